What follows belongs to an exercise in optimizing a design on an open flow for small area; a production flow would make more cautious choices. The RTL was checked by simulation tests, not by an equivalence proof against the original design. Order is by start time. A run may have started before the one above it ended, and the first run may already hold edits. Some runs may be left out. An edit can pass the tests and still lose a function that they never use. The clock port is modelled as an ideal driver; clocking choices that lean on that would not hold on a real chip.

==> flow/design.v <==
module freq_div #(
parameter FREQUENCY = 50000000 	 
)
(
input clk_in,							 
input rst,								 
output clk_out						 
);
localparam FREQ_DIV = 50000000/FREQUENCY;		 
reg [26:0] counter;					 
wire count_out;										 
always@(posedge clk_in)begin 							 
if (rst) begin counter <= FREQ_DIV*2;			 
end else if (counter > 0) begin counter <= counter - 1;	 
end else begin 											 
counter <= FREQ_DIV*2; 									 
end
end
assign clk_out = (counter>=((FREQ_DIV)))?1:0;	 
assign count_out = counter;							 
endmodule
module Button_DB 
(
input clk_in,				 
input rst,					 
input Button_in,			 
output reg Button_out	 
);
localparam DB_MAX = 32;						 
localparam DB_WIDTH = ( 
 ((DB_MAX) <= 2) ? 1 : 
 ((DB_MAX) <= 4) ? 2 : 
 ((DB_MAX) <= 8) ? 3 : 
 ((DB_MAX) <= 16) ? 4 : 
 ((DB_MAX) <= 32) ? 5 : 
 ((DB_MAX) <= 64) ? 6 : 
 ((DB_MAX) <= 128) ? 7 : 
 ((DB_MAX) <= 256) ? 8 : 
 ((DB_MAX) <= 512) ? 9 : 
 ((DB_MAX) <= 1024) ? 10 : 
 ((DB_MAX) <= 2048) ? 11 : 
 ((DB_MAX) <= 4096) ? 12 : 16);	 
localparam DB_HIGH = ((9*DB_MAX)/10);	 
localparam DB_LOW = ((1*DB_MAX)/10);	 
reg [DB_WIDTH-1:0] counter;				 
reg Button_db;									 
reg Button_check;								 
reg clk_en_q;									 
wire clk_en;									 
wire clk_en_rise = clk_en & ~clk_en_q;	 
freq_div #(6250000) fd1 				 
(.clk_in(clk_in),					 
.rst(rst),							 
.clk_out(clk_en)					 
);
always@(posedge clk_in)			 
begin
if (rst) begin
	counter = 0;
	Button_db = 0;
	Button_check = 0;
	Button_out <= 0;
	clk_en_q = 1;
end else begin
	Button_check = Button_in;	 
	if ((Button_db == 0) && (counter>DB_HIGH)) begin	 
	Button_db = 1;													 
	end		
	if ((Button_db == 1) && (counter<DB_LOW)) begin		 
	Button_db = 0;													 
	end
	Button_out <= Button_db;		 
	if ((Button_check == 1) && (clk_en_rise == 1)) begin		 
	if (counter < (DB_MAX - 1)) begin					 
	counter = counter + 1;									 
	end
	end
	if ((Button_check == 0) && (clk_en_rise == 1)) begin	 
	if (counter > 0) begin									 
	counter = counter - 1;									 
	end
	end
	clk_en_q = clk_en;
end
end
endmodule
module b_test
(
input clock_in,					 
input rst,							 
input Button_input0,				 
input Button_input1,				 
input Button_input2,				 
input Button_input3,				 
output reg [3:0]Button_press,	 
output reg reset					 
);
reg b_flag;    								 
reg c_flag;    								 
reg [3:0] timeout;    						 
wire [3:0] Button_in;						 
wire Button_out0;								 
wire Button_out1;								 
wire Button_out2;								 
wire Button_out3;								 
wire Button_in0, Button_in1, Button_in2, Button_in3;	 
wire clk_en;									 
assign Button_in0 = ~Button_input0;		 
assign Button_in1 = ~Button_input1;		 
assign Button_in2 = ~Button_input2;		 
assign Button_in3 = ~Button_input3;		 
always@(posedge clock_in) begin
if (rst) begin
	b_flag = 0;
	c_flag = 0;
	timeout = 0;
	Button_press <= 4'b0000;
	reset <= 0;
end else begin
Button_press <= 4'b0000; 			 
if ((Button_out0 == 1)&&(Button_out1 == 0)&&(Button_out2 == 0)&&(Button_out3 == 0)) begin  
		if (b_flag == 0) begin		 
		Button_press <= 4'b0001;		 
		b_flag = 1;						 
		timeout = 0;					 
		end
end
else 
if ((Button_out1 == 1)&&(Button_out0 == 0)&&(Button_out2 == 0)&&(Button_out3 == 0)) begin  
		if (b_flag == 0) begin		 
		Button_press <= 4'b0010;		 
		b_flag = 1;						 
		timeout = 0;					 
		end
end
else 
if ((Button_out2 == 1)&&(Button_out0 == 0)&&(Button_out1 == 0)&&(Button_out3 == 0)) begin	 
		if (b_flag == 0) begin		 
		Button_press <= 4'b0100;		 
		b_flag = 1;						 
		timeout = 0;					 
		end
end
else 
if ((Button_out3 == 1)&&(Button_out0 == 0)&&(Button_out1 == 0)&&(Button_out2 == 0)) begin	 
		if (b_flag == 0) begin		 
		Button_press <= 4'b1000;		 
		b_flag = 1;						 
		timeout = 0;					 
		end
end
else 
if ((Button_out3 == 0)&&(Button_out0 == 0)&&(Button_out1 == 0)&&(Button_out2 == 0))begin  
		b_flag = 0;						 
		Button_press <= 4'b0000;		 
end
if (clk_en == 1) begin				 
if (c_flag == 0) begin				 
	timeout = timeout +1;			 
	c_flag = 1;							 
end
end
else 
if (clk_en == 0) begin				 
	c_flag = 0;							 
end
if (timeout >= 5) begin				 
	reset <= 1;							 
	timeout = 0;						 
end 
else begin								 
	reset <= 0;							 
end
end
end
freq_div #(50000) fd1 			 
(.clk_in(clock_in),			 
.rst(rst),						 
.clk_out(clk_en)				 
);
Button_DB Button0 (			 
.clk_in(clock_in),			 
.rst(rst),						 
.Button_in(Button_in0), 	 
.Button_out(Button_out0)	 
);
Button_DB Button1 (			 
.clk_in(clock_in),			 
.rst(rst),						 
.Button_in(Button_in1), 	 
.Button_out(Button_out1)	 
);
Button_DB Button2 (			 
.clk_in(clock_in),			 
.rst(rst),						 
.Button_in(Button_in2), 	 
.Button_out(Button_out2)	 
);
Button_DB Button3 (			 
.clk_in(clock_in),			 
.rst(rst),						 
.Button_in(Button_in3), 	 
.Button_out(Button_out3)	 
);
endmodule
module seg7
(
input [2:0]in_seg,				 
input clock_in,					 
input rst,							 
input error,						 
input [16:0] count_in,			 
output reg [6:0] segm_disp0,	 
output reg [6:0] segm_disp1,	 
output reg [6:0] segm_disp2,	 
output reg [6:0] segm_disp3,	 
output reg [6:0] segm_disp4,	 
output reg [6:0] segm_disp5	 
);
localparam State_0 = 3'b000;
localparam State_1 = 3'b001;
localparam State_2 = 3'b010;
localparam State_3 = 3'b011;
localparam State_4 = 3'b100;
localparam State_5 = 3'b101;
localparam seg_C = 7'b0100111;		 
localparam seg_L = 7'b1000111;		 
localparam seg_O = 7'b1000000;		 
localparam seg_S = 7'b0010010;		 
localparam seg_E = 7'b0000110;		 
localparam seg_D = 7'b0100001;		 
localparam seg_P = 7'b0001100;		 
localparam seg_N = 7'b0101011;		 
localparam seg_R = 7'b0101111;		 
localparam seg_CL = 7'b1111111;		 
localparam seg_0 = 7'b1000000;		 
localparam seg_1 = 7'b1111001;		 
localparam seg_2 = 7'b0100100;		 
localparam seg_3 = 7'b0110000;		 
localparam seg_4 = 7'b0011001;		 
localparam seg_5 = 7'b0010010;		 
localparam seg_6 = 7'b0000010;		 
localparam seg_7 = 7'b1111000;		 
localparam seg_8 = 7'b0000000;		 
localparam seg_9 = 7'b0010000;		 
integer Value_in;    					 
reg [2:0] seg7_state;          		 
reg [4:0] e_count;    					 
wire clk_en;								 
reg c_flag;    							 
reg error_flag;    						 
always@(posedge clock_in) begin		 
if (rst) begin
	seg7_state = State_0;
	e_count = 0;
	c_flag = 0;
	error_flag = 0;
	Value_in = 0;
	segm_disp0 = seg_C;
	segm_disp1 = seg_L;
	segm_disp2 = seg_O;
	segm_disp3 = seg_S;
	segm_disp4 = seg_E;
	segm_disp5 = seg_D;
end else begin
if (error_flag == 1) begin				 
if (clk_en == 1) begin					 
if (c_flag == 0) begin					 
	e_count = e_count+1;					 
	c_flag = 1;								 
end
end
else if (clk_en == 0) begin			 
	c_flag = 0;								 
end
end
if (e_count == 2) begin					 
	e_count = 15;							 
	error_flag = 0;						 
end
if (error_flag == 0) begin				 
seg7_state = in_seg;						 
e_count = 15;								 
end
if (error == 1) begin					 
	seg7_state = State_2;				 
	error_flag = 1;						 
	e_count = 0;							 
end
case(seg7_state)
	State_0: begin  
		segm_disp0 = seg_C;
		segm_disp1 = seg_L;
		segm_disp2 = seg_O;
		segm_disp3 = seg_S;
		segm_disp4 = seg_E;
		segm_disp5 = seg_D;
	end
	State_1: begin  
		segm_disp0 = seg_O;
		segm_disp1 = seg_P;
		segm_disp2 = seg_E;
		segm_disp3 = seg_N;
		segm_disp4 = seg_CL;
		segm_disp5 = seg_CL;
	end
	State_2: begin  
		segm_disp0 = seg_E;
		segm_disp1 = seg_R;
		segm_disp2 = seg_R;
		segm_disp3 = seg_O;
		segm_disp4 = seg_R;
		segm_disp5 = seg_CL;
	end
	State_3: begin	 
		segm_disp0 = seg_CL;
		segm_disp1 = seg_CL;
		segm_disp2 = seg_CL;
		segm_disp3 = seg_CL;
		segm_disp4 = seg_CL;
		segm_disp5 = seg_CL;
	end
	State_4: begin	 
	Value_in = count_in;				 
	if(Value_in >= 900000) begin
	segm_disp0 = seg_9;
	Value_in = Value_in - 900000;
	end else
	if(Value_in >= 800000) begin
	segm_disp0 = seg_8;
	Value_in = Value_in - 800000;
	end else
	if(Value_in >= 700000) begin 
	segm_disp0 = seg_7;
	Value_in = Value_in - 700000;
	end else
	if(Value_in >= 600000) begin 
	segm_disp0 = seg_6;
	Value_in = Value_in - 600000;
	end else
	if(Value_in >= 500000) begin 
	segm_disp0 = seg_5;
	Value_in = Value_in - 500000;
	end else
	if(Value_in >= 400000) begin 
	segm_disp0 = seg_4;
	Value_in = Value_in - 400000;
	end else
	if(Value_in >= 300000) begin 
	segm_disp0 = seg_3;
	Value_in = Value_in - 300000;
	end else
	if(Value_in >= 200000) begin 
	segm_disp0 = seg_2;
	Value_in = Value_in - 200000;
	end else
	if(Value_in >= 100000) begin 
	segm_disp0 = seg_1;
	Value_in = Value_in - 100000;
	end else segm_disp0 = seg_0;
	if(Value_in >= 90000) begin 
	segm_disp1 = seg_9;
	Value_in = Value_in - 90000;
	end else
	if(Value_in >= 80000) begin 
	segm_disp1 = seg_8;
	Value_in = Value_in - 80000;
	end else
	if(Value_in >= 70000) begin 
	segm_disp1 = seg_7;
	Value_in = Value_in - 70000;
	end else
	if(Value_in >= 60000) begin 
	segm_disp1 = seg_6;
	Value_in = Value_in - 60000;
	end else
	if(Value_in >= 50000) begin 
	segm_disp1 = seg_5;
	Value_in = Value_in - 50000;
	end else
	if(Value_in >= 40000) begin 
	segm_disp1 = seg_4;
	Value_in = Value_in - 40000;
	end else
	if(Value_in >= 30000) begin 
	segm_disp1 = seg_3;
	Value_in = Value_in - 30000;
	end else
	if(Value_in >= 20000) begin 
	segm_disp1 = seg_2;
	Value_in = Value_in - 20000;
	end else
	if(Value_in >= 10000) begin 
	segm_disp1 = seg_1;
	Value_in = Value_in - 10000;
	end else segm_disp1 = seg_0;
	if(Value_in >= 9000) begin 
	segm_disp2 = seg_9;
	Value_in = Value_in - 9000;
	end else
	if(Value_in >= 8000) begin 
	segm_disp2 = seg_8;
	Value_in = Value_in - 8000;
	end else
	if(Value_in >= 7000) begin 
	segm_disp2 = seg_7;
	Value_in = Value_in - 7000;
	end else
	if(Value_in >= 6000) begin 
	segm_disp2 = seg_6;
	Value_in = Value_in - 6000;
	end else
	if(Value_in >= 5000) begin 
	segm_disp2 = seg_5;
	Value_in = Value_in - 5000;
	end else
	if(Value_in >= 4000) begin 
	segm_disp2 = seg_4;
	Value_in = Value_in - 4000;
	end else
	if(Value_in >= 3000) begin 
	segm_disp2 = seg_3;
	Value_in = Value_in - 3000;
	end else
	if(Value_in >= 2000) begin 
	segm_disp2 = seg_2;
	Value_in = Value_in - 2000;
	end else
	if(Value_in >= 1000) begin 
	segm_disp2 = seg_1;
	Value_in = Value_in - 1000;
	end else segm_disp2 = seg_0;
	if(Value_in >= 900) begin 
	segm_disp3 = seg_9;
	Value_in = Value_in - 900;
	end else
	if(Value_in >= 800) begin 
	segm_disp3 = seg_8;
	Value_in = Value_in - 800;
	end else
	if(Value_in >= 700) begin 
	segm_disp3 = seg_7;
	Value_in = Value_in - 700;
	end else
	if(Value_in >= 600) begin 
	segm_disp3 = seg_6;
	Value_in = Value_in - 600;
	end else
	if(Value_in >= 500) begin 
	segm_disp3 = seg_5;
	Value_in = Value_in - 500;
	end else
	if(Value_in >= 400) begin 
	segm_disp3 = seg_4;
	Value_in = Value_in - 400;
	end else
	if(Value_in >= 300) begin 
	segm_disp3 = seg_3;
	Value_in = Value_in - 300;
	end else
	if(Value_in >= 200) begin 
	segm_disp3 = seg_2;
	Value_in = Value_in - 200;
	end else
	if(Value_in >= 100) begin 
	segm_disp3 = seg_1;
	Value_in = Value_in - 100;
	end else segm_disp3 = seg_0;
	if(Value_in >= 90) begin 
	segm_disp4 = seg_9;
	Value_in = Value_in - 90;
	end else
	if(Value_in >= 80) begin 
	segm_disp4 = seg_8;
	Value_in = Value_in - 80;
	end else
	if(Value_in >= 70) begin 
	segm_disp4 = seg_7;
	Value_in = Value_in - 70;
	end else
	if(Value_in >= 60) begin 
	segm_disp4 = seg_6;
	Value_in = Value_in - 60;
	end else
	if(Value_in >= 50) begin 
	segm_disp4 = seg_5;
	Value_in = Value_in - 50;
	end else
	if(Value_in >= 40) begin 
	segm_disp4 = seg_4;
	Value_in = Value_in - 40;
	end else
	if(Value_in >= 30) begin 
	segm_disp4 = seg_3;
	Value_in = Value_in - 30;
	end else
	if(Value_in >= 20) begin 
	segm_disp4 = seg_2;
	Value_in = Value_in - 20;
	end else
	if(Value_in >= 10) begin 
	segm_disp4 = seg_1;
	Value_in = Value_in - 10;
	end else segm_disp4 = seg_0;
	if(Value_in >= 9) begin 
	segm_disp5 = seg_9;
	Value_in = Value_in - 9;
	end else
	if(Value_in >= 8) begin 
	segm_disp5 = seg_8;
	Value_in = Value_in - 8;
	end else
	if(Value_in >= 7) begin 
	segm_disp5 = seg_7;
	Value_in = Value_in - 7;
	end else
	if(Value_in >= 6) begin 
	segm_disp5 = seg_6;
	Value_in = Value_in - 6;
	end else
	if(Value_in >= 5) begin 
	segm_disp5 = seg_5;
	Value_in = Value_in - 5;
	end else
	if(Value_in >= 4) begin 
	segm_disp5 = seg_4;
	Value_in = Value_in - 4;
	end else
	if(Value_in >= 3) begin 
	segm_disp5 = seg_3;
	Value_in = Value_in - 3;
	end else
	if(Value_in >= 2) begin 
	segm_disp5 = seg_2;
	Value_in = Value_in - 2;
	end else
	if(Value_in >= 1) begin 
	segm_disp5 = seg_1;
	Value_in = Value_in - 1;
	end else segm_disp5 = seg_0;
	end
endcase
end
end
freq_div #(50000) fd1 			 
(.clk_in(clock_in),			 
.rst(rst),						 
.clk_out(clk_en)				 
);
endmodule
module Pin_Verify
(
input 			clock_in,		 
input 			sys_reset,		 
input  Button_input0,			 
input  Button_input1,			 
input  Button_input2,			 
input  Button_input3,			 
output reg PIN_TRUE,				 
output reg PIN_FALSE,			 
output [6:0] seg0,				 
output [6:0] seg1,				 
output [6:0] seg2,				 
output [6:0] seg3,				 
output [6:0] seg4,				 
output [6:0] seg5,				 
output [6:0] redled_out			 
);
localparam State_0 = 3'b000;
localparam State_1 = 3'b001;
localparam State_2 = 3'b010;
localparam State_3 = 3'b011;
localparam State_4 = 3'b100;
reg [2:0] savestate;					 
reg [4:0]entry_number;			 
reg [4:0]entry_number2;		 
reg [7:0] redled;						 
reg [2:0] state;			 
reg [3:0] PIN_LI [11:0];			 
reg [3:0] PIN [5:0];					 
reg [3:0] PIN_INPUT [5:0];			 
reg [3:0] PIN_STORE;			 
reg [3:0] PIN_STORE2;			 
wire [3:0] PIN_Value;				 
reg pin_test;						 
wire rst;								 
reg reset;							 
reg pin_entry;					 
reg p_press;						 
reg seg_out;				 
reg pin_flag;
reg [4:0] entry_number_q;			 
assign redled_out = redled;		 
always@(posedge clock_in) begin	 
	if (sys_reset) begin			 
		savestate = State_0;
		entry_number = 0;
		entry_number2 = 0;
		redled = 8'b00100000;
		state = State_0;
		PIN_LI[0] = 0; PIN_LI[1] = 0; PIN_LI[2] = 0; PIN_LI[3] = 0;
		PIN_LI[4] = 0; PIN_LI[5] = 0; PIN_LI[6] = 0; PIN_LI[7] = 0;
		PIN_LI[8] = 0; PIN_LI[9] = 0; PIN_LI[10] = 0; PIN_LI[11] = 0;
		PIN[0] = 4'b0001; PIN[1] = 4'b0010; PIN[2] = 4'b0100;
		PIN[3] = 4'b1000; PIN[4] = 4'b0100; PIN[5] = 4'b1000;
		PIN_INPUT[0] = 0; PIN_INPUT[1] = 0; PIN_INPUT[2] = 0;
		PIN_INPUT[3] = 0; PIN_INPUT[4] = 0; PIN_INPUT[5] = 0;
		PIN_STORE = 0;
		PIN_STORE2 = 0;
		pin_test = 0;
		reset = 1;
		pin_entry = 0;
		p_press = 0;
		seg_out <= State_0;
		pin_flag <= 0;
		PIN_TRUE = 0;
		PIN_FALSE = 0;
	end else begin
		if (rst == 1) begin			 
		reset = 1;						 
		end
		if (reset == 1) begin				 
			PIN_INPUT[0] = 0;
			PIN_INPUT[1] = 0;
			PIN_INPUT[2] = 0;
			PIN_INPUT[3] = 0;
			PIN_INPUT[4] = 0;
			PIN_INPUT[5] = 0;
			PIN_LI[0] = 0;
			PIN_LI[1] = 0;
			PIN_LI[2] = 0;
			PIN_LI[3] = 0;
			PIN_LI[4] = 0;
			PIN_LI[5] = 0;
			PIN_LI[6] = 0;
			PIN_LI[7] = 0;
			PIN_LI[8] = 0;
			PIN_LI[9] = 0;
			PIN_LI[10] = 0;
			PIN_LI[11] = 0;
			entry_number = 0;
			PIN_STORE = 0;
			reset = 0;
		end
		pin_flag <= 0;					 
		if (PIN_FALSE == 1) begin	 
		if (p_press == 0) begin		 
		pin_flag <= 1;					 
		p_press = 1;					 
		end
		end
		else begin						 
		pin_flag <= 0;					 
		p_press = 0;					 
		end
		if (pin_entry != 1) begin	 
		PIN[0] = 4'b0001;				 
		PIN[1] =	4'b0010;				 
		PIN[2] =	4'b0100;				 
		PIN[3] = 4'b1000;				 
		PIN[4] =	4'b0100;				 
		PIN[5] = 4'b1000;				 
		PIN_TRUE = 0;					 
		PIN_FALSE = 0;					 
		pin_entry = 1;					 
		end
		if(pin_test == 1) begin					 
		entry_number2 = entry_number - 6;	 
		end else begin								 
		entry_number2 = entry_number;			 
		end
		if(entry_number2 == 0)  begin			 
		redled = 6'b100000;						 
		end
		if(entry_number2 == 1)  begin			 
		redled = 6'b110000;						 
		end
		if(entry_number2 == 2)  begin			 
		redled = 6'b111000;						 
		end
		if(entry_number2 == 3)  begin			 
		redled = 6'b111100;						 
		end
		if(entry_number2 == 4) begin			 
		redled = 6'b111110;						 
		end
		if(entry_number2 == 5) begin			 
		redled = 6'b111111;						 
		end
case(state)						 
	State_0: begin				 
		seg_out <= State_0;	 
		PIN_STORE = PIN_Value;	 
		if ((PIN_STORE != 4'b0000)&&(PIN_STORE != 0)&&(PIN_STORE2 == 4'b0000)) begin	 
		PIN_INPUT[entry_number] = PIN_STORE;		 
		entry_number = entry_number+1;				 
		end		
		PIN_STORE2 = PIN_Value;							 
		if (entry_number >= 6) begin			 
		entry_number = 0;							 
		PIN_TRUE = 0;								 
		PIN_FALSE = 0;								 
			if (PIN_INPUT[0] == PIN[0]) begin	
				if (PIN_INPUT[1] == PIN[1]) begin
					if (PIN_INPUT[2] == PIN[2]) begin
						if (PIN_INPUT[3] == PIN[3]) begin
							if (PIN_INPUT[4] == PIN[4]) begin
								if (PIN_INPUT[5] == PIN[5]) begin  
						PIN_TRUE = 1;			 
						state = State_1;		 
						reset = 1;				 
								end 
							end
						end
					end
				end
			end
			if ((PIN_TRUE == 0) && (PIN_FALSE == 0)) begin  
			PIN_FALSE = 1;				 
			p_press = 0;				 
			savestate = state;		 
			state = State_4;			 
			reset = 1;					 
			end
end
end  
State_1: begin  
		seg_out <= State_1;	 
		if (((PIN_TRUE == 1) || (PIN_FALSE == 1))) begin	 
		reset = 1;				 
		state = State_3;		 
		end
end  
State_2: begin	 
		seg_out <= State_0;	 
		if (((PIN_TRUE == 1) || (PIN_FALSE == 1))) begin	 
		reset = 1;				 
		state = State_0;		 
		end
end  
State_3: begin	 
		seg_out <= State_1;	 
		PIN_STORE = PIN_Value;					 
		if ((PIN_STORE != 4'b0000)&&(PIN_STORE != 0)&&(PIN_STORE2 == 4'b0000)) begin	 
		PIN_LI[entry_number] = PIN_STORE;	 
		entry_number = entry_number+1;		 
		end
		PIN_STORE2 = PIN_Value;					 
		if (entry_number >= 6) begin			 
		pin_test = 1;								 
		end else begin								 
		pin_test = 0;								 
		end
		if (entry_number >= 12) begin			 
		entry_number = 0;							 
		pin_test = 0;								 
		PIN_TRUE = 0;								 
		PIN_FALSE = 0;								 
			if (PIN_LI[0] == PIN[0]) begin
				if (PIN_LI[1] == PIN[1]) begin
					if (PIN_LI[2] == PIN[2]) begin
						if (PIN_LI[3] == PIN[3]) begin
							if (PIN_LI[4] == PIN[4]) begin
								if (PIN_LI[5] == PIN[5]) begin
									if (PIN_LI[6] == PIN[0]) begin
										if (PIN_LI[7] == PIN[1]) begin
											if (PIN_LI[8] == PIN[2]) begin
												if (PIN_LI[9] == PIN[3]) begin
													if (PIN_LI[10] == PIN[4]) begin
														if (PIN_LI[11] == PIN[5]) begin	 
														PIN_TRUE = 1;			 
														state = State_2;		 
														reset = 1;				 
														end
													end
												end
											end
										end
									end
								end
							end
						end
					end
				end
			end	
			if ((PIN_TRUE == 0) && (PIN_FALSE == 0)) begin	 
			PIN_FALSE = 1;			 
			p_press = 0;			 
			savestate = state;	 
			state = State_4;		 
			reset = 1;				 
			end
end						
end  
State_4: begin	 
		seg_out <= State_2;		 
		if (((PIN_TRUE == 1) || (PIN_FALSE == 1))) begin	 
		reset = 1;				 
		state = savestate;	 
		end
end  
default: begin
end
endcase
	end
	entry_number_q <= entry_number;	 
end
b_test Button_Check(	
.clock_in(clock_in),							 
.rst(sys_reset),							 
.Button_input0(Button_input0), 			 
.Button_input1(Button_input1), 			 
.Button_input2(Button_input2), 			 
.Button_input3(Button_input3),  			 
.Button_press(PIN_Value),					 
.reset(rst)										 
);
seg7 Segment_Display(
.in_seg(seg_out),								 
.clock_in(clock_in),							 
.rst(sys_reset),							 
.error(pin_flag),								 
.count_in(entry_number_q),					 
.segm_disp0(seg5),							 
.segm_disp1(seg4),							 
.segm_disp2(seg3),							 
.segm_disp3(seg2),							 
.segm_disp4(seg1),							 
.segm_disp5(seg0)								 
);
endmodule 
==> flow/run.sh <==
#!/bin/bash
# synth_recipe.tcl (not shown) runs the flow's synth.tcl, then flattens the netlist and writes it again
# the make line also repeats each setting of config.mk as NAME=value (left out here)
make -C /OpenROAD-flow-scripts/flow DESIGN_CONFIG=/design/flow/config.mk WORK_HOME=/design/flow/orfs CLKGATE_MAP_FILE= SYNTH_SCRIPT=/design/flow/synth_recipe.tcl finish
==> flow/config.mk <==
export PLATFORM = sky130hd
export DESIGN_NAME = Pin_Verify
export DESIGN_NICKNAME = Pin_Verify
export VERILOG_FILES = /design/flow/design.v
export SDC_FILE = /design/flow/constraint.sdc
export NUM_CORES = 4
export LEC_CHECK = 0
export CAP_MARGIN = 20
export CORE_MARGIN = 2
export CORE_UTILIZATION = 40
export SLEW_MARGIN = 20
==> flow/constraint.sdc <==
create_clock -name core_clock -period 10.0 [get_ports {clock_in}]
set_input_delay 2.0000 -clock core_clock [delete_from_list [all_inputs] [get_ports {clock_in}]]
set_output_delay 2.0000 -clock core_clock [all_outputs]
set_load 0.01 [all_outputs]
==> results of run 1 <==
-- final timing paths --
kind                       from                         to  cells after the start
max            reset$_SDFF_PP1_  savestate[2]$_SDFFE_PP0P_                     13
min          p_press$_SDFF_PP0_        pin_flag$_SDFF_PP0_                      1
max reg2reg    reset$_SDFF_PP1_  savestate[2]$_SDFFE_PP0P_                     13
min reg2reg  p_press$_SDFF_PP0_        pin_flag$_SDFF_PP0_                      1
-- per-layer routing --
layer,global-route usage (%),routed length (µm)
met4,7.69,1690
met1,27.9,24800
met3,3.38,2970
met2,34.3,24300
met5,0,0
-- flip-flops by register name, indices dropped and copies added, names as in the netlist, 6 cells and up --
| signal | count |
|---|---|
| PIN | 24 |
| Button_Check.Button2.fd1.counter | 27 |
| Segment_Display.fd1.counter | 27 |
| Segment_Display.segm_disp4 | 6 |
| PIN_LI | 48 |
| Button_Check.Button0.fd1.counter | 27 |
| Button_Check.fd1.counter | 27 |
| PIN_INPUT | 24 |
| Button_Check.Button1.fd1.counter | 27 |
| Segment_Display.segm_disp5 | 7 |
| Button_Check.Button3.fd1.counter | 27 |
-- per-stage QoR --
step	hold slack, ns	utilization (%)	setup slack [ns]	instances	area (µm²)
after floorplan	0.372	-	5.47	2455	19600
after global placement	0.379	42.1	5.40	2995	20500
after detailed placement	0.378	42.1	5.31	2995	20500
after CTS	0.385	45.2	5.27	3073	22000
after global routing	0.391	45.2	5.00	3073	22000
final	0.386	45.2	5.16	3073	22000
-- final cells by class --
| type | count | area (µm²) |
|---|---|---|
| fill | 4808 | 26700 |
| multi-input combinational | 1877 | 11500 |
| sequential | 364 | 7290 |
| clock buffer | 60 | 1250 |
| tap | 622 | 778 |
| timing repair buffer | 76 | 707 |
| clock inverter | 18 | 254 |
| inverter | 56 | 210 |
-- cell usage in the layout (no fill, tap or decap), drive strengths merged, types with 30 or more instances in the layout --
master / count
dfxtp: 364
nor2: 336
nand3: 106
or3: 30
nor3: 67
clkbuf: 60
mux2i: 45
clkdlybuf4s50: 53
a21oi: 172
nand2: 248
and2: 41
nand4: 31
ha: 46
o21ai: 83
nor4: 51
xor2: 69
xnor2: 110
nand2b: 32
inv: 55
-- synthesized netlist by cell type (all sizes together) (21+ instances only) --
| library cell | number | share of area, % |
|---|---|---|
| nor3 | 67 | 1.7 |
| o211ai | 21 | 0.80 |
| inv | 55 | 1.1 |
| nor2 | 336 | 6.4 |
| or3 | 30 | 0.96 |
| buf | 43 | 1.3 |
| and2 | 41 | 1.3 |
| nor3b | 22 | 0.84 |
| nand3 | 106 | 2.7 |
| o31ai | 21 | 0.87 |
| ha | 46 | 2.9 |
| o21ai | 83 | 2.1 |
| dfxtp | 364 | 37 |
| nand2b | 32 | 1.0 |
| xor2 | 69 | 3.1 |
| a211oi | 22 | 0.91 |
| nand2 | 248 | 4.7 |
| nand4 | 31 | 0.99 |
| mux2i | 45 | 2.3 |
| clkbuf | 115 | 2.2 |
| xnor2 | 110 | 4.9 |
| a21oi | 172 | 4.4 |
| nor4 | 51 | 1.7 |
| a31oi | 24 | 0.76 |
| nor2b | 22 | 0.74 |
-- cell families after synthesis --
kind of cell	after synthesis	share of synthesized area, %
compound gates	498	16.8
xor+xnor	179	7.99
fa+ha+maj	46	2.93
buf+inv	214	4.54
flops	364	37.1
mux	61	3.21
other cells	2	0.0383
simple gates	1090	27.4
-- worst reg2reg max path, stage by stage (launching register included) --
cell and delay (ns):
dfxtp_1 0.29, buf_4 0.25, or3b_2 0.58, inv_1 0.16, ha_1 0.44, o41a_1 0.47
nand3_1 0.23, mux2_2 0.33, a2111oi_0 0.50, o2111a_1 0.34, nand4_1 0.13, nor4_2 0.52
nand2b_1 0.30, and4_1 0.21
==> flow_summary.toml, run 1 <==
[cts]
cts_buffers = 43
h-tree-depth = 2
clkTransAtPathRegs_ns = 0.06
worstSkewPairLatency_ns = 0.58
cts_buffer_depth = 3
ctsResizeCount = 0
cts.sinks = 364
cts_setup_buffers = 0
tritoncts = "done"
ctsHoldBuffers = 0
cts_root_buf = "clkbuf_16"

[sta]
tns_ns = 0
clock.fmax_ghz = 0.207
worst_slew_pin_slew_ns = 1.10
min_period_ns = 4.84
rsz0062_at_grt = "no"
slew_headroom_pct = 25.9
finalHoldViolCount = 0
setup_violations = 0
slew_viol_final = 0
skew_ns = 0.0359
fin_crit_sh_pct = 48.4

[die]
io_pins = 57
core-area_um2 = 48600
rows = 81
die_w_um = 226
floorplan.initialDensity_pct = 40.3
floorplan.die.height_um = 226
dieArea_um2 = 50900

[yosys]
synth-edff-count = 0
ys_seq_area_share_pct = 37.1
yosys_warnings = 11
netlist_area_um2 = 19600
ys_async_sr_fraction_pct = 0
ys_ff_latch = 364
syn_avg_cell_area_um2 = 8.00
synth_cell_type_count = 90
ys_dominant_reg_cell = "dfxtp_1"
synthCells = 2454

[drt]
drc = 0
drtPass1Iterations = 8
vias = 17600
drtAntennaViolNets = 0
post_drt_wl_per_cell_um = 17.5
viasPerCell = 5.71
drtIter0Drc = 1487
postRouteWirelength_um = 53700

[hold_path]
min_path_type = "register to register"

[final_layout]
drive_above_1_share_pct = 6.49
n_antenna_cell = 0
nNetsFinal = 2470
syn2layout_area_growth_pct = 12.1

[placed_design]
port_buffers = 54
dp.final_hpwl_um = 36600
place_congestion = 0.925

[setup_path]
start_kind = "register"
slowest_delay_ns = 0.58
worstPathCellList = "buf_4, or3b_2, inv_1, ha_1, o41a_1, nand3_1, mux2_2, a2111oi_0, o2111a_1, nand4_1, nor4_2, nand2b_1, and4_1"
cp_slowest_cell = "or3b_2"
worstSetupPathType = "register to register"
endpoint_kind = "register"
cp_max_fo = 28
crit_required_ns = 10.50
critPathArrivalTime_ns = 5.34
cp.buffers_inverters = 2
critPathTopFamily = "simple AND/OR/NAND/NOR gates"
rrSetupSlack_ns = 5.16

[global_routing]
gr-total-overflow = 0
grt_pass1_vias = 16600
antenna_found_initial = 0
grt_max_degree = 101
grt.total_usage_pct = 21.0
grt_pass1_wl_um = 87400

[flow_run]
cap_violations = 0

[run_status]
status = "finished clean"
Power of run 1 is not shown: the default activity estimate is doubtful for this run.
==> run 2: changes to the inputs <==
==> flow/design.v (replaced) <==
module Pin_Verify
(
input        clock_in,
input        sys_reset,
input        Button_input0,
input        Button_input1,
input        Button_input2,
input        Button_input3,
output reg   PIN_TRUE,
output reg   PIN_FALSE,
output [6:0] seg0,
output [6:0] seg1,
output [6:0] seg2,
output [6:0] seg3,
output [6:0] seg4,
output [6:0] seg5,
output [6:0] redled_out
);
reg [4:0] dc;
wire rise = (dc == 5'd16);
always @(posedge clock_in)
	if (sys_reset)       dc <= 5'd17;
	else if (dc == 5'd0) dc <= 5'd16;
	else if (dc == 5'd17) dc <= 5'd15;
	else                 dc <= dc - 5'd1;
reg [10:0] c1;
wire tick   = (c1 == 11'd2000);
wire clk_en = (c1 >= 11'd1000);
always @(posedge clock_in)
	if (sys_reset || c1 == 11'd0) c1 <= 11'd2000;
	else                          c1 <= c1 - 11'd1;
wire [3:0] bin = ~{Button_input3, Button_input2, Button_input1, Button_input0};
reg  [4:0] cnt [3:0];
reg  [3:0] db;
genvar i;
generate for (i = 0; i < 4; i = i + 1) begin : g_db
	always @(posedge clock_in)
		if (sys_reset) begin
			cnt[i] <= 5'd0;
			db[i]  <= 1'b0;
		end else begin
			db[i] <= db[i] ? (cnt[i] >= 5'd3) : (cnt[i] > 5'd28);
			if (rise) begin
				if (bin[i]) begin
					if (cnt[i] != 5'd31) cnt[i] <= cnt[i] + 5'd1;
				end else begin
					if (cnt[i] != 5'd0)  cnt[i] <= cnt[i] - 5'd1;
				end
			end
		end
end endgenerate
wire db_zero   = (db == 4'b0000);
wire db_onehot = (db == 4'b0001) | (db == 4'b0010) | (db == 4'b0100) | (db == 4'b1000);
reg  bflag;      
reg  rep;        
reg  [2:0] tmo;  
reg  tpulse;     
wire report = db_onehot & ~bflag;
wire [2:0] tmo_a = report ? 3'd0 : tmo;
wire [2:0] tmo_b = tick ? tmo_a + 3'd1 : tmo_a;
always @(posedge clock_in)
	if (sys_reset) begin
		bflag  <= 1'b0;
		rep    <= 1'b0;
		tmo    <= 3'd0;
		tpulse <= 1'b0;
	end else begin
		if (db_zero)     bflag <= 1'b0;
		else if (report) bflag <= 1'b1;
		rep    <= report;
		tpulse <= (tmo_b == 3'd5);
		tmo    <= (tmo_b == 3'd5) ? 3'd0 : tmo_b;
	end
localparam S0 = 3'd0, S1 = 3'd1, S2 = 3'd2, S3 = 3'd3, S4A = 3'd4, S4B = 3'd5;
reg [2:0] state;
reg [2:0] k;       
reg       g;       
reg       mf;      
reg [2:0] r;       
reg       seg_out;
reg       s;       
reg       pin_flag;
wire [3:0] exp_key = (k == 3'd0) ? 4'b0001 :
                     (k == 3'd1) ? 4'b0010 :
                     (k == 3'd2 || k == 3'd4) ? 4'b0100 : 4'b1000;
wire hit   = |(db & exp_key);
wire clr   = tpulse;
wire [2:0] k_e  = clr ? 3'd0 : k;
wire       g_e  = clr ? 1'b0 : g;
wire       mf_e = clr ? 1'b1 : mf;
wire collect = (state == S0) | (state == S3);
wire entry   = collect & rep;
wire last    = (k_e == 3'd5) & ((state == S0) | g_e);
wire ok      = mf_e & hit;
always @(posedge clock_in)
	if (sys_reset) begin
		state <= S0; k <= 3'd0; g <= 1'b0; mf <= 1'b1; r <= 3'd0;
		PIN_TRUE <= 1'b0; PIN_FALSE <= 1'b0;
		seg_out <= 1'b0; s <= 1'b0; pin_flag <= 1'b0;
	end else begin
		r        <= (clr & g) ? r : k_e;
		seg_out  <= (state == S1) | (state == S3);
		s        <= seg_out;
		pin_flag <= (state == S4A) | (state == S4B);
		k  <= k_e;
		g  <= g_e;
		mf <= mf_e;
		case (state)
		S1:  state <= S3;
		S2:  state <= S0;
		S4A: state <= S0;
		S4B: state <= S3;
		default: ;
		endcase
		if (entry) begin
			if (last) begin
				k  <= 3'd0;
				g  <= 1'b0;
				mf <= 1'b1;
				PIN_TRUE  <= ok;
				PIN_FALSE <= ~ok;
				if (state == S0) state <= ok ? S1 : S4A;
				else             state <= ok ? S2 : S4B;
			end else begin
				mf <= ok;
				if (k_e == 3'd5) begin k <= 3'd0; g <= 1'b1; end
				else k <= k_e + 3'd1;
			end
		end
	end
wire [6:0] led_th = {1'b0, 1'b1, (r >= 3'd1), (r >= 3'd2), (r >= 3'd3), (r >= 3'd4), (r >= 3'd5)};
assign redled_out = led_th;
reg ef;    
reg ec;    
reg cf;    
wire inc = ef & clk_en & ~cf;
always @(posedge clock_in)
	if (sys_reset) begin
		ef <= 1'b0; ec <= 1'b0; cf <= 1'b0;
	end else begin
		if (ef) cf <= clk_en;
		if (pin_flag) begin
			ef <= 1'b1; ec <= 1'b0;
		end else if (inc) begin
			if (ec) ef <= 1'b0;
			ec <= 1'b1;
		end
	end
localparam seg_C = 7'b0100111, seg_L = 7'b1000111, seg_O = 7'b1000000,
           seg_S = 7'b0010010, seg_E = 7'b0000110, seg_D = 7'b0100001,
           seg_P = 7'b0001100, seg_N = 7'b0101011, seg_R = 7'b0101111,
           seg_CL = 7'b1111111;
assign seg5 = ef ? seg_E  : s ? seg_O  : seg_C;
assign seg4 = ef ? seg_R  : s ? seg_P  : seg_L;
assign seg3 = ef ? seg_R  : s ? seg_E  : seg_O;
assign seg2 = ef ? seg_O  : s ? seg_N  : seg_S;
assign seg1 = ef ? seg_R  : s ? seg_CL : seg_E;
assign seg0 = ef ? seg_CL : s ? seg_CL : seg_D;
endmodule
==> flow_summary.toml, run 2 <==
[final_layout]
fill_cells = 949
nNetsFinal = 513
reg_top3 = "cnt (20), c1 (11), dc (5)"
syn2layout_area_growth_pct = 12.3
n_antenna_cell = 0
drive_above_1_share_pct = 6.56
final_core_utilization_pct = 45.8
largest_reg_flops = 20
final_common_cell = "dfxtp_1"
final_cell_mix = "65 x dfxtp_1, 45 x nor2_1, 43 x clkdlybuf4s50_1"

[global_routing]
busiest_layer = "met2"
use_met2_pct = 21.5
grt.total_usage_pct = 13.7
grt_max_degree = 56
use_met1_pct = 18.2
grt_pass1_wl_um = 11900
grt_pass1_vias = 2728
antenna_found_initial = 0
gr-total-overflow = 0
grt_use_met3_pct = 2.98

[cts]
cts_buffers = 9
h-tree-depth = 3
cts_setup_buffers = 0
clkTransAtPathRegs_ns = 0.07
ctsResizeCount = 0
cts_buffer_depth = 2
ctsHoldBuffers = 0
worstSkewPairLatency_ns = 0.33
cts.sinks = 65
cts_root_buf = "clkbuf_8"
tritoncts = "done"

[drt]
drtAntennaViolNets = 0
drtPass1Iterations = 4
drc = 0
drtIter0Drc = 97
postRouteWirelength_um = 6960
vias = 3069
post_drt_wl_per_cell_um = 11.2
viasPerCell = 4.94

[yosys]
synthTopCellsByArea = "dfxtp_1 33%, buf_4 7.3%, ha_1 6.4%, a21oi_1 5.0%, xnor2_1 4.5%"
yosys_warnings = 2
synth_top_cell_by_area = "dfxtp_1"
synthCells = 471
syn_avg_cell_area_um2 = 8.34
synth_common_cells = "65 x dfxtp_1, 45 x nor2_1, 39 x a21oi_1"
yosysMostFrequentCell = "dfxtp_1"
ys_seq_area_share_pct = 33.1
synth_top_area_share_pct = 33.1
synth-edff-count = 0
synth_cell_type_count = 54
ys_dominant_reg_cell = "dfxtp_1"
ys_ff_latch = 65
netlist_area_um2 = 3930
ys_async_sr_fraction_pct = 0

[placed_design]
port_buffers = 44
place_congestion = 0.783
dp.final_hpwl_um = 4980

[sta]
fin_crit_sh_pct = 38.4
min_period_ns = 3.84
holdWs_ns = 0.426
tns_ns = 0
setup_violations = 0
worst_slew_pin_slew_ns = 0.594
finalHoldViolCount = 0
clock.fmax_ghz = 0.260
skew_ns = 0.00636
slew_headroom_pct = 60.4
rsz0062_at_grt = "no"
slew_viol_final = 0

[setup_path]
worstSetupPathType = "input pin to register"
critPathArrivalTime_ns = 4.10
endpoint_kind = "register"
cp_max_fo = 6
crit_required_ns = 10.26
start_kind = "input pin"

[die]
floorplan.die.height_um = 103
floorplan.initialDensity_pct = 40.8
die_w_um = 103
rows = 36
core-area_um2 = 9640
dieArea_um2 = 10600
io_pins = 57

[run_status]
status = "finished clean"

[hold_path]
min_path_type = "register to register"

[flow_run]
cap_violations = 0
-- run 2: changes by cell type in the layout (fill, tap and decap cells not counted), moves of 89 or more --
cell     change
a21oi_1    -133
nand3_1     -89
dfxtp_1    -294
nor2_1     -290
xnor2_1     -90
nand2_1    -226
-- run 2: routing by layer --
metal / part of all wire, % / vias to the layer above
met4: 1.4 / 0
li1: - / 1611
met1: 50 / 1391
met3: 4.1 / 10
met2: 45 / 57
met5: 0 / -
-- run 2: worst paths after layout --
kind | from | to | slack, ns | depth (start not counted)
max reg2reg | db[2]$_SDFF_PP0_ | tmo[0]$_SDFF_PP0_ | 7.52 | 7
min | pin_flag$_SDFF_PP0_ | ec$_SDFFE_PP0P_ | 0.43 | 1
max | Button_input3 | cnt[3][4]$_SDFFE_PP0P_ | 6.16 | 8
min reg2reg | pin_flag$_SDFF_PP0_ | ec$_SDFFE_PP0P_ | 0.43 | 1
-- run 2: critical path: stages --
cell and delay [ns]:
clkdlybuf4s50_1 0.58, inv_1 0.12, fa_1 0.46, nor2b_1 0.12, o21ai_0 0.09, and3_1 0.20, or4_1 0.39, a21oi_1 0.14
-- run 2: cell type report --
class / count / area (µm²) / area share, %
Clock inverter: 3 / 40.0 / 0.908
Multi-Input combinational cell: 333 / 2200 / 49.9
Clock buffer: 13 / 149 / 3.37
Tap cell: 133 / 166 / 3.77
Sequential cell: 65 / 1300 / 29.5
Timing Repair Buffer: 45 / 443 / 10.0
Inverter: 29 / 109 / 2.47
-- run 2: cell families (layout without fill, tap and decap cells) --
logic type	Yosys count	in the layout	synth area share [%]
and+or+nand+nor	166	166	22.5
AOI/OAI and AO/OA	93	93	14.9
buffers and inverters	83	90	11.8
DFF	65	65	33.1
adders and majority gates	24	24	8.41
xor gates and xnor gates	23	23	5.13
muxes	15	15	3.98
other	2	12	0.191
-- run 2: metrics by stage --
stage | worst slack, ns | cells | cell area (µm²)
global placement | 5.86 | 605 | 4220
floorplan | 6.55 | 481 | 3970
global route | 6.02 | 621 | 4410
detailed placement | 5.80 | 605 | 4220
CTS | 6.16 | 621 | 4410
finish | 6.16 | 621 | 4410
Power of run 2 is not shown: the default activity estimate is doubtful for this run.
==> run 3: changes to the inputs <==
--- a/flow/design.v
+++ b/flow/design.v
@@ -18,16 +18,20 @@
 );
 reg [4:0] dc;
-wire rise = (dc == 5'd16);
+reg       rise;
+wire dc_term = ~dc[1] & ~dc[3] & ~dc[4];
+always @(posedge clock_in) begin
+	if (sys_reset | dc_term) dc <= 5'h1c;
+	else                     dc <= {dc[3:0], dc[4] ^ dc[2]};
+	rise <= ~sys_reset & dc_term;
+end
+reg        h;
+reg  [9:0] c1;
+wire c1_term = (c1 == 10'h29b);
+wire tick    = &c1[8:0];
+wire clk_en  = h;
 always @(posedge clock_in)
-	if (sys_reset)       dc <= 5'd17;
-	else if (dc == 5'd0) dc <= 5'd16;
-	else if (dc == 5'd17) dc <= 5'd15;
-	else                 dc <= dc - 5'd1;
-reg [10:0] c1;
-wire tick   = (c1 == 11'd2000);
-wire clk_en = (c1 >= 11'd1000);
-always @(posedge clock_in)
-	if (sys_reset || c1 == 11'd0) c1 <= 11'd2000;
-	else                          c1 <= c1 - 11'd1;
+	if (sys_reset | (c1_term & ~h)) begin h <= 1'b1; c1 <= 10'h3ff; end
+	else if (c1_term)               begin h <= 1'b0; c1 <= 10'h3fe; end
+	else                            c1 <= {c1[8:0], c1[9] ^ c1[6]};
 wire [3:0] bin = ~{Button_input3, Button_input2, Button_input1, Button_input0};
 reg  [4:0] cnt [3:0];
@@ -35,4 +39,12 @@
 genvar i;
 generate for (i = 0; i < 4; i = i + 1) begin : g_db
+	wire [4:0] x = cnt[i] ~^ {5{bin[i]}};
+	wire a1 = x[0];
+	wire a2 = a1 & x[1];
+	wire a3 = a2 & x[2];
+	wire a4 = a3 & x[3];
+	wire e  = rise & ~(a4 & x[4]);
+	wire [4:0] t = {e & a4, e & a3, e & a2, e & a1, e};
+	wire [4:0] c = cnt[i];
 	always @(posedge clock_in)
 		if (sys_reset) begin
@@ -40,12 +52,7 @@
 			db[i]  <= 1'b0;
 		end else begin
-			db[i] <= db[i] ? (cnt[i] >= 5'd3) : (cnt[i] > 5'd28);
-			if (rise) begin
-				if (bin[i]) begin
-					if (cnt[i] != 5'd31) cnt[i] <= cnt[i] + 5'd1;
-				end else begin
-					if (cnt[i] != 5'd0)  cnt[i] <= cnt[i] - 5'd1;
-				end
-			end
+			db[i]  <= db[i] ? (c[4] | c[3] | c[2] | (c[1] & c[0]))
+			                : (c[4] & c[3] & c[2] & (c[1] | c[0]));
+			cnt[i] <= c ^ t;
 		end
 end endgenerate
--- a/flow/config.mk
+++ b/flow/config.mk
@@ -9,3 +9,5 @@
 export CORE_MARGIN = 2
 export CORE_UTILIZATION = 40
+export CTS_CLUSTER_DIAMETER = 500
+export CTS_CLUSTER_SIZE = 100
 export SLEW_MARGIN = 20
==> flow_summary.toml, run 3 <==
[setup_path]
endpoint_kind = "primary output"
crit_required_ns = 8.00
worst_r2r_path_depth = 9
start_kind = "register"
rrSetupSlack_ns = 7.69
crit-reg2reg-launch = "db[2]$_SDFF_PP0_"
cp_max_fo = 12
r2r_end = "tpulse$_SDFF_PP0_"
critPathArrivalTime_ns = 1.81
worstSetupPathType = "register to primary output"

[yosys]
ys_ff_latch = 66
synth_top_area_share_pct = 38.2
synth_common_cells = "66 x dfxtp_1, 41 x buf_4, 33 x nor2_1"
yosys_warnings = 2
ys_dominant_reg_cell = "dfxtp_1"
ys_async_sr_fraction_pct = 0
netlist_area_um2 = 3460
synth-edff-count = 0
syn_avg_cell_area_um2 = 8.84
synth_top_cell_by_area = "dfxtp_1"
synthCells = 392
ys_seq_area_share_pct = 38.2
synthTopCellsByArea = "dfxtp_1 38%, buf_4 8.9%, xor2_1 5.3%, nor2_1 3.6%, xnor2_1 3.5%"
synth_cell_type_count = 52
yosysMostFrequentCell = "dfxtp_1"

[final_layout]
syn2layout_area_growth_pct = 11.8
final_common_cell = "dfxtp_1"
n_antenna_cell = 0
finalInstanceArea_um2 = 3870
fill_cells = 822
regArea_um2 = 1320
final_cell_mix = "66 x dfxtp_1, 43 x clkdlybuf4s50_1, 33 x nor2_1"
drive_above_1_share_pct = 9.48
largest_reg_flops = 20
reg_top3 = "cnt (20), c1 (10), dc (5)"
multi_input_area_um2 = 1760
nNetsFinal = 407

[cts]
clkTransAtPathRegs_ns = 0.06
cts_setup_buffers = 0
tritoncts = "done"
cts.sinks = 66
cts_buffer_depth = 2
cts_buffers = 9
cts_root_buf = "clkbuf_8"
worstSkewPairLatency_ns = 0.34
h-tree-depth = 3
ctsHoldBuffers = 0
ctsResizeCount = 0

[die]
dieArea_um2 = 9420
io_pins = 57
rows = 33
die_w_um = 97.1
core-area_um2 = 8300
floorplan.initialDensity_pct = 41.7
floorplan.die.height_um = 97.1

[hold_path]
min_path_type = "register to register"
worstHoldEndpoint = "ec$_SDFFE_PP0P_"
hold_start = "pin_flag$_SDFF_PP0_"
min_path_cells = 1

[drt]
drc = 0
viasPerCell = 5.07
post_drt_wl_per_cell_um = 11.5
drtPass1Iterations = 4
vias = 2566
drtIter0Drc = 199
postRouteWirelength_um = 5830
drtAntennaViolNets = 0

[global_routing]
grt_pass1_wl_um = 9920
grt_pass1_vias = 2251
grt.total_usage_pct = 12.6
grt_max_degree = 67
gr-total-overflow = 0
antenna_found_initial = 0

[placed_design]
dp.final_hpwl_um = 3920
place_congestion = 0.790
port_buffers = 44
placed_area_um2 = 3690

[sta]
skew_ns = 0.00892
slew_headroom_pct = 56.4
setup_violations = 0
slew_viol_final = 0
finalHoldViolCount = 0
tns_ns = 0
fin_crit_sh_pct = 38.1
min_period_ns = 3.81
clock.fmax_ghz = 0.263
rsz0062_at_grt = "no"
worst_slew_pin_slew_ns = 0.654

[flow_run]
cap_violations = 0

[run_status]
status = "finished clean"
run 3: critical path, stage by stage (launching register included):
cell	delay [ns]
dfxtp_1	0.41
or2_2	0.39
inv_1	0.13
clkdlybuf4s50_1	0.55
run 3: layout make-up:
type / instances / area share (%)
Sequential cell: 66 / 34.1
Clock buffer: 12 / 3.75
Tap cell: 105 / 3.39
Inverter: 8 / 0.775
Clock inverter: 3 / 1.03
Timing Repair Buffer: 45 / 11.4
Multi-Input combinational cell: 267 / 45.5
run 3: how the worst max path moves through the flow:
stage                    startpoint                    to  slack [ns]  cells past startpoint
CTS                 ef$_SDFFE_PP0P_               seg2[4]        6.15                      3
finish              ef$_SDFFE_PP0P_               seg2[4]        6.19                      3
detailed placement    Button_input1  cnt[1][0]$_SDFF_PP0_        6.11                      6
floorplan             Button_input0  cnt[0][1]$_SDFF_PP0_        6.72                      6
global route        ef$_SDFFE_PP0P_               seg2[4]        6.01                      3
global placement      Button_input0  cnt[0][1]$_SDFF_PP0_        6.15                      6
run 3: kinds of logic (layout without fill, tap and decap cells):
| family | after synthesis | in the layout | synth area share [%] |
|---|---|---|---|
| AO/OA/AOI/OAI | 69 | 69 | 13.6 |
| XOR/XNOR | 35 | 35 | 8.85 |
| adder cells (fa/ha/maj) | 4 | 4 | 1.45 |
| buffers and inverters | 69 | 68 | 12.1 |
| flip-flops | 66 | 66 | 38.2 |
| multiplexers | 7 | 7 | 2.10 |
| other | 2 | 12 | 0.217 |
| AND/OR/NAND/NOR | 140 | 140 | 23.6 |
run 3: per-layer routing:
layer	global-route usage, %	part of all wire (%)	up-vias
li1	-	-	1318
met1	15.8	48	1168
met2	20.3	45	73
met3	4.39	6.6	7
met4	3.90	0.81	0
met5	0	0	-
run 3: through the flow:
step                      std cells  setup WS [ns]  utilization, %  hold WS, ns
final                           506           6.19            46.7        0.424
after global routing            506           6.01            46.7        0.445
after CTS                       506           6.15            46.7        0.428
after detailed placement        491           6.11            44.4        0.418
after global placement          491           6.15            44.4        0.417
after floorplan                 402           6.72               -        0.402
Power of run 3 is not shown: the default activity estimate is doubtful for this run.
==> run 4: changes to the inputs <==
--- a/flow/config.mk
+++ b/flow/config.mk
@@ -8,6 +8,7 @@
 export CAP_MARGIN = 20
 export CORE_MARGIN = 2
-export CORE_UTILIZATION = 40
+export CORE_UTILIZATION = 70
 export CTS_CLUSTER_DIAMETER = 500
 export CTS_CLUSTER_SIZE = 100
+export PLACE_DENSITY = 0.8
 export SLEW_MARGIN = 20
==> flow_summary.toml, run 4 <==
[cts]
h-tree-depth = 3
cts_setup_buffers = 0
cts_root_buf = "clkbuf_8"
cts_buffer_depth = 2
cts_buffers = 9
clkTransAtPathRegs_ns = 0.06
worstSkewPairLatency_ns = 0.34
cts.sinks = 66
ctsHoldBuffers = 0
ctsResizeCount = 0
tritoncts = "done"

[hold_path]
worstHoldEndpoint = "ec$_SDFFE_PP0P_"
min_path_type = "register to register"
hold_start = "pin_flag$_SDFF_PP0_"
min_path_cells = 1

[setup_path]
cp_max_fo = 12
crit_required_ns = 8.00
crit-reg2reg-launch = "db[2]$_SDFF_PP0_"
worst_r2r_path_depth = 8
r2r_end = "tpulse$_SDFF_PP0_"
worstSetupPathType = "register to primary output"
start_kind = "register"
setup.worst_path.start = "ef$_SDFFE_PP0P_"
rrSetupSlack_ns = 7.66
critPathArrivalTime_ns = 1.83
endpoint_kind = "primary output"

[sta]
finalHoldViolCount = 0
clock.fmax_ghz = 0.261
slew_viol_final = 0
slew_headroom_pct = 64.2
holdWs_ns = 0.435
worst_slew_pin_slew_ns = 0.537
rsz0062_at_grt = "no"
fin_crit_sh_pct = 38.3
tns_ns = 0
min_period_ns = 3.83
skew_ns = 0.00672
setup_violations = 0

[drt]
vias = 2616
viasPerCell = 5.59
drtIter0Drc = 116
drc = 0
post_drt_wl_per_cell_um = 13.3
postRouteWirelength_um = 6210
drtAntennaViolNets = 0
drtPass1Iterations = 5

[yosys]
ys_async_sr_fraction_pct = 0
yosysMostFrequentCell = "dfxtp_1"
ys_dominant_reg_cell = "dfxtp_1"
synth_top_area_share_pct = 38.2
synthTopCellsByArea = "dfxtp_1 38%, buf_4 8.9%, xor2_1 5.3%, nor2_1 3.6%, xnor2_1 3.5%"
synth_common_cells = "66 x dfxtp_1, 41 x buf_4, 33 x nor2_1"
syn_avg_cell_area_um2 = 8.84
netlist_area_um2 = 3460
synth-edff-count = 0
synthCells = 392
synth_top_cell_by_area = "dfxtp_1"
ys_ff_latch = 66
synth_cell_type_count = 52
ys_seq_area_share_pct = 38.2
yosys_warnings = 2

[die]
core-area_um2 = 4750
io_pins = 57
floorplan.initialDensity_pct = 72.8
die_w_um = 74.3
rows = 25
floorplan.die.height_um = 74.3
dieArea_um2 = 5530

[global_routing]
grt.total_usage_pct = 23.9
antenna_found_initial = 0
grt_pass1_wl_um = 10100
grt_max_degree = 67
grt_pass1_vias = 2320
gr-total-overflow = 0

[final_layout]
final_cell_mix = "66 x dfxtp_1, 43 x clkdlybuf4s50_1, 33 x nor2_1"
fill_cells = 334
final_common_cell = "dfxtp_1"
largest_reg_flops = 20
nNetsFinal = 407
multi_input_area_um2 = 1760
n_antenna_cell = 0
drive_above_1_share_pct = 9.98
syn2layout_area_growth_pct = 12.4
reg_top3 = "cnt (20), c1 (10), dc (5)"
regArea_um2 = 1320

[placed_design]
port_buffers = 44
place_congestion = 0.769
dp.final_hpwl_um = 4080

[flow_run]
cap_violations = 0

[run_status]
status = "finished clean"
## run 4: cell count changes in the layout (fill, tap and decap cells not counted)
cell / before / now
buf_4: 1 / 0
buf_12: 0 / 1
clkbuf_1: 2 / 0
clkinvlp_4: 0 / 1
bufinv_16: 1 / 3
clkinv_2: 2 / 1
## run 4: how the worst max path moves through the flow
| stage | slack, ns | end | cells past startpoint |
|---|---|---|---|
| after floorplan | 6.72 | cnt[0][1]$_SDFF_PP0_ | 6 |
| after CTS | 6.14 | seg5[5] | 3 |
| after detailed placement | 6.09 | cnt[0][0]$_SDFF_PP0_ | 6 |
| after global placement | 6.14 | cnt[1][0]$_SDFF_PP0_ | 6 |
| final | 6.17 | seg5[5] | 3 |
| after global routing | 6.05 | seg5[5] | 3 |
## run 4: layer usage
layer,wire length (µm),GRT usage [%],vias to the layer above
li1,-,-,1325
met1,2800,29.5,1204
met2,2980,39.4,77
met3,326,6.23,10
met4,96,11.3,0
met5,0,0,-
## run 4: area by class of cell
class / count / share of cell area, %
Multi-Input combinational cell: 267 / 45.3
Sequential cell: 66 / 33.9
Timing Repair Buffer: 45 / 11.7
Clock buffer: 10 / 3.54
Clock inverter: 5 / 2.64
Tap cell: 67 / 2.15
Inverter: 8 / 0.771
## run 4: through the flow
step | utilization (%) | std cells | setup WS (ns) | cell area (µm²)
after CTS | 81.4 | 467 | 6.14 | 3870
after global routing | 81.9 | 468 | 6.05 | 3890
final | 81.9 | 468 | 6.17 | 3890
after detailed placement | 76.4 | 452 | 6.09 | 3630
after global placement | 76.4 | 452 | 6.14 | 3630
after floorplan | - | 402 | 6.72 | 3500
## run 4: logic make-up after synthesis
| logic type | synth area share [%] |
|---|---|
| simple gates | 23.6 |
| compound gates | 13.6 |
| buf+inv | 12.1 |
| flops | 38.2 |
| xor+xnor | 8.85 |
| mux | 2.10 |
| fa+ha+maj | 1.45 |
| other cells | 0.217 |
## run 4: critical path, cell delays in order, from the launching register on
cell             delay [ns]
dfxtp_1                0.41
or2_2                  0.39
inv_1                  0.13
clkdlybuf4s50_1        0.56
Power of run 4 is not shown: the default activity estimate is doubtful for this run.
==> run 5: changes to the inputs <==
--- a/flow/config.mk
+++ b/flow/config.mk
@@ -8,7 +8,4 @@
 export CAP_MARGIN = 20
 export CORE_MARGIN = 2
-export CORE_UTILIZATION = 70
-export CTS_CLUSTER_DIAMETER = 500
-export CTS_CLUSTER_SIZE = 100
-export PLACE_DENSITY = 0.8
+export CORE_UTILIZATION = 40
 export SLEW_MARGIN = 20
==> flow_summary.toml, run 5 <==
[run_status]
status = "finished clean"

[setup_path]
cp_max_fo = 12
crit_required_ns = 8.00
critPathArrivalTime_ns = 1.81
cp_slowest_cell = "clkdlybuf4s50_1"
worstSetupPathType = "register to primary output"
start_kind = "register"
endpoint_kind = "primary output"
worstPathCellList = "or2_2, inv_1, clkdlybuf4s50_1"
cp.buffers_inverters = 2
slowest_delay_ns = 0.55
critPathTopFamily = "buffers and inverters"

[cts]
h-tree-depth = 3
cts_root_buf = "clkbuf_8"
cts_buffer_depth = 2
ctsHoldBuffers = 0
ctsResizeCount = 0
cts_buffers = 9
tritoncts = "done"
cts.sinks = 66
cts_setup_buffers = 0
clkTransAtPathRegs_ns = 0.06
worstSkewPairLatency_ns = 0.34

[yosys]
synth_cell_type_count = 52
ys_seq_area_share_pct = 38.2
synth-edff-count = 0
syn_avg_cell_area_um2 = 8.84
synth_top_area_share_pct = 38.2
netlist_area_um2 = 3460
yosys_warnings = 2
synth_top_cell_by_area = "dfxtp_1"
ys_ff_latch = 66
synthTopCellsByArea = "dfxtp_1 38%, buf_4 8.9%, xor2_1 5.3%, nor2_1 3.6%, xnor2_1 3.5%"
ys_dominant_reg_cell = "dfxtp_1"
ys_async_sr_fraction_pct = 0
synth_common_cells = "66 x dfxtp_1, 41 x buf_4, 33 x nor2_1"
yosysMostFrequentCell = "dfxtp_1"
synthCells = 392

[placed_design]
port_buffers = 44
dp.final_hpwl_um = 3920
place_congestion = 0.790

[sta]
skew_ns = 0.00892
setup_violations = 0
clock.fmax_ghz = 0.263
fin_crit_sh_pct = 38.1
tns_ns = 0
slew_viol_final = 0
worst_slew_pin_slew_ns = 0.654
rsz0062_at_grt = "no"
finalHoldViolCount = 0
min_period_ns = 3.81
slew_headroom_pct = 56.4

[flow_run]
cap_violations = 0

[final_layout]
multi_input_area_um2 = 1760
drive_above_1_share_pct = 9.48
regArea_um2 = 1320
syn2layout_area_growth_pct = 11.8
fill_cells = 822
nNetsFinal = 407
reg_top3 = "cnt (20), c1 (10), dc (5)"
final_common_cell = "dfxtp_1"
n_antenna_cell = 0
final_cell_mix = "66 x dfxtp_1, 43 x clkdlybuf4s50_1, 33 x nor2_1"
largest_reg_flops = 20

[drt]
drtAntennaViolNets = 0
drtPass1Iterations = 4
drc = 0
post_drt_wl_per_cell_um = 11.5
postRouteWirelength_um = 5830
drtIter0Drc = 199
viasPerCell = 5.07
vias = 2566

[hold_path]
min_path_type = "register to register"

[global_routing]
antenna_found_initial = 0
grt.total_usage_pct = 12.6
grt_pass1_vias = 2251
gr-total-overflow = 0
grt_max_degree = 67
grt_pass1_wl_um = 9920

[die]
core-area_um2 = 8300
floorplan.initialDensity_pct = 41.7
dieArea_um2 = 9420
die_w_um = 97.1
rows = 33
floorplan.die.height_um = 97.1
io_pins = 57
run 5: cell counts after synthesis:
No cell type changed its count.
run 5: metrics by stage:
stage                     instances  hold WS, ns  utilization, %  area [µm²]  setup WS, ns
after floorplan                 402        0.402               -        3500          6.72
after global placement          491        0.417            44.4        3690          6.15
after detailed placement        491        0.418            44.4        3690          6.11
after CTS                       506        0.428            46.7        3870          6.15
after global routing            506        0.445            46.7        3870          6.01
final                           506        0.424            46.7        3870          6.19
run 5: final timing paths:
check                                          to  cells past startpoint  slack (ns)           startpoint
worst max register to register  tpulse$_SDFF_PP0_                      9        7.69     db[2]$_SDFF_PP0_
worst max-delay path                      seg2[4]                      3        6.19      ef$_SDFFE_PP0P_
worst min-delay path              ec$_SDFFE_PP0P_                      1        0.42  pin_flag$_SDFF_PP0_
worst min register to register    ec$_SDFFE_PP0P_                      1        0.42  pin_flag$_SDFF_PP0_
run 5: logic make-up (layout without fill, tap and decap cells):
| kind of cell | count (synthesis) | in the layout | synth area share (%) |
|---|---|---|---|
| AO/OA/AOI/OAI | 69 | 69 | 13.6 |
| XOR/XNOR | 35 | 35 | 8.85 |
| adder cells (fa/ha/maj) | 4 | 4 | 1.45 |
| buffers and inverters | 69 | 68 | 12.1 |
| flip-flops | 66 | 66 | 38.2 |
| multiplexers | 7 | 7 | 2.10 |
| other | 2 | 12 | 0.217 |
| AND/OR/NAND/NOR | 140 | 140 | 23.6 |
run 5: final cells by class:
type | instances | share of cell area [%]
multi-input combinational | 267 | 45.5
sequential | 66 | 34.1
timing repair buffer | 45 | 11.4
clock buffer | 12 | 3.75
tap | 105 | 3.39
clock inverter | 3 | 1.03
inverter | 8 | 0.775
run 5: layer usage:
layer,vias to the layer above,share of wire [%],GRT usage [%]
met4,0,0.81,3.90
met3,7,6.6,4.39
met1,1168,48,15.8
met5,-,0,0
met2,73,45,20.3
li1,1318,-,-
Power of run 5 is not shown: the default activity estimate is doubtful for this run.
==> run 6: changes to the inputs <==
--- a/flow/design.v
+++ b/flow/design.v
@@ -79,63 +79,55 @@
 		tmo    <= (tmo_b == 3'd5) ? 3'd0 : tmo_b;
 	end
-localparam S0 = 3'd0, S1 = 3'd1, S2 = 3'd2, S3 = 3'd3, S4A = 3'd4, S4B = 3'd5;
-reg [2:0] state;
-reg [2:0] k;       
-reg       g;       
-reg       mf;      
+reg       L, b;
+reg [2:0] k;
+reg       g;
+reg       mf;
 reg [2:0] r;       
 reg       seg_out;
 reg       s;       
 reg       pin_flag;
-wire [3:0] exp_key = (k == 3'd0) ? 4'b0001 :
-                     (k == 3'd1) ? 4'b0010 :
-                     (k == 3'd2 || k == 3'd4) ? 4'b0100 : 4'b1000;
-wire hit   = |(db & exp_key);
+wire key0 = ~k[2] & ~k[0];
+wire key1 = ~k[1] &  k[0];
+wire key2 =  k[1] & (k[2] ^ k[0]);
+wire key3 =  k[2] & (k[1] ~^ k[0]);
+wire hit  = (db[0] & key0) | (db[1] & key1) | (db[2] & key2) | (db[3] & key3);
 wire clr   = tpulse;
-wire [2:0] k_e  = clr ? 3'd0 : k;
-wire       g_e  = clr ? 1'b0 : g;
-wire       mf_e = clr ? 1'b1 : mf;
-wire collect = (state == S0) | (state == S3);
-wire entry   = collect & rep;
-wire last    = (k_e == 3'd5) & ((state == S0) | g_e);
-wire ok      = mf_e & hit;
+wire k5    = k[2] & ~k[1];
+wire judge = rep & k5 & (~L | g);
+wire ok    = mf & hit;
 always @(posedge clock_in)
 	if (sys_reset) begin
-		state <= S0; k <= 3'd0; g <= 1'b0; mf <= 1'b1; r <= 3'd0;
+		L <= 1'b0; b <= 1'b0; k <= 3'b000; g <= 1'b0; mf <= 1'b1; r <= 3'b000;
 		PIN_TRUE <= 1'b0; PIN_FALSE <= 1'b0;
 		seg_out <= 1'b0; s <= 1'b0; pin_flag <= 1'b0;
 	end else begin
-		r        <= (clr & g) ? r : k_e;
-		seg_out  <= (state == S1) | (state == S3);
+		seg_out  <= L & ~b;
 		s        <= seg_out;
-		pin_flag <= (state == S4A) | (state == S4B);
-		k  <= k_e;
-		g  <= g_e;
-		mf <= mf_e;
-		case (state)
-		S1:  state <= S3;
-		S2:  state <= S0;
-		S4A: state <= S0;
-		S4B: state <= S3;
-		default: ;
-		endcase
-		if (entry) begin
-			if (last) begin
-				k  <= 3'd0;
+		pin_flag <= b;
+		b        <= judge & ~ok;
+		if (judge & ok) L <= ~L;
+		if (judge) begin
+			PIN_TRUE  <= ok;
+			PIN_FALSE <= ~ok;
+		end
+		if (clr) begin
+			if (~g) r <= 3'b000;
+			k  <= 3'b000;
+			g  <= 1'b0;
+			mf <= 1'b1;
+		end else begin
+			r <= k;
+			if (judge) begin
+				k  <= 3'b000;
 				g  <= 1'b0;
 				mf <= 1'b1;
-				PIN_TRUE  <= ok;
-				PIN_FALSE <= ~ok;
-				if (state == S0) state <= ok ? S1 : S4A;
-				else             state <= ok ? S2 : S4B;
-			end else begin
+			end else if (rep) begin
+				k  <= {k[1:0], ~k[2]};
+				if (k5) g <= 1'b1;
 				mf <= ok;
-				if (k_e == 3'd5) begin k <= 3'd0; g <= 1'b1; end
-				else k <= k_e + 3'd1;
 			end
 		end
 	end
-wire [6:0] led_th = {1'b0, 1'b1, (r >= 3'd1), (r >= 3'd2), (r >= 3'd3), (r >= 3'd4), (r >= 3'd5)};
-assign redled_out = led_th;
+assign redled_out = {1'b0, 1'b1, r[0] | r[2], r[1] | r[2], r[2], r[2] & ~r[0], r[2] & ~r[1]};
 reg ef;    
 reg ec;    
==> flow_summary.toml, run 6 <==
[final_layout]
final_cell_mix = "65 x dfxtp_1, 43 x clkdlybuf4s50_1, 36 x nor2_1"
fill_cells = 774
nNetsFinal = 388
reg_top3 = "cnt (20), c1 (10), dc (5)"
drive_above_1_share_pct = 9.38
syn2layout_area_growth_pct = 13.6
final_common_cell = "dfxtp_1"
largest_reg_flops = 20
n_antenna_cell = 0

[yosys]
synthCells = 372
ys_dominant_reg_cell = "dfxtp_1"
synth_cell_type_count = 56
synth_common_cells = "65 x dfxtp_1, 39 x buf_4, 36 x nor2_1"
synth_top_cell_by_area = "dfxtp_1"
ys_async_sr_fraction_pct = 0
synth-edff-count = 0
synthTopCellsByArea = "dfxtp_1 39%, buf_4 8.8%, xor2_1 5.8%, nor2_1 4.1%, xnor2_1 3.7%"
synth_top_area_share_pct = 39.3
syn_avg_cell_area_um2 = 8.91
ys_ff_latch = 65
yosys_warnings = 2
yosysMostFrequentCell = "dfxtp_1"
ys_seq_area_share_pct = 39.3
netlist_area_um2 = 3310

[die]
die_w_um = 95.0
core-area_um2 = 8130
dieArea_um2 = 9030
floorplan.die.height_um = 95.0
io_pins = 57
floorplan.initialDensity_pct = 40.7
rows = 33

[cts]
cts_setup_buffers = 0
cts_buffers = 9
cts.sinks = 65
clkTransAtPathRegs_ns = 0.07
tritoncts = "done"
cts_buffer_depth = 2
cts_root_buf = "clkbuf_8"
ctsResizeCount = 0
worstSkewPairLatency_ns = 0.34
ctsHoldBuffers = 0
h-tree-depth = 3

[placed_design]
dp.final_hpwl_um = 3650
place_congestion = 0.727
port_buffers = 44

[drt]
viasPerCell = 4.88
drc = 0
drtPass1Iterations = 4
drtAntennaViolNets = 0
post_drt_wl_per_cell_um = 11.0
drtIter0Drc = 74
vias = 2384
postRouteWirelength_um = 5360

[sta]
fin_crit_sh_pct = 37.7
slew_headroom_pct = 29.9
tns_ns = 0
skew_ns = 0.0101
setup_violations = 0
finalHoldViolCount = 0
min_period_ns = 3.77
clock.fmax_ghz = 0.265
slew_viol_final = 0
holdWs_ns = 0.413
rsz0062_at_grt = "no"
worst_slew_pin_slew_ns = 1.05

[setup_path]
critPathArrivalTime_ns = 1.77
worstSetupPathType = "register to primary output"
crit-reg2reg-launch = "db[1]$_SDFF_PP0_"
start_kind = "register"
rrSetupSlack_ns = 7.61
crit_required_ns = 8.00
setup.worst_path.start = "ef$_SDFFE_PP0P_"
r2r_end = "tmo[2]$_SDFF_PP0_"
worst_r2r_path_depth = 9
endpoint_kind = "primary output"
cp_max_fo = 11
crit_path_end = "seg1[3]"

[run_status]
status = "finished clean"

[hold_path]
hold_start = "b$_SDFF_PP0_"
min_path_type = "register to register"

[global_routing]
grt_max_degree = 64
antenna_found_initial = 0
grt_pass1_vias = 2044
grt.total_usage_pct = 12.7
grt_pass1_wl_um = 9110
gr-total-overflow = 0

[flow_run]
cap_violations = 0
==> run 6: final cells by class <==
cell class                 instances  area, µm²  area share, %
clock buffer                       9        124           3.29
clock inverter                     7        125           3.32
inverter                          12       45.0           1.20
multi-input combinational        247       1600           42.6
sequential                        65       1300           34.6
tap                              105        131           3.49
timing repair buffer              44        435           11.6
==> run 6: cells by family (layout without fill, tap and decap cells) <==
group           after synthesis  in the layout  share of synthesized area, %
simple gates                130            130                          21.6
compound gates               60             60                          12.5
mux                           6              6                          2.23
buf+inv                      70             72                          13.6
other cells                   2             12                         0.227
flops                        65             65                          39.3
xor+xnor                     36             36                          9.51
fa+ha+maj                     3              3                          1.13
==> run 6: worst min path at each step <==
stage / end / slack (ns) / cells after the start
2_1_floorplan: seg_out$_SDFF_PP0_ / 0.38 / 1
3_3_place_gp: seg_out$_SDFF_PP0_ / 0.39 / 1
3_5_place_dp: seg_out$_SDFF_PP0_ / 0.39 / 1
4_1_cts: seg_out$_SDFF_PP0_ / 0.42 / 1
5_1_grt: ec$_SDFFE_PP0P_ / 0.43 / 1
6_report: seg_out$_SDFF_PP0_ / 0.41 / 1
==> run 6: critical path, stage by stage (launching register included) <==
cell	delay [ns]
dfxtp_1	0.52
nor2_1	0.18
inv_1	0.17
clkdlybuf4s50_1	0.56
==> run 6: routing by layer <==
| layer | global-route usage, % | part of all wire [%] | vias up | wire length [µm] |
|---|---|---|---|---|
| met5 | 0 | 0 | - | 0 |
| met4 | 6.88 | 1.9 | 0 | 103 |
| met3 | 3.08 | 4.6 | 9 | 247 |
| met2 | 20.5 | 44 | 64 | 2340 |
| met1 | 15.7 | 50 | 1065 | 2670 |
| li1 | - | - | 1246 | - |
==> run 6: stage by stage <==
step / util [%] / std cells / instance area [µm²] / worst slack, ns
2_1_floorplan: - / 382 / 3350 / 6.72
6_report: 46.3 / 489 / 3760 / 6.23
3_3_place_gp: 43.2 / 473 / 3510 / 6.15
5_1_grt: 46.3 / 489 / 3760 / 6.01
3_5_place_dp: 43.2 / 473 / 3510 / 6.10
4_1_cts: 46.3 / 489 / 3760 / 6.16
Power of run 6 is not shown: the default activity estimate is doubtful for this run.
==> run 7: changes to the inputs <==
--- a/flow/design.v
+++ b/flow/design.v
@@ -17,16 +17,16 @@
 output [6:0] redled_out
 );
-reg [4:0] dc;
-reg       rise;
-wire dc_term = ~dc[1] & ~dc[3] & ~dc[4];
-always @(posedge clock_in) begin
-	if (sys_reset | dc_term) dc <= 5'h1c;
-	else                     dc <= {dc[3:0], dc[4] ^ dc[2]};
-	rise <= ~sys_reset & dc_term;
-end
+reg  [4:0] dc;
+wire rise = ~dc[0] & ~dc[1] & ~dc[3];
+always @(posedge clock_in)
+	if (sys_reset) dc <= 5'b00111;
+	else if (rise) dc <= 5'b01111;
+	else           dc <= {dc[3:0], dc[4] ^ dc[2]};
 reg        h;
 reg  [9:0] c1;
 wire c1_term = (c1 == 10'h29b);
-wire tick    = &c1[8:0];
+wire c1_top  = &c1[8:1];
+wire tick    = c1_top & c1[0];
+wire tick_d  = c1_top & ~c1[0] & c1[9] & h;
 wire clk_en  = h;
 always @(posedge clock_in)
@@ -62,29 +62,24 @@
 reg  rep;        
 reg  [2:0] tmo;  
-reg  tpulse;     
 wire report = db_onehot & ~bflag;
 wire [2:0] tmo_a = report ? 3'd0 : tmo;
 wire [2:0] tmo_b = tick ? tmo_a + 3'd1 : tmo_a;
+wire clr = tick_d & (tmo == 3'd0);
 always @(posedge clock_in)
 	if (sys_reset) begin
-		bflag  <= 1'b0;
-		rep    <= 1'b0;
-		tmo    <= 3'd0;
-		tpulse <= 1'b0;
+		bflag <= 1'b0;
+		rep   <= 1'b0;
+		tmo   <= 3'd0;
 	end else begin
 		if (db_zero)     bflag <= 1'b0;
 		else if (report) bflag <= 1'b1;
-		rep    <= report;
-		tpulse <= (tmo_b == 3'd5);
-		tmo    <= (tmo_b == 3'd5) ? 3'd0 : tmo_b;
+		rep <= report;
+		tmo <= (tmo_b == 3'd5) ? 3'd0 : tmo_b;
 	end
-reg       L, b;
+reg       L, j1, j2;
 reg [2:0] k;
 reg       g;
 reg       mf;
 reg [2:0] r;       
-reg       seg_out;
-reg       s;       
-reg       pin_flag;
 wire key0 = ~k[2] & ~k[0];
 wire key1 = ~k[1] &  k[0];
@@ -92,5 +87,4 @@
 wire key3 =  k[2] & (k[1] ~^ k[0]);
 wire hit  = (db[0] & key0) | (db[1] & key1) | (db[2] & key2) | (db[3] & key3);
-wire clr   = tpulse;
 wire k5    = k[2] & ~k[1];
 wire judge = rep & k5 & (~L | g);
@@ -98,12 +92,10 @@
 always @(posedge clock_in)
 	if (sys_reset) begin
-		L <= 1'b0; b <= 1'b0; k <= 3'b000; g <= 1'b0; mf <= 1'b1; r <= 3'b000;
+		L <= 1'b0; j1 <= 1'b0; j2 <= 1'b0;
+		k <= 3'b000; g <= 1'b0; mf <= 1'b1; r <= 3'b000;
 		PIN_TRUE <= 1'b0; PIN_FALSE <= 1'b0;
-		seg_out <= 1'b0; s <= 1'b0; pin_flag <= 1'b0;
 	end else begin
-		seg_out  <= L & ~b;
-		s        <= seg_out;
-		pin_flag <= b;
-		b        <= judge & ~ok;
+		j1 <= judge;
+		j2 <= j1;
 		if (judge & ok) L <= ~L;
 		if (judge) begin
@@ -129,4 +121,6 @@
 		end
 	end
+wire pin_flag = j2 & PIN_FALSE;
+wire s = L ^ ((j1 | j2) & PIN_TRUE);
 assign redled_out = {1'b0, 1'b1, r[0] | r[2], r[1] | r[2], r[2], r[2] & ~r[0], r[2] & ~r[1]};
 reg ef;    
==> flow/flow/run.sh (new file) <==
#!/bin/bash
# Own layout flow: ORFS with three changes.
#  1. Synthesis is synth_recipe.tcl (the standard synthesis) with ORFS's ABC
#     script replaced by flow/abc.script (area-oriented mapping).
#  2. Ports are buffered with sky130_fd_sc_hd__buf_1.
#  3. Before CTS the registers are split by position into two groups, each
#     driven by its own clkbuf_16 on the clock port (flow/prects.tcl); CTS
#     then finds the clock already buffered and leaves it alone.
set -euo pipefail
W=$(pwd)
F=$W/flow
sed "s#^source \$::env(SCRIPTS_DIR)/synth_preamble.tcl#&\nset abc_args [lreplace \$abc_args 1 1 $F/abc.script]#" \
  "$FLOW_HOME/scripts/synth.tcl" > "$W/synth_orfs_area.tcl"
grep -q "abc.script" "$W/synth_orfs_area.tcl"
sed "s#source \$::env(SCRIPTS_DIR)/synth.tcl#source $W/synth_orfs_area.tcl#" \
  "$W/synth_recipe.tcl" > "$W/synth_area.tcl"
grep -q "synth_orfs_area.tcl" "$W/synth_area.tcl"
make -C "$FLOW_HOME" DESIGN_CONFIG="$W/config.mk" WORK_HOME="$W/orfs" CLKGATE_MAP_FILE= \
  SYNTH_SCRIPT="$W/synth_area.tcl" \
  "BUFFER_PORTS_ARGS=-buffer_cell sky130_fd_sc_hd__buf_1" \
  "CTS_ARGS=-sink_clustering_enable -repair_clock_nets -dont_use_dummy_load" \
  PRE_CTS_TCL="$F/prects.tcl" NCLK=2 CLKBUF=sky130_fd_sc_hd__clkbuf_16 \
  finish > "$W/make.log" 2>&1
R=$W/orfs/results/sky130hd/Pin_Verify/base
: # left out here: write the final layout as DEF
==> flow/flow/abc.script (new file) <==
strash; &get -n; &deepsyn -T 20; &put; strash; &get -n; &dch -f; &nf -a -R 1000; &put
==> flow/flow/prects.tcl (new file) <==
# Clock buffering before CTS: split the registers into NCLK groups by
# position (k-means) and drive each group from its own clock buffer on the
# clock port; CTS then finds the clock net already buffered and skips it.
set ncl [expr {[info exists ::env(NCLK)] ? $::env(NCLK) : 3}]
set bcell [expr {[info exists ::env(CLKBUF)] ? $::env(CLKBUF) : "sky130_fd_sc_hd__clkbuf_8"}]
set blk [ord::get_db_block]
set dbu [$blk getDbUnitsPerMicron]
set pins {}
foreach it [[$blk findNet clock_in] getITerms] {
  set inst [$it getInst]
  set bb [$inst getBBox]
  lappend pins [list [$inst getName] [$it getMTerm] [expr {([$bb xMin]+[$bb xMax])/2.0/$dbu}] [expr {([$bb yMin]+[$bb yMax])/2.0/$dbu}]]
}
set n [llength $pins]
# initial centres: spread along x order
set sorted [lsort -real -index 2 $pins]
set cent {}
for {set c 0} {$c < $ncl} {incr c} {
  set p [lindex $sorted [expr {int(($c + 0.5) * $n / $ncl)}]]
  lappend cent [list [lindex $p 2] [lindex $p 3]]
}
for {set iter 0} {$iter < 20} {incr iter} {
  set sx {}; set sy {}; set sn {}
  for {set c 0} {$c < $ncl} {incr c} { lappend sx 0.0; lappend sy 0.0; lappend sn 0 }
  set asg {}
  foreach p $pins {
    set best 0; set bd 1e30
    for {set c 0} {$c < $ncl} {incr c} {
      set dx [expr {[lindex $p 2] - [lindex $cent $c 0]}]
      set dy [expr {[lindex $p 3] - [lindex $cent $c 1]}]
      set d [expr {$dx*$dx + $dy*$dy}]
      if {$d < $bd} { set bd $d; set best $c }
    }
    lappend asg $best
    lset sx $best [expr {[lindex $sx $best] + [lindex $p 2]}]
    lset sy $best [expr {[lindex $sy $best] + [lindex $p 3]}]
    lset sn $best [expr {[lindex $sn $best] + 1}]
  }
  for {set c 0} {$c < $ncl} {incr c} {
    if {[lindex $sn $c] > 0} {
      lset cent $c [list [expr {[lindex $sx $c] / [lindex $sn $c]}] [expr {[lindex $sy $c] / [lindex $sn $c]}]]
    }
  }
}
for {set c 0} {$c < $ncl} {incr c} {
  set loads {}
  foreach p $pins a $asg {
    if {$a == $c} { lappend loads [get_pins "[lindex $p 0]/[[lindex $p 1] getName]"] }
  }
  if {[llength $loads] == 0} continue
  puts "clock group $c: [llength $loads] sinks at [lindex $cent $c]"
  insert_buffer -buffer_cell $bcell -net clock_in -load_pins $loads \
    -location [lindex $cent $c] -buffer_name clkbuf_g$c
}
==> flow/standard.sh (new file) <==
#!/bin/bash
# synth_recipe.tcl (not shown) runs the flow's synth.tcl, then flattens the netlist and writes it again
# the make line also repeats each setting of config.mk as NAME=value (left out here)
make -C /OpenROAD-flow-scripts/flow DESIGN_CONFIG=/design/flow/config.mk WORK_HOME=/design/flow/orfs CLKGATE_MAP_FILE= SYNTH_SCRIPT=/design/flow/synth_recipe.tcl "${@:-finish}"
removed: flow/run.sh
==> flow_summary.toml, run 7 <==
[placed_design]
place_congestion = 0.761
placed_area_um2 = 2830
pre_cts_ws_ns = 6.44
dp.final_hpwl_um = 3520
port_buffers = 44

[die]
die_w_um = 87.6
core-area_um2 = 6790
floorplan.die.height_um = 87.6
dieArea_um2 = 7670
io_pins = 57
floorplan.initialDensity_pct = 41.1
rows = 30

[sta]
worst_slew_pin_slew_ns = 0.769
slew_headroom_pct = 48.4
clock.fmax_ghz = 0.284
rsz0062_at_grt = "no"
tns_ns = 0
fin_crit_sh_pct = 35.2
min_period_ns = 3.52
setup_violations = 0
slew_viol_final = 0
skew_ns = 0.0234
finalHoldViolCount = 0
setup_slack_ns = 6.48

[cts]
worstSkewPairLatency_ns = 0.18
cts_setup_buffers = 0
ctsHoldBuffers = 0
ctsResizeCount = 0
clkTransAtPathRegs_ns = 0.12

[final_layout]
syn2layout_area_growth_pct = 3.13
final_core_utilization_pct = 42.4
largest_reg_flops = 20
fill_cells = 684
n_antenna_cell = 0
reg_top3 = "cnt (20), c1 (10), dc (5)"
drive_above_1_share_pct = 0.845
final_cell_mix = "61 x dfxtp_1, 44 x buf_1, 38 x nor2_1"
regArea_um2 = 1220
multi_input_area_um2 = 1250
nNetsFinal = 366
final_common_cell = "dfxtp_1"
finalInstanceArea_um2 = 2880

[yosys]
synth-edff-count = 0
synth_common_cells = "61 x dfxtp_1, 39 x buf_4, 38 x nor2_1"
synth_top_area_share_pct = 43.7
ys_seq_area_share_pct = 43.7
ys_ff_latch = 61
ys_async_sr_fraction_pct = 0
yosysMostFrequentCell = "dfxtp_1"
synthCells = 337
synthTopCellsByArea = "dfxtp_1 44%, buf_4 10%, nor2_1 5.1%, a21oi_1 3.9%, nand2_1 3.8%"
yosys_warnings = 2
synth_cell_type_count = 31
ys_dominant_reg_cell = "dfxtp_1"
synth_top_cell_by_area = "dfxtp_1"
netlist_area_um2 = 2790
syn_avg_cell_area_um2 = 8.29

[drt]
vias = 2217
drtAntennaViolNets = 0
drc = 0
post_drt_wl_per_cell_um = 10.5
drtPass1Iterations = 4
drtIter0Drc = 61
viasPerCell = 4.92
postRouteWirelength_um = 4750

[global_routing]
grt_pass1_vias = 1924
antenna_found_initial = 0
grt_pass1_wl_um = 8110
grt_max_degree = 43
gr-total-overflow = 0
grt.total_usage_pct = 12.2

[setup_path]
critPathTopFamily = "flip-flops"
r2r_end = "tmo[0]$_SDFF_PP0_"
cp_max_fo = 7
worst_r2r_path_depth = 8
rrSetupSlack_ns = 7.87
cp_slowest_cell = "dfxtp_1"
critPathArrivalTime_ns = 1.52
worstPathCellList = "o21ai_0, xnor2_1, nor2_1, clkinv_1, buf_1"
crit_path_end = "seg5[2]"
endpoint_kind = "primary output"
crit-reg2reg-launch = "db[1]$_SDFF_PP0_"
start_kind = "register"
cp.buffers_inverters = 2
slowest_delay_ns = 0.35
worstSetupPathType = "register to primary output"
crit_required_ns = 8.00
setup.worst_path.start = "j2$_SDFF_PP0_"
worstSetupPathDepth = 5

[flow_run]
cap_violations = 0

[run_status]
status = "finished clean"

[hold_path]
min_path_type = "register to register"
## run 7: kinds of logic (layout without fill, tap and decap cells)
kind of cell	Yosys count	in the layout	synth area share, %
multiplexers	1	1	0.358
AND/OR/NAND/NOR	135	135	23.7
flip-flops	61	61	43.7
adder cells (fa/ha/maj)	3	3	1.34
AO/OA/AOI/OAI	65	65	13.5
other	2	12	0.269
XOR/XNOR	14	14	4.39
buffers and inverters	56	64	12.8
## run 7: how the worst min path moves through the flow
stage,start,slack (ns),cells past startpoint,end
3_3_place_gp,dc[1]$_SDFF_PP1_,0.43,1,dc[2]$_SDFF_PP1_
2_1_floorplan,dc[0]$_SDFF_PP1_,0.42,1,dc[1]$_SDFF_PP1_
4_1_cts,dc[1]$_SDFF_PP1_,0.42,1,dc[2]$_SDFF_PP1_
5_1_grt,dc[1]$_SDFF_PP1_,0.48,1,dc[2]$_SDFF_PP1_
3_5_place_dp,dc[1]$_SDFF_PP1_,0.42,1,dc[2]$_SDFF_PP1_
6_report,dc[1]$_SDFF_PP1_,0.45,1,dc[2]$_SDFF_PP1_
## run 7: area by class of cell, clock buffers not listed
class                           count  share of cell area (%)
Multi-Input combinational cell    230                    43.5
Sequential cell                    61                    42.4
Inverter                           17                    2.21
Timing Repair Buffer               45                    5.99
Tap cell                           96                    4.17
## run 7: routing by layer
| layer | track usage [%] | share of wire, % | vias to the layer above |
|---|---|---|---|
| met2 | 22.7 | 47 | 52 |
| met3 | 0.848 | 3.4 | 2 |
| met1 | 16.4 | 49 | 1008 |
| met4 | 0.699 | 0.40 | 0 |
| li1 | - | - | 1155 |
| met5 | 0 | 0 | - |
## run 7: metrics by stage
stage | std cells | hold slack (ns)
after floorplan | 347 | 0.416
after global placement | 449 | 0.428
after detailed placement | 449 | 0.423
after CTS | 451 | 0.423
after global routing | 451 | 0.481
final | 451 | 0.446
Power of run 7 is not shown: the default activity estimate is doubtful for this run.
==> run 8: changes to the inputs <==
--- a/flow/flow/run.sh
+++ b/flow/flow/run.sh
@@ -1,4 +1,4 @@
 #!/bin/bash
-# Own layout flow: ORFS with three changes.
+# Own layout flow: ORFS with four changes.
 #  1. Synthesis is synth_recipe.tcl (the standard synthesis) with ORFS's ABC
 #     script replaced by flow/abc.script (area-oriented mapping).
@@ -7,4 +7,5 @@
 #     driven by its own clkbuf_16 on the clock port (flow/prects.tcl); CTS
 #     then finds the clock already buffered and leaves it alone.
+#  4. Constant outputs share the tie cells Yosys made (no tie cell per port).
 set -euo pipefail
 W=$(pwd)
@@ -21,4 +22,5 @@
   "CTS_ARGS=-sink_clustering_enable -repair_clock_nets -dont_use_dummy_load" \
   PRE_CTS_TCL="$F/prects.tcl" NCLK=2 CLKBUF=sky130_fd_sc_hd__clkbuf_16 \
+  SKIP_REPAIR_TIE_FANOUT=1 \
   finish > "$W/make.log" 2>&1
 R=$W/orfs/results/sky130hd/Pin_Verify/base
==> flow/flow/abc.script (replaced) <==
strash; &get -n; &deepsyn -T 20; &put; strash; &get -n; &dch -f; &nf -a -p -R 1000 -F 8 -A 8 -C 32; &put
==> flow_summary.toml, run 8 <==
[die]
core-area_um2 = 6760
die_w_um = 87.1
io_pins = 57
floorplan.initialDensity_pct = 40.9
dieArea_um2 = 7590
floorplan.die.height_um = 87.1
rows = 30

[cts]
worstSkewPairLatency_ns = 0.17
cts_setup_buffers = 0
ctsResizeCount = 0
clkTransAtPathRegs_ns = 0.11
ctsHoldBuffers = 0

[setup_path]
r2r_end = "cnt[0][4]$_SDFF_PP0_"
critPathArrivalTime_ns = 1.53
worst_r2r_path_depth = 6
crit_required_ns = 8.00
setup.worst_path.start = "j2$_SDFF_PP0_"
start_kind = "register"
crit-reg2reg-launch = "dc[3]$_SDFF_PP0_"
rrSetupSlack_ns = 7.83
endpoint_kind = "primary output"
worstSetupPathType = "register to primary output"
cp_max_fo = 7

[hold_path]
min_path_type = "register to register"
worstHoldEndpoint = "dc[2]$_SDFF_PP1_"
min_path_cells = 1
hold_start = "dc[1]$_SDFF_PP1_"

[yosys]
ys_dominant_reg_cell = "dfxtp_1"
ys_seq_area_share_pct = 44.2
synth_top_cell_by_area = "dfxtp_1"
netlist_area_um2 = 2770
synthTopCellsByArea = "dfxtp_1 44%, buf_4 11%, a21oi_1 5.1%, nor2_1 5.0%, o21ai_0 3.6%"
yosys_warnings = 2
syn_avg_cell_area_um2 = 8.35
synthCells = 331
ys_ff_latch = 61
yosysMostFrequentCell = "dfxtp_1"
synth_common_cells = "61 x dfxtp_1, 39 x buf_4, 37 x nor2_1"
ys_async_sr_fraction_pct = 0
synth_top_area_share_pct = 44.2
synth-edff-count = 0
synth_cell_type_count = 35

[sta]
slew_headroom_pct = 45.5
fin_crit_sh_pct = 35.3
min_period_ns = 3.53
holdWs_ns = 0.451
tns_ns = 0
finalHoldViolCount = 0
rsz0062_at_grt = "no"
setup_violations = 0
skew_ns = 0.0125
clock.fmax_ghz = 0.283
slew_viol_final = 0
worst_slew_pin_slew_ns = 0.812

[drt]
postRouteWirelength_um = 4640
vias = 2056
drtIter0Drc = 68
drc = 0
viasPerCell = 4.91
drtAntennaViolNets = 0
drtPass1Iterations = 4
post_drt_wl_per_cell_um = 11.1

[global_routing]
grt_max_degree = 37
grt_pass1_wl_um = 7880
antenna_found_initial = 0
grt.total_usage_pct = 12.1
grt_pass1_vias = 1844
gr-total-overflow = 0

[final_layout]
multi_input_area_um2 = 1180
regArea_um2 = 1220
largest_reg_flops = 20
reg_top3 = "cnt (20), c1 (10), dc (5)"
drive_above_1_share_pct = 0.885
final_common_cell = "dfxtp_1"
syn2layout_area_growth_pct = 1.09
nNetsFinal = 350
fill_cells = 688
n_antenna_cell = 0
final_cell_mix = "61 x dfxtp_1, 44 x buf_1, 37 x nor2_1"

[flow_run]
cap_violations = 0

[placed_design]
port_buffers = 44
dp.final_hpwl_um = 3280
place_congestion = 0.802

[run_status]
status = "finished clean"
-- run 8: worst max path at each step --
stage               slack (ns)  cells past startpoint              end
CTS                       6.26                      7  ec$_SDFFE_PP0P_
finish                    6.47                      5          seg5[2]
detailed placement        6.26                      7  ec$_SDFFE_PP0P_
floorplan                 6.51                      5          seg4[1]
global placement          6.35                      7  ec$_SDFFE_PP0P_
global route              6.27                      5          seg5[2]
-- run 8: final cells by class, clock buffers not listed --
cell class                 count  share of cell area (%)
inverter                      18                    2.42
multi-input combinational    213                    42.3
sequential                    61                    43.7
tap                           80                    3.58
timing repair buffer          45                    6.18
-- run 8: through the flow --
stage	utilization [%]	setup WS, ns	cell area (µm²)	instances
after CTS	41.4	6.26	2800	419
after global placement	40.6	6.35	2750	417
final	41.4	6.47	2800	419
after global routing	41.4	6.27	2800	419
after floorplan	-	6.51	2770	331
after detailed placement	40.6	6.26	2750	417
-- run 8: logic make-up (layout without fill, tap and decap cells) --
family          after synthesis  count (layout)  share of synthesized area (%)
compound gates               72              72                           15.0
xor+xnor                     16              16                           5.07
fa+ha+maj                     3               3                           1.36
buf+inv                      57              65                           13.0
flops                        61              61                           44.2
mux                           1               1                          0.362
other cells                   2               2                          0.272
simple gates                119             119                           20.7
-- run 8: layer usage --
metal  global-route usage (%)  wire length, µm  up-vias
li1                         -                -     1112
met1                     16.2             2410      898
met2                     22.1             2040       42
met3                     1.14              163        4
met4                    0.699               23        0
met5                        0                0        -
-- run 8: critical path: stages, from the launching register on --
cell      delay, ns
dfxtp_1        0.35
o21ai_0        0.21
xnor2_1        0.12
nor2_1         0.32
clkinv_1       0.19
buf_1          0.17
Power of run 8 is not shown: the default activity estimate is doubtful for this run.
==> run 9: changes to the inputs <==
--- a/flow/design.v
+++ b/flow/design.v
@@ -64,6 +64,6 @@
 wire report = db_onehot & ~bflag;
 wire [2:0] tmo_a = report ? 3'd0 : tmo;
-wire [2:0] tmo_b = tick ? tmo_a + 3'd1 : tmo_a;
-wire clr = tick_d & (tmo == 3'd0);
+wire [2:0] tmo_b = tick ? {tmo_a[1:0], ~tmo_a[2]} : tmo_a;
+wire clr = tick_d & ~tmo[2] & ~tmo[0];
 always @(posedge clock_in)
 	if (sys_reset) begin
@@ -75,5 +75,5 @@
 		else if (report) bflag <= 1'b1;
 		rep <= report;
-		tmo <= (tmo_b == 3'd5) ? 3'd0 : tmo_b;
+		tmo <= (tmo_b == 3'b100) ? 3'd0 : tmo_b;
 	end
 reg       L, j1, j2;
@@ -82,10 +82,6 @@
 reg       mf;
 reg [2:0] r;       
-wire key0 = ~k[2] & ~k[0];
-wire key1 = ~k[1] &  k[0];
-wire key2 =  k[1] & (k[2] ^ k[0]);
-wire key3 =  k[2] & (k[1] ~^ k[0]);
-wire hit  = (db[0] & key0) | (db[1] & key1) | (db[2] & key2) | (db[3] & key3);
-wire k5    = k[2] & ~k[1];
+wire hit  = k[1] ? (k[0] ? db[3] : db[2]) : (k[0] ? db[1] : db[0]);
+wire k5    = k[2] & k[0];
 wire judge = rep & k5 & (~L | g);
 wire ok    = mf & hit;
@@ -115,5 +111,5 @@
 				mf <= 1'b1;
 			end else if (rep) begin
-				k  <= {k[1:0], ~k[2]};
+				k  <= {k[0] ? (k[1] & ~k[2]) : k[2], k[0] ? ~k[2] : k[1], ~k[0]};
 				if (k5) g <= 1'b1;
 				mf <= ok;
@@ -123,5 +119,5 @@
 wire pin_flag = j2 & PIN_FALSE;
 wire s = L ^ ((j1 | j2) & PIN_TRUE);
-assign redled_out = {1'b0, 1'b1, r[0] | r[2], r[1] | r[2], r[2], r[2] & ~r[0], r[2] & ~r[1]};
+assign redled_out = {1'b0, 1'b1, r[0] | r[1] | r[2], r[1] | r[2], r[2] | (r[1] & r[0]), r[2], r[2] & r[0]};
 reg ef;    
 reg ec;    
==> flow/flow/run.sh (replaced) <==
#!/bin/bash
# Own layout flow: ORFS with four changes.
#  1. Synthesis is synth_recipe.tcl (the standard synthesis) except for the
#     ABC step: ABC runs once per flow/abc*.script (area-oriented mapping,
#     different random seeds) on the same design and the smallest result is
#     kept (flow/best_abc.tcl). Registers are mapped before ABC, as in the
#     standard synthesis, so they come out the same.
#  2. Ports are buffered with sky130_fd_sc_hd__buf_1.
#  3. Before CTS the registers are split by position into two groups, each
#     driven by its own clkbuf_16 on the clock port (flow/prects.tcl); CTS
#     then finds the clock already buffered and leaves it alone.
#  4. Constant outputs share the tie cells Yosys made (no tie cell per port).
# Each tool's output goes to a log file in this folder (make.log, with the
# per-step ORFS logs under orfs/logs/) and write_def.log.
set -euo pipefail
W=$(pwd)
F=$W/flow
sed 's#^  log_cmd abc {\*}\$abc_args#  best_abc $abc_args#' \
  "$FLOW_HOME/scripts/synth.tcl" > "$W/synth_orfs_best.tcl"
grep -q "best_abc \$abc_args" "$W/synth_orfs_best.tcl"
{
  echo "source $F/best_abc.tcl"
  sed "s#source \$::env(SCRIPTS_DIR)/synth.tcl#source $W/synth_orfs_best.tcl#" "$W/synth_recipe.tcl"
} > "$W/synth_best.tcl"
grep -q "synth_orfs_best.tcl" "$W/synth_best.tcl"
export BEST_ABC_SCRIPTS="$(ls "$F"/abc*.script | tr '\n' ' ')"
make -C "$FLOW_HOME" DESIGN_CONFIG="$W/config.mk" WORK_HOME="$W/orfs" CLKGATE_MAP_FILE= \
  SYNTH_SCRIPT="$W/synth_best.tcl" \
  "BUFFER_PORTS_ARGS=-buffer_cell sky130_fd_sc_hd__buf_1" \
  "CTS_ARGS=-sink_clustering_enable -repair_clock_nets -dont_use_dummy_load" \
  PRE_CTS_TCL="$F/prects.tcl" NCLK=2 CLKBUF=sky130_fd_sc_hd__clkbuf_16 \
  SKIP_REPAIR_TIE_FANOUT=1 \
  finish > "$W/make.log" 2>&1
R=$W/orfs/results/sky130hd/Pin_Verify/base
: # left out here: write the final layout as DEF
==> flow/flow/abc0.script (new file) <==
strash; &get -n; &deepsyn -T 20 -S 0; &put; strash; &get -n; &dch -f; &nf -a -p -R 1000 -F 8 -A 8 -C 32; &put
==> flow/flow/abc1.script (new file) <==
strash; &get -n; &deepsyn -T 20 -S 1; &put; strash; &get -n; &dch -f; &nf -a -p -R 1000 -F 8 -A 8 -C 32; &put
==> flow/flow/abc2.script (new file) <==
strash; &get -n; &deepsyn -T 20 -S 2; &put; strash; &get -n; &dch -f; &nf -a -p -R 1000 -F 8 -A 8 -C 32; &put
==> flow/flow/abc3.script (new file) <==
strash; &get -n; &deepsyn -T 20 -S 3; &put; strash; &get -n; &dch -f; &nf -a -p -R 1000 -F 8 -A 8 -C 32; &put
==> flow/flow/abc4.script (new file) <==
strash; &get -n; &deepsyn -T 20 -S 4; &put; strash; &get -n; &dch -f; &nf -a -p -R 1000 -F 8 -A 8 -C 32; &put
==> flow/flow/abc5.script (new file) <==
strash; &get -n; &deepsyn -T 20 -S 5; &put; strash; &get -n; &dch -f; &nf -a -p -R 1000 -F 8 -A 8 -C 32; &put
==> flow/flow/best_abc.tcl (new file) <==
# Run ABC once per script listed in $::env(BEST_ABC_SCRIPTS) on the same
# pre-ABC design and keep the result with the smallest cell area.
proc best_abc { abc_args } {
  set scripts $::env(BEST_ABC_SCRIPTS)
  set lib [lindex $::env(LIB_FILES) 0]
  yosys design -save pre_best_abc
  set best_area 1e30
  set best_i -1
  set i 0
  foreach sc $scripts {
    yosys design -load pre_best_abc
    set a [lreplace $abc_args 1 1 $sc]
    yosys abc {*}$a
    yosys opt_clean
    set st [yosys tee -q -s result.string stat -liberty $lib]
    set area 1e30
    regexp {Chip area for module [^:]*: ([0-9.]+)} $st -> area
    puts "best_abc: script $sc area $area"
    if {$area < $best_area} {
      set best_area $area
      set best_i $i
      yosys design -save best_abc_result
    }
    incr i
  }
  puts "best_abc: chose [lindex $scripts $best_i] area $best_area"
  yosys design -load best_abc_result
}
removed: flow/flow/abc.script
==> flow_summary.toml, run 9 <==
[setup_path]
crit_required_ns = 8.00
start_kind = "register"
cp_max_fo = 7
endpoint_kind = "primary output"
worstSetupPathType = "register to primary output"
critPathArrivalTime_ns = 1.48

[global_routing]
antenna_found_initial = 0
grt.total_usage_pct = 11.3
gr-total-overflow = 0
grt_pass1_wl_um = 7280
grt_pass1_vias = 1726
grt_max_degree = 42

[drt]
drc = 0
vias = 2045
post_drt_wl_per_cell_um = 10.5
drtIter0Drc = 70
drtPass1Iterations = 6
postRouteWirelength_um = 4350
drtAntennaViolNets = 0
viasPerCell = 4.95

[final_layout]
multi_input_area_um2 = 1160
largest_reg_flops = 20
final_common_cell = "dfxtp_1"
n_antenna_cell = 0
fill_cells = 687
nNetsFinal = 341
syn2layout_area_growth_pct = 1.10
finalInstanceArea_um2 = 2750
reg_top3 = "cnt (20), c1 (10), dc (5)"
drive_above_1_share_pct = 1.20
final_cell_mix = "61 x dfxtp_1, 44 x buf_1, 42 x nor2_1"
regArea_um2 = 1220

[sta]
min_period_ns = 3.48
worst_slew_pin_slew_ns = 0.872
rsz0062_at_grt = "no"
setup_violations = 0
clock.fmax_ghz = 0.287
slew_viol_final = 0
finalHoldViolCount = 0
skew_ns = 0.0172
tns_ns = 0
fin_crit_sh_pct = 34.8
slew_headroom_pct = 41.3

[yosys]
yosys_warnings = 2
synth-edff-count = 0
ys_ff_latch = 61
ys_async_sr_fraction_pct = 0
synth_cell_type_count = 36
netlist_area_um2 = 2720
synthTopCellsByArea = "dfxtp_1 45%, buf_4 11%, nor2_1 5.8%, a21oi_1 5.0%, o21ai_0 4.6%"
synth_top_cell_by_area = "dfxtp_1"
synthCells = 325
syn_avg_cell_area_um2 = 8.38
ys_seq_area_share_pct = 44.8
synth_common_cells = "61 x dfxtp_1, 42 x nor2_1, 39 x buf_4"
yosysMostFrequentCell = "dfxtp_1"
ys_dominant_reg_cell = "dfxtp_1"
synth_top_area_share_pct = 44.8

[placed_design]
port_buffers = 44
dp.final_hpwl_um = 3090
placed_area_um2 = 2700
place_congestion = 0.800

[die]
rows = 30
die_w_um = 86.5
io_pins = 57
dieArea_um2 = 7490
floorplan.initialDensity_pct = 40.8
core-area_um2 = 6680
floorplan.die.height_um = 86.5

[cts]
worstSkewPairLatency_ns = 0.17
cts_setup_buffers = 0
ctsResizeCount = 0
ctsHoldBuffers = 0
clkTransAtPathRegs_ns = 0.12

[flow_run]
cap_violations = 0

[hold_path]
min_path_type = "register to register"

[run_status]
status = "finished clean"
[run 9: changes by cell type in the layout (fill, tap and decap cells not counted), moves of 3 or more]
| cell | change |
|---|---|
| nand3_1 | -5 |
| nor3_1 | -3 |
| o21ai_0 | +5 |
| clkinv_1 | -6 |
| ha_1 | -3 |
| nor2_1 | +5 |
[run 9: critical path, cell delays in order, from the launching register on]
cell      delay, ns
dfxtp_1        0.35
o21ai_0        0.21
xnor2_1        0.13
nor2_1         0.29
clkinv_1       0.18
buf_1          0.16
[run 9: logic make-up after synthesis]
group / synth area share (%)
simple gates: 20.8
compound gates: 15.7
flops: 44.8
buf+inv: 12.4
xor+xnor: 4.82
mux: 1.19
other cells: 0.276
[run 9: layer usage]
metal | wire length, µm | part of all wire (%) | track usage, % | vias to the layer above
met1 | 2180 | 50 | 15.1 | 913
met3 | 152 | 3.5 | 1.14 | 3
met2 | 1990 | 46 | 20.3 | 39
met5 | 0 | 0 | 0 | -
met4 | 34 | 0.78 | 0.994 | 0
li1 | - | - | - | 1090
[run 9: final cells by class, clock buffers not listed]
cell class	count	share of cell area, %
sequential	61	44.3
tap	80	3.63
inverter	12	1.64
multi-input combinational	213	42.3
timing repair buffer	45	6.27
[run 9: path summary, 6_finish.rpt]
| check | startpoint | end | slack, ns | depth (start not counted) |
|---|---|---|---|---|
| worst min register to register | dc[1]$_SDFF_PP1_ | dc[2]$_SDFF_PP1_ | 0.45 | 1 |
| worst max-delay path | j2$_SDFF_PP0_ | seg5[2] | 6.52 | 5 |
| worst max register to register | dc[3]$_SDFF_PP0_ | cnt[2][4]$_SDFF_PP0_ | 7.55 | 7 |
| worst min-delay path | dc[1]$_SDFF_PP1_ | dc[2]$_SDFF_PP1_ | 0.45 | 1 |
[run 9: metrics by stage]
step / instances / util, % / setup slack (ns) / hold slack, ns
6_report: 413 / 41.2 / 6.52 / 0.447
5_1_grt: 413 / 41.2 / 6.33 / 0.468
4_1_cts: 413 / 41.2 / 6.44 / 0.426
3_5_place_dp: 411 / 40.5 / 6.44 / 0.426
3_3_place_gp: 411 / 40.5 / 6.49 / 0.425
2_1_floorplan: 325 / - / 6.51 / 0.416
Power of run 9 is not shown: the default activity estimate is doubtful for this run.
==> run 10: changes to the inputs <==
==> flow/flow/abc2.script (replaced) <==
strash; &get -n; &deepsyn -T 20 -S 3; &put; strash; &get -n; &dch -f; &nf -a -p -R 1000 -F 8 -A 8 -C 32; &put
==> flow/flow/abc3.script (replaced) <==
strash; &get -n; &deepsyn -T 20; &put; strash; &get -n; &dch -f; &nf -a -p -R 1000 -F 8 -A 8 -C 32 -E 50; &put
==> flow/flow/abc4.script (replaced) <==
strash; &get -n; &deepsyn -T 20; &put; strash; &get -n; &dch; &nf -a -p -R 1000 -F 8 -A 8 -C 32; &put
==> flow/flow/abc5.script (replaced) <==
strash; &get -n; &deepsyn -T 20 -S 1; &put; strash; &get -n; &dch -f; &nf -a -p -R 1000 -F 8 -A 8 -C 32 -E 50; &put
==> flow/flow/abc6.script (new file) <==
strash; &get -n; &deepsyn -T 20; &put; strash; &get -n; &dch; &nf -a -p -R 1000 -F 8 -A 8 -C 32 -E 50; &put
==> flow/flow/abc7.script (new file) <==
strash; &get -n; &deepsyn -T 20 -S 1; &put; strash; &get -n; &dch; &nf -a -p -R 1000 -F 8 -A 8 -C 32 -E 50; &put
==> flow/flow/abc8.script (new file) <==
strash; &get -n; &deepsyn -T 20 -S 3; &put; strash; &get -n; &dch; &nf -a -p -R 1000 -F 8 -A 8 -C 32; &put
==> flow_summary.toml, run 10 <==
[global_routing]
grt.total_usage_pct = 11.5
grt_pass1_vias = 1753
antenna_found_initial = 0
grt_max_degree = 40
grt_pass1_wl_um = 7440
gr-total-overflow = 0

[yosys]
ys_dominant_reg_cell = "dfxtp_1"
synth-edff-count = 0
synth_common_cells = "61 x dfxtp_1, 40 x nor2_1, 39 x buf_4"
syn_avg_cell_area_um2 = 8.31
synthCells = 326
synthTopCellsByArea = "dfxtp_1 45%, buf_4 11%, a21oi_1 6.6%, nor2_1 5.5%, o21ai_0 5.4%"
synth_top_cell_by_area = "dfxtp_1"
synth_cell_type_count = 32
yosys_warnings = 2
ys_async_sr_fraction_pct = 0
ys_seq_area_share_pct = 45.1
yosysMostFrequentCell = "dfxtp_1"
ys_ff_latch = 61
synth_top_area_share_pct = 45.1
netlist_area_um2 = 2710

[final_layout]
reg_top3 = "cnt (20), c1 (10), dc (5)"
n_antenna_cell = 0
drive_above_1_share_pct = 1.20
final_cell_mix = "61 x dfxtp_1, 44 x buf_1, 40 x nor2_1"
final_common_cell = "dfxtp_1"
largest_reg_flops = 20
fin_cells = 411
nNetsFinal = 342
syn2layout_area_growth_pct = 0.969

[drt]
post_drt_wl_per_cell_um = 10.5
wl_met1_um = 2120
drtPass1Iterations = 4
wl_met2_um = 2000
topRoutingLayerUsed = "met4"
drtAntennaViolNets = 0
viasPerCell = 5.06
postRouteWirelength_um = 4310
drc = 0
wl_met3_um = 171
vias = 2078
drtIter0Drc = 46

[setup_path]
endpoint_kind = "primary output"
critPathArrivalTime_ns = 1.48
cp_max_fo = 7
start_kind = "register"
worstSetupPathType = "register to primary output"
crit_required_ns = 8.00

[sta]
tns_ns = 0
finalHoldViolCount = 0
slew_viol_final = 0
fin_crit_sh_pct = 34.8
skew_ns = 0.00557
rsz0062_at_grt = "no"
clock.fmax_ghz = 0.287
slew_headroom_pct = 43.5
setup_slack_ns = 6.52
min_period_ns = 3.48
setup_violations = 0
worst_slew_pin_slew_ns = 0.841
holdWs_ns = 0.456

[placed_design]
dp.cells = 409
pre_cts_ws_ns = 6.43
place_congestion = 0.744
port_buffers = 44
dp.final_hpwl_um = 3090

[die]
die_w_um = 86.3
floorplan.initialDensity_pct = 42.0
core-area_um2 = 6460
rows = 29
dieArea_um2 = 7450
io_pins = 57
floorplan.die.height_um = 86.3

[cts]
cts_setup_buffers = 0
ctsResizeCount = 0
worstSkewPairLatency_ns = 0.17
ctsHoldBuffers = 0
clkTransAtPathRegs_ns = 0.11

[flow_run]
cap_violations = 0

[run_status]
status = "finished clean"

[hold_path]
min_path_type = "register to register"
## run 10: cell count changes in the layout (fill, tap and decap cells not counted), moves of 3 or more
cell and change:
clkinv_1 +3, or2_0 -4, a21oi_1 +9, o21ai_0 +4, xor2_1 -4, nand2_1 -6
## run 10: stage by stage
stage	area [µm²]	util, %
floorplan	2710	-
global placement	2690	41.6
detailed placement	2690	41.6
CTS	2740	42.4
global route	2740	42.4
finish	2740	42.4
## run 10: worst paths after layout
path / start / end / slack [ns] / cells past startpoint
hold reg to reg: dc[0]$_SDFF_PP1_ / dc[1]$_SDFF_PP1_ / 0.46 / 1
setup / recovery: j2$_SDFF_PP0_ / seg4[0] / 6.52 / 5
setup reg to reg: dc[3]$_SDFF_PP0_ / cnt[3][4]$_SDFF_PP0_ / 7.63 / 6
hold / removal: dc[0]$_SDFF_PP1_ / dc[1]$_SDFF_PP1_ / 0.46 / 1
## run 10: cells by family after synthesis
kind of cell	count (synthesis)	share of synthesized area (%)
AO/OA/AOI/OAI	88	18.4
XOR/XNOR	10	3.23
buffers and inverters	54	12.9
flip-flops	61	45.1
multiplexers	1	0.831
other	2	0.277
AND/OR/NAND/NOR	110	19.3
## run 10: layout make-up, clock buffers not listed
cell class                 count  area [µm²]
tap                           77        96.3
sequential                    61        1220
fill                         640        3720
timing repair buffer          45         173
inverter                      15        56.3
multi-input combinational    211        1140
## run 10: metal layers
layer,up-vias,track usage [%]
met2,43,21.8
met3,4,0.952
li1,1116,-
met1,915,14.8
met5,-,0
met4,0,0.568
## run 10: critical path: stages (launching register included)
cell and delay (ns):
dfxtp_1 0.34, o21ai_0 0.21, xnor2_1 0.13, nor2_1 0.29
clkinv_1 0.18, buf_1 0.16
Power of run 10 is not shown: the default activity estimate is doubtful for this run.
==> run 11: changes to the inputs <==
--- a/flow/design.v
+++ b/flow/design.v
@@ -79,9 +79,10 @@
 reg       L, j1, j2;
 reg [2:0] k;
+reg       e1, q;
 reg       g;
 reg       mf;
-reg [2:0] r;       
-wire hit  = k[1] ? (k[0] ? db[3] : db[2]) : (k[0] ? db[1] : db[0]);
-wire k5    = k[2] & k[0];
+wire [2:0] ke = q ? 3'b000 : k;    
+wire hit  = ke[1] ? (ke[0] ? db[3] : db[2]) : (ke[0] ? db[1] : db[0]);
+wire k5    = ke[2] & ke[0];
 wire judge = rep & k5 & (~L | g);
 wire ok    = mf & hit;
@@ -89,9 +90,11 @@
 	if (sys_reset) begin
 		L <= 1'b0; j1 <= 1'b0; j2 <= 1'b0;
-		k <= 3'b000; g <= 1'b0; mf <= 1'b1; r <= 3'b000;
+		k <= 3'b000; e1 <= 1'b0; q <= 1'b0; g <= 1'b0; mf <= 1'b1;
 		PIN_TRUE <= 1'b0; PIN_FALSE <= 1'b0;
 	end else begin
 		j1 <= judge;
 		j2 <= j1;
+		e1 <= rep & ~judge;
+		q  <= clr & g;
 		if (judge & ok) L <= ~L;
 		if (judge) begin
@@ -100,16 +103,14 @@
 		end
 		if (clr) begin
-			if (~g) r <= 3'b000;
-			k  <= 3'b000;
+			if (~g) k <= 3'b000;
 			g  <= 1'b0;
 			mf <= 1'b1;
 		end else begin
-			r <= k;
+			if (q | j1)  k <= 3'b000;
+			else if (e1) k <= {k[0] ? (k[1] & ~k[2]) : k[2], k[0] ? ~k[2] : k[1], ~k[0]};
 			if (judge) begin
-				k  <= 3'b000;
 				g  <= 1'b0;
 				mf <= 1'b1;
 			end else if (rep) begin
-				k  <= {k[0] ? (k[1] & ~k[2]) : k[2], k[0] ? ~k[2] : k[1], ~k[0]};
 				if (k5) g <= 1'b1;
 				mf <= ok;
@@ -119,5 +120,5 @@
 wire pin_flag = j2 & PIN_FALSE;
 wire s = L ^ ((j1 | j2) & PIN_TRUE);
-assign redled_out = {1'b0, 1'b1, r[0] | r[1] | r[2], r[1] | r[2], r[2] | (r[1] & r[0]), r[2], r[2] & r[0]};
+assign redled_out = {1'b0, 1'b1, k[0] | k[1] | k[2], k[1] | k[2], k[2] | (k[1] & k[0]), k[2], k[2] & k[0]};
 reg ef;    
 reg ec;    
==> flow_summary.toml, run 11 <==
[global_routing]
grt_pass1_vias = 1795
busiest_layer = "met2"
grt_max_degree = 44
grt.total_usage_pct = 11.7
antenna_found_initial = 0
gr-total-overflow = 0
grt_pass1_wl_um = 7600
grt_use_met3_pct = 0.866
use_met1_pct = 15.6
use_met2_pct = 21.4

[run_status]
status = "finished clean"

[yosys]
syn_avg_cell_area_um2 = 8.42
netlist_area_um2 = 2700
ys_seq_area_share_pct = 44.6
synthTopCellsByArea = "dfxtp_1 45%, buf_4 11%, nor2_1 5.4%, a21oi_1 4.8%, o21ai_0 3.7%"
synth_cell_type_count = 36
yosys_warnings = 2
synth_top_cell_by_area = "dfxtp_1"
synth_top_area_share_pct = 44.6
yosysMostFrequentCell = "dfxtp_1"
synth_common_cells = "60 x dfxtp_1, 39 x buf_4, 39 x nor2_1"
ys_dominant_reg_cell = "dfxtp_1"
synth-edff-count = 0
ys_async_sr_fraction_pct = 0
ys_ff_latch = 60
synthCells = 320

[hold_path]
worstHoldEndpoint = "c1[5]$_SDFF_PP1_"
min_path_type = "register to register"
hold_start = "c1[4]$_SDFF_PP1_"
min_path_cells = 1

[sta]
finalHoldViolCount = 0
setup_violations = 0
skew_ns = 0.0260
rsz0062_at_grt = "no"
worst_slew_pin_slew_ns = 0.791
min_period_ns = 3.87
slew_viol_final = 0
tns_ns = 0
fin_crit_sh_pct = 38.7
clock.fmax_ghz = 0.259
slew_headroom_pct = 46.9

[drt]
drtIter0Drc = 92
postRouteWirelength_um = 4460
drtPass1Iterations = 4
drc = 0
drtAntennaViolNets = 0
viasPerCell = 5.18
post_drt_wl_per_cell_um = 11.0
vias = 2098

[setup_path]
endpoint_kind = "register"
start_kind = "input pin"
cp_max_fo = 43
crit_top_cell = "nand2_1"
r2r_end = "cnt[1][4]$_SDFF_PP0_"
slowest_delay_ns = 0.55
crit_required_ns = 10.11
critPathArrivalTime_ns = 3.98
crit-reg2reg-launch = "dc[1]$_SDFF_PP1_"
worstPathCellList = "buf_1, buf_4, clkinv_1, and3_1, or2_0, nor3_1, nand2_1, nand2_1"
cp_slowest_cell = "clkinv_1"
worstSetupPathType = "input pin to register"
rrSetupSlack_ns = 7.76
worst_r2r_path_depth = 5

[final_layout]
multi_input_area_um2 = 1160
syn2layout_area_growth_pct = 0.975
final_cell_mix = "60 x dfxtp_1, 44 x buf_1, 39 x nor2_1"
final_common_cell = "dfxtp_1"
regArea_um2 = 1200
n_antenna_cell = 0
largest_reg_flops = 20
fill_cells = 661
nNetsFinal = 336
final_core_utilization_pct = 42.4
drive_above_1_share_pct = 0.915
reg_top3 = "cnt (20), c1 (10), dc (5)"

[cts]
cts_setup_buffers = 0
worstSkewPairLatency_ns = 0.18
clkTransAtPathRegs_ns = 0.12
ctsHoldBuffers = 0
ctsResizeCount = 0

[flow_run]
cap_violations = 0

[die]
die_w_um = 86.1
floorplan.die.height_um = 86.1
io_pins = 57
core-area_um2 = 6420
floorplan.initialDensity_pct = 42.0
dieArea_um2 = 7410
rows = 29

[placed_design]
place_congestion = 0.745
port_buffers = 44
dp.final_hpwl_um = 3170
-- run 11: cell types whose count changed after synthesis, moves of 3 or more --
cell | before | now
nor3_1 | 7 | 17
a22oi_1 | 3 | 0
a21oi_1 | 36 | 26
xor2_1 | 3 | 7
clkinv_1 | 15 | 11
o21ai_0 | 29 | 20
nor3b_1 | 0 | 3
-- run 11: kinds of logic after synthesis --
group	share of synthesized area, %
other	0.279
AO/OA/AOI/OAI	16.3
flip-flops	44.6
XOR/XNOR	4.22
AND/OR/NAND/NOR	22.2
buffers and inverters	12.4
-- run 11: through the flow --
stage | worst slack, ns | cells | area (µm²) | hold WS, ns
global route | 5.94 | 405 | 2720 | 0.486
floorplan | 6.64 | 320 | 2700 | 0.416
detailed placement | 5.92 | 403 | 2670 | 0.435
global placement | 5.94 | 403 | 2670 | 0.424
finish | 6.13 | 405 | 2720 | 0.459
CTS | 5.91 | 405 | 2720 | 0.434
-- run 11: worst max-delay path by stage --
stage                          start                 to  slack (ns)  cells past startpoint
2_1_floorplan  PIN_TRUE$_SDFFE_PP0P_            seg1[6]        6.64                      5
3_3_place_gp               sys_reset  k[2]$_SDFFE_PP0P_        5.94                      8
3_5_place_dp               sys_reset  k[2]$_SDFFE_PP0P_        5.92                      8
4_1_cts                    sys_reset  k[2]$_SDFFE_PP0P_        5.91                      8
5_1_grt                    sys_reset  k[2]$_SDFFE_PP0P_        5.94                      8
6_report                   sys_reset  k[2]$_SDFFE_PP0P_        6.13                      8
-- run 11: layer usage --
| layer | vias up | part of all wire, % |
|---|---|---|
| met2 | 40 | 46 |
| met1 | 960 | 49 |
| met5 | - | 0 |
| met4 | 0 | 0.76 |
| met3 | 3 | 4.1 |
| li1 | 1095 | - |
-- run 11: area by class of cell, clock buffers not listed --
cell class | instances | area share [%]
well taps | 77 | 3.54
flip-flops and latches | 60 | 44.1
inverters | 11 | 1.52
multi-input cells | 210 | 42.6
repair buffers | 45 | 6.34
-- run 11: worst max-delay path, delay by kind of cell --
family,cells,cell delay [ns]
and+or+nand+nor,5,0.99
buffers and inverters,3,0.97
Power of run 11 is not shown: the default activity estimate is doubtful for this run.
==> run 12: changes to the inputs <==
--- a/flow/design.v
+++ b/flow/design.v
@@ -77,5 +77,5 @@
 		tmo <= (tmo_b == 3'b100) ? 3'd0 : tmo_b;
 	end
-reg       L, j1, j2;
+reg       L, j2;
 reg [2:0] k;
 reg       e1, q;
@@ -87,13 +87,13 @@
 wire judge = rep & k5 & (~L | g);
 wire ok    = mf & hit;
+wire j1    = e1 & k[2] & k[0] & ~g;
 always @(posedge clock_in)
 	if (sys_reset) begin
-		L <= 1'b0; j1 <= 1'b0; j2 <= 1'b0;
+		L <= 1'b0; j2 <= 1'b0;
 		k <= 3'b000; e1 <= 1'b0; q <= 1'b0; g <= 1'b0; mf <= 1'b1;
 		PIN_TRUE <= 1'b0; PIN_FALSE <= 1'b0;
 	end else begin
-		j1 <= judge;
 		j2 <= j1;
-		e1 <= rep & ~judge;
+		e1 <= rep;
 		q  <= clr & g;
 		if (judge & ok) L <= ~L;
==> flow/flow/abc10.script (new file) <==
strash; &get -n; &deepsyn -T 20 -S 7; &put; strash; &get -n; &dch; &nf -a -p -R 1000 -F 8 -A 8 -C 32 -E 50; &put
==> flow/flow/abc11.script (new file) <==
strash; &get -n; &deepsyn -T 20 -S 8; &put; strash; &get -n; &dch; &nf -a -p -R 1000 -F 8 -A 8 -C 32 -E 50; &put
==> flow/flow/abc9.script (new file) <==
strash; &get -n; &deepsyn -T 20 -S 6; &put; strash; &get -n; &dch; &nf -a -p -R 1000 -F 8 -A 8 -C 32 -E 50; &put
==> flow_summary.toml, run 12 <==
[global_routing]
grt_max_degree = 42
grt_pass1_vias = 1809
use_met2_pct = 22.1
antenna_found_initial = 0
use_met1_pct = 16.2
grt_pass1_wl_um = 7830
gr-total-overflow = 0
busiest_layer = "met2"
grt_use_met3_pct = 0.962
grt.total_usage_pct = 12.0

[placed_design]
port_buffers = 44
place_congestion = 0.803
dp.final_hpwl_um = 3310

[yosys]
yosys_warnings = 2
synth_top_area_share_pct = 43.8
synth_common_cells = "59 x dfxtp_1, 39 x buf_4, 37 x a21oi_1"
synth_cell_type_count = 35
synth.area.mux_share_pct = 0
synthAdderAreaFrac_pct = 0
ys_ff_latch = 59
ys_seq_area_share_pct = 43.8
yosysMostFrequentCell = "dfxtp_1"
synthSimpleGateAreaFrac_pct = 23.8
syn_avg_cell_area_um2 = 8.46
synth_compound_area_share_pct = 15.7
netlist_area_um2 = 2700
ys_dominant_reg_cell = "dfxtp_1"
synthTopCellsByArea = "dfxtp_1 44%, buf_4 11%, a21oi_1 6.9%, nor2_1 5.0%, or3_1 3.0%"
synth-edff-count = 0
synth_xor_area_share_pct = 4.54
synthCells = 319
ys_async_sr_fraction_pct = 0
synth_top_family_by_area = "simple AND/OR/NAND/NOR gates"
synth_top_cell_by_area = "dfxtp_1"

[setup_path]
critPathArrivalTime_ns = 1.96
worstSetupPathType = "register to primary output"
crit_required_ns = 8.00
r2r_end = "k[2]$_SDFFE_PP0P_"
critPathTopFamily = "simple AND/OR/NAND/NOR gates"
cp_max_fo = 8
crit-reg2reg-launch = "c1[6]$_SDFF_PP1_"
start_kind = "register"
worstPathCellList = "and2_0, and3b_1, o21ai_0, xor2_1, nor2_1, clkinv_1, buf_1"
endpoint_kind = "primary output"
rrSetupSlack_ns = 7.58
cp.buffers_inverters = 2
cp_slowest_cell = "dfxtp_1"
worst_r2r_path_depth = 8
slowest_delay_ns = 0.47

[sta]
fin_crit_sh_pct = 39.6
slew_headroom_pct = 48.3
rsz0062_at_grt = "no"
skew_ns = 0.0110
finalHoldViolCount = 0
clock.fmax_ghz = 0.253
slew_viol_final = 0
min_period_ns = 3.96
tns_ns = 0
worst_slew_pin_slew_ns = 0.765
setup_violations = 0

[final_layout]
reg_top3 = "cnt (20), c1 (10), dc (5)"
multi_input_area_um2 = 1190
n_antenna_cell = 0
fill_cells = 664
regArea_um2 = 1180
largest_reg_flops = 20
nNetsFinal = 335
final_cell_mix = "59 x dfxtp_1, 44 x buf_1, 37 x a21oi_1"
syn2layout_area_growth_pct = 0.973
drive_above_1_share_pct = 0.917
final_common_cell = "dfxtp_1"

[flow_run]
cap_violations = 0

[die]
rows = 29
dieArea_um2 = 7420
die_w_um = 86.1
io_pins = 57
core-area_um2 = 6420
floorplan.die.height_um = 86.1
floorplan.initialDensity_pct = 42.0

[drt]
post_drt_wl_per_cell_um = 11.2
vias = 2093
postRouteWirelength_um = 4540
viasPerCell = 5.18
drtAntennaViolNets = 0
drtPass1Iterations = 4
drtIter0Drc = 68
drc = 0

[hold_path]
min_path_cells = 2
worstHoldEndpoint = "mf$_SDFFE_PP1P_"
hold_start = "mf$_SDFFE_PP1P_"
min_path_type = "register to register"

[cts]
worstSkewPairLatency_ns = 0.17
ctsResizeCount = 0
cts_setup_buffers = 0
ctsHoldBuffers = 0
clkTransAtPathRegs_ns = 0.11

[run_status]
status = "finished clean"
==> run 12: changes by cell type in the layout (fill, tap and decap cells not counted), moves of 3 or more <==
cell / change
a21oi_1: +11
and2_0: +3
and3_1: +6
clkinv_1: -3
nand2_1: -8
nand2b_1: +3
nand3_1: +4
nor2_1: -3
nor3_1: -3
nor3b_1: -3
o21ai_0: -8
==> run 12: worst max path at each step <==
stage / start / endpoint / slack (ns) / cells past startpoint
5_1_grt: k[0]$_SDFFE_PP0P_ / seg5[2] / 5.79 / 7
6_report: k[0]$_SDFFE_PP0P_ / seg5[1] / 6.04 / 7
4_1_cts: sys_reset / k[2]$_SDFFE_PP0P_ / 6.00 / 7
3_3_place_gp: sys_reset / k[2]$_SDFFE_PP0P_ / 6.07 / 7
2_1_floorplan: k[0]$_SDFFE_PP0P_ / seg4[1] / 6.06 / 7
3_5_place_dp: sys_reset / k[2]$_SDFFE_PP0P_ / 6.01 / 7
==> run 12: cell families (layout without fill, tap and decap cells) <==
| logic type | count (synthesis) | count (layout) |
|---|---|---|
| flip-flops | 59 | 59 |
| XOR/XNOR | 14 | 14 |
| AND/OR/NAND/NOR | 125 | 125 |
| other | 2 | 2 |
| AO/OA/AOI/OAI | 72 | 72 |
| buffers and inverters | 47 | 55 |
==> run 12: per-layer routing <==
layer / routed length, µm / part of all wire, %
met1: 2250 / 50
met2: 2060 / 45
met3: 193 / 4.3
met4: 27 / 0.60
met5: 0 / 0
==> run 12: layout make-up, clock buffers not listed <==
class / count / area share (%)
multi-input cells: 213 / 43.8
repair buffers: 45 / 6.34
flip-flops and latches: 59 / 43.3
well taps: 77 / 3.54
inverters: 8 / 1.10
==> run 12: tightest hold or removal path, stage by stage (launching register included) <==
cell and delay [ns]:
dfxtp_1 0.33, nand2_1 0.05, nand2_1 0.04
==> run 12: through the flow <==
| stage | hold slack, ns | cells | worst slack [ns] | utilization [%] | instance area, µm² |
|---|---|---|---|---|---|
| final | 0.446 | 404 | 6.04 | 42.4 | 2730 |
| after global routing | 0.479 | 404 | 5.79 | 42.4 | 2730 |
| after global placement | 0.431 | 402 | 6.07 | 41.7 | 2680 |
| after floorplan | 0.415 | 319 | 6.06 | - | 2700 |
| after CTS | 0.437 | 404 | 6.00 | 42.4 | 2730 |
| after detailed placement | 0.437 | 402 | 6.01 | 41.7 | 2680 |
Power of run 12 is not shown: the default activity estimate is doubtful for this run.
==> run 13: changes to the inputs <==
--- a/flow/flow/run.sh
+++ b/flow/flow/run.sh
@@ -2,7 +2,9 @@
 # Own layout flow: ORFS with four changes.
 #  1. Synthesis is synth_recipe.tcl (the standard synthesis) except for the
-#     ABC step: ABC runs once per flow/abc*.script (area-oriented mapping,
-#     different random seeds) on the same design and the smallest result is
-#     kept (flow/best_abc.tcl). Registers are mapped before ABC, as in the
+#     ABC step: ABC runs once per flow/abc*.script (AIG resynthesis with
+#     &deepsyn, then area-oriented mapping with &nf; the first two scripts
+#     stop &deepsyn by step count, so they give the same result every run)
+#     on the same design and the smallest result is kept
+#     (flow/best_abc.tcl). Registers are mapped before ABC, as in the
 #     standard synthesis, so they come out the same.
 #  2. Ports are buffered with sky130_fd_sc_hd__buf_1.
==> flow/flow/abc0.script (replaced) <==
strash; &get -n; &deepsyn -I 1 -J 1000 -S 1; &put; strash; &get -n; &dch; &nf -a -p -R 1000 -F 8 -A 8 -C 32; &put
==> flow/flow/abc1.script (replaced) <==
strash; &get -n; &deepsyn -I 1 -J 1000 -S 1; &put; strash; &get -n; &dch -f; &nf -a -p -R 1000 -F 8 -A 8 -C 32; &put
==> flow/flow/abc3.script (replaced) <==
strash; &get -n; &deepsyn -T 20 -S 1; &put; strash; &get -n; &dch -f; &nf -a -p -R 1000 -F 8 -A 8 -C 32 -E 50; &put
==> flow/flow/abc4.script (replaced) <==
strash; &get -n; &deepsyn -T 20 -S 8; &put; strash; &get -n; &dch; &nf -a -p -R 1000 -F 8 -A 8 -C 32 -E 50; &put
removed: flow/flow/abc10.script
removed: flow/flow/abc11.script
removed: flow/flow/abc5.script
removed: flow/flow/abc6.script
removed: flow/flow/abc7.script
removed: flow/flow/abc8.script
removed: flow/flow/abc9.script
==> flow_summary.toml, run 13 <==
[global_routing]
gr-total-overflow = 0
grt_max_degree = 42
grt.total_usage_pct = 12.0
antenna_found_initial = 0
grt_pass1_vias = 1809
grt_pass1_wl_um = 7830

[die]
io_pins = 57
core-area_um2 = 6420
dieArea_um2 = 7420
rows = 29
die_w_um = 86.1
floorplan.initialDensity_pct = 42.0
floorplan.die.height_um = 86.1

[placed_design]
port_buffers = 44
place_congestion = 0.803
placed_area_um2 = 2680
dp.final_hpwl_um = 3310

[final_layout]
final_common_cell = "dfxtp_1"
finalInstanceArea_um2 = 2730
largest_reg_flops = 20
drive_above_1_share_pct = 0.917
final_cell_mix = "59 x dfxtp_1, 44 x buf_1, 37 x a21oi_1"
syn2layout_area_growth_pct = 0.973
nNetsFinal = 335
reg_top3 = "cnt (20), c1 (10), dc (5)"
n_antenna_cell = 0

[drt]
postRouteWirelength_um = 4540
drtPass1Iterations = 4
post_drt_wl_per_cell_um = 11.2
viasPerCell = 5.18
vias = 2093
drtAntennaViolNets = 0
drtIter0Drc = 68
drc = 0

[yosys]
ys_dominant_reg_cell = "dfxtp_1"
synth_common_cells = "59 x dfxtp_1, 39 x buf_4, 37 x a21oi_1"
ys_ff_latch = 59
synthCells = 319
ys_async_sr_fraction_pct = 0
yosys_warnings = 2
synth_top_cell_by_area = "dfxtp_1"
synthTopCellsByArea = "dfxtp_1 44%, buf_4 11%, a21oi_1 6.9%, nor2_1 5.0%, or3_1 3.0%"
synth_cell_type_count = 35
netlist_area_um2 = 2700
synth-edff-count = 0
yosysMostFrequentCell = "dfxtp_1"
ys_seq_area_share_pct = 43.8
syn_avg_cell_area_um2 = 8.46
synth_top_area_share_pct = 43.8

[setup_path]
cp_max_fo = 8
worst_r2r_path_depth = 8
crit-reg2reg-launch = "c1[6]$_SDFF_PP1_"
critPathArrivalTime_ns = 1.96
start_kind = "register"
setup.worst_path.start = "k[0]$_SDFFE_PP0P_"
endpoint_kind = "primary output"
r2r_end = "k[2]$_SDFFE_PP0P_"
worstSetupPathType = "register to primary output"
rrSetupSlack_ns = 7.58
crit_required_ns = 8.00

[sta]
tns_ns = 0
clock.fmax_ghz = 0.253
setup_violations = 0
min_period_ns = 3.96
skew_ns = 0.0110
slew_viol_final = 0
finalHoldViolCount = 0
rsz0062_at_grt = "no"
fin_crit_sh_pct = 39.6
slew_headroom_pct = 48.3
worst_slew_pin_slew_ns = 0.765

[cts]
clkTransAtPathRegs_ns = 0.11
cts_setup_buffers = 0
ctsHoldBuffers = 0
worstSkewPairLatency_ns = 0.17
ctsResizeCount = 0

[hold_path]
hold_start = "mf$_SDFFE_PP1P_"
min_path_type = "register to register"
worstHoldEndpoint = "mf$_SDFFE_PP1P_"
min_path_cells = 2

[flow_run]
cap_violations = 0

[run_status]
status = "finished clean"
run 13: cell counts after synthesis:
No cell type changed its count.
run 13: metrics by stage:
stage	std cells	setup WS (ns)	hold slack [ns]	utilization [%]
floorplan	319	6.06	0.415	-
global placement	402	6.07	0.431	41.7
detailed placement	402	6.01	0.437	41.7
CTS	404	6.00	0.437	42.4
global route	404	5.79	0.479	42.4
finish	404	6.04	0.446	42.4
run 13: worst max path at each step:
stage / end / slack [ns]
global route: seg5[2] / 5.79
CTS: k[2]$_SDFFE_PP0P_ / 6.00
detailed placement: k[2]$_SDFFE_PP0P_ / 6.01
floorplan: seg4[1] / 6.06
global placement: k[2]$_SDFFE_PP0P_ / 6.07
finish: seg5[1] / 6.04
run 13: cells by family (layout without fill, tap and decap cells):
logic type	Yosys count	after routing	synth area share [%]
other	2	2	0.278
xor gates and xnor gates	14	14	4.54
and+or+nand+nor	125	125	23.8
DFF	59	59	43.8
buffers and inverters	47	55	12.0
AOI/OAI and AO/OA	72	72	15.7
run 13: layer usage:
layer  part of all wire, %  up-vias  GRT usage [%]  wire, µm
li1                      -     1093              -         -
met5                     0        -              0         0
met4                  0.60        0          0.577        27
met1                    50      949           16.2      2250
met2                    45       48           22.1      2060
met3                   4.3        3          0.962       193
run 13: final cells by class, clock buffers not listed:
class | instances | area [µm²]
fill | 664 | 3700
inverter | 8 | 30.0
multi-input combinational | 213 | 1190
sequential | 59 | 1180
tap | 77 | 96.3
timing repair buffer | 45 | 173
run 13: critical path, stage by stage, from the launching register on:
cell and delay [ns]:
dfxtp_1 0.47, and2_0 0.21, and3b_1 0.20, o21ai_0 0.10, xor2_1 0.18, nor2_1 0.29, clkinv_1 0.17, buf_1 0.16
Power of run 13 is not shown: the default activity estimate is doubtful for this run.
==> run 14: changes to the inputs <==
==> flow/flow/abc0.script (replaced) <==
strash; &get -n; &deepsyn -I 1 -J 1000 -S 6; &put; strash; &get -n; &dch; &nf -a -p -R 1000 -F 8 -A 8 -C 32; &put
==> flow/flow/abc1.script (replaced) <==
strash; &get -n; &deepsyn -I 1 -J 1000 -S 5; &put; strash; &get -n; &dch; &nf -a -p -R 1000 -F 8 -A 8 -C 32; &put
removed: flow/flow/abc3.script
removed: flow/flow/abc4.script
==> flow_summary.toml, run 14 <==
[cts]
clkTransAtPathRegs_ns = 0.12
ctsResizeCount = 0
cts_setup_buffers = 0
ctsHoldBuffers = 0
worstSkewPairLatency_ns = 0.17

[setup_path]
crit_required_ns = 8.00
critPathArrivalTime_ns = 2.03
start_kind = "register"
cp_max_fo = 9
cp.buffers_inverters = 2
r2r_end = "cnt[2][3]$_SDFF_PP0_"
endpoint_kind = "primary output"
rrSetupSlack_ns = 7.97
critPathTopFamily = "simple AND/OR/NAND/NOR gates"
crit-reg2reg-launch = "dc[1]$_SDFF_PP1_"
cp_slowest_cell = "dfxtp_1"
worstSetupPathType = "register to primary output"
worstPathCellList = "nand2_1, nor3b_1, o21ai_0, xnor2_1, nor2_1, clkinv_1, buf_1"
slowest_delay_ns = 0.50
worst_r2r_path_depth = 8

[die]
core-area_um2 = 6420
die_w_um = 85.9
floorplan.initialDensity_pct = 41.8
dieArea_um2 = 7380
floorplan.die.height_um = 85.9
io_pins = 57
rows = 29

[sta]
slew_headroom_pct = 56.3
worst_slew_pin_slew_ns = 0.647
fin_crit_sh_pct = 40.3
rsz0062_at_grt = "no"
finalHoldViolCount = 0
min_period_ns = 4.03
setup_slack_ns = 5.97
tns_ns = 0
setup_violations = 0
slew_viol_final = 0
clock.fmax_ghz = 0.248
skew_ns = 0.0183

[final_layout]
reg_top3 = "cnt (20), c1 (10), dc (5)"
fill_cells = 655
final_core_utilization_pct = 42.3
drive_above_1_share_pct = 1.20
final_common_cell = "dfxtp_1"
nNetsFinal = 341
n_antenna_cell = 0
largest_reg_flops = 20
final_cell_mix = "59 x dfxtp_1, 44 x buf_1, 36 x a21oi_1"
syn2layout_area_growth_pct = 1.26

[yosys]
syn_avg_cell_area_um2 = 8.28
ys_async_sr_fraction_pct = 0
synthCells = 324
synth_top_cell_by_area = "dfxtp_1"
ys_ff_latch = 59
yosysMostFrequentCell = "dfxtp_1"
netlist_area_um2 = 2680
yosys_warnings = 2
synthTopCellsByArea = "dfxtp_1 44%, buf_4 11%, a21oi_1 6.7%, nor2_1 4.1%, o21ai_0 3.7%"
synth_common_cells = "59 x dfxtp_1, 39 x buf_4, 36 x a21oi_1"
ys_dominant_reg_cell = "dfxtp_1"
synth_top_area_share_pct = 44.0
synth-edff-count = 0
synth_cell_type_count = 36
ys_seq_area_share_pct = 44.0

[hold_path]
worstHoldEndpoint = "tmo[1]$_SDFF_PP0_"
min_path_cells = 2
hold_start = "tmo[1]$_SDFF_PP0_"
min_path_type = "register to register"

[drt]
drtIter0Drc = 79
viasPerCell = 5.11
drtPass1Iterations = 4
post_drt_wl_per_cell_um = 11.3
drc = 0
vias = 2097
postRouteWirelength_um = 4620
drtAntennaViolNets = 0

[placed_design]
dp.final_hpwl_um = 3300
pre_cts_ws_ns = 6.16
port_buffers = 44
place_congestion = 0.822

[global_routing]
grt_max_degree = 38
antenna_found_initial = 0
grt_pass1_vias = 1879
grt.total_usage_pct = 12.4
grt_pass1_wl_um = 8100
gr-total-overflow = 0

[run_status]
status = "finished clean"

[flow_run]
cap_violations = 0
==> run 14: cell count changes after synthesis, moves of 4 or more <==
cell      change
nand2_1      +12
o21ai_0       +8
clkinv_1      +7
nor2_1        -7
nor3_1        -6
and3_1        -5
xor2_1        -5
xnor2_1       -4
==> run 14: how the worst max path moves through the flow <==
stage	from	end	depth (start not counted)	slack (ns)
final	k[0]$_SDFFE_PP0P_	seg5[2]	7	5.97
after global routing	k[0]$_SDFFE_PP0P_	seg5[1]	7	5.70
after CTS	sys_reset	k[1]$_SDFFE_PP0P_	6	6.15
after detailed placement	sys_reset	k[1]$_SDFFE_PP0P_	6	6.16
after global placement	sys_reset	k[1]$_SDFFE_PP0P_	6	6.18
after floorplan	k[0]$_SDFFE_PP0P_	seg4[1]	7	6.20
==> run 14: tightest hold or removal path: cells and delay by family, from the launching register on <==
| family | cells | cell delay, ns |
|---|---|---|
| DFF | 1 | 0.33 |
| AOI/OAI and AO/OA | 1 | 0.05 |
| buffers and inverters | 1 | 0.04 |
==> run 14: cell type report, clock buffers not listed <==
cell class | count | area [µm²] | share of cell area [%]
inverters | 15 | 56.3 | 2.07
multi-input cells | 211 | 1150 | 42.4
flip-flops and latches | 59 | 1180 | 43.5
well taps | 77 | 96.3 | 3.55
repair buffers | 46 | 180 | 6.63
==> run 14: kinds of logic (layout without fill, tap and decap cells) <==
| group | after synthesis | count (layout) | synth area share [%] |
|---|---|---|---|
| flip-flops | 59 | 59 | 44.0 |
| AND/OR/NAND/NOR | 120 | 120 | 22.6 |
| XOR/XNOR | 5 | 5 | 1.63 |
| other | 2 | 2 | 0.280 |
| multiplexers | 1 | 1 | 0.373 |
| buffers and inverters | 54 | 63 | 13.0 |
| AO/OA/AOI/OAI | 83 | 83 | 18.1 |
==> run 14: stage by stage <==
step	cells	instance area [µm²]	hold WS, ns
final	410	2720	0.446
after global routing	410	2720	0.469
after CTS	410	2720	0.430
after detailed placement	408	2670	0.430
after global placement	408	2670	0.428
after floorplan	324	2680	0.417
==> run 14: per-layer routing <==
metal | track usage, % | part of all wire (%)
met3 | 0.866 | 3.6
met4 | 0.577 | 0.41
met2 | 23.1 | 46
met5 | 0 | 0
met1 | 16.6 | 49
Power of run 14 is not shown: the default activity estimate is doubtful for this run.

## port drivers added, routing unchanged
How much do the figures lean on ideal ports? The routed layouts below were timed once more, with nothing changed but the port constraints. Step 1 assumes that a clkbuf_16 drives the clock port and a buf_2 every other input. Step 2 times the ports against the registers' clock, not the clock port: input delays grow and output delays shrink by t, the midpoint of the rising clock arrivals with the driver on. Slacks: ideal ports / drivers / drivers and shift; pairs: ideal ports / drivers.
run | shift t [ns] | setup WS [ns] | worst slew at a driven data input, ns
run 1 | 0.623 | 5.160 / 5.160 / 5.160 | 0.06
run 2 | 0.355 | 6.159 / 6.164 / 5.809 | 0.03
run 3 | 0.358 | 6.193 / 6.164 / 6.109 | 0.03
run 4 | 0.368 | 6.171 / 6.142 / 6.105 | 0.03
run 5 | 0.358 | 6.193 / 6.164 / 6.109 | 0.03
run 6 | 0.365 | 6.232 / 6.203 / 6.103 | 0.03
run 7 | 0.214 | 6.483 / 6.438 / 6.524 | 0.03
run 8 | 0.211 | 6.469 / 6.423 / 6.312 | 0.03
run 9 | 0.213 | 6.517 / 6.470 / 6.442 | 0.03
run 10 | 0.210 | 6.518 / 6.473 / 6.425 | 0.03
run 11 | 0.214 | 6.132 / 6.160 / 5.947 | 0.03
run 12 | 0.213 | 6.042 / 5.995 / 6.017 | 0.03
run 13 | 0.213 | 6.042 / 5.995 / 6.017 | 0.03
run 14 | 0.209 | 5.968 / 5.924 / 6.133 | 0.03
After both steps setup and hold are still met in every run listed. The setup slack of run 2, which loses most, moves by +0.005 ns with the drivers and by -0.350 ns with both steps.
